Context: an optimization exercise on an open-source flow, tuned for a short achievable clock period and few clock cycles. The choices shown serve that exercise and are no tape-out recipe. Where RTL was checked, it was by simulation tests only, not by an equivalence proof against the original. Order is by start time. A run may have started before the one above it ended, and the first run may already hold edits. The series may have gaps, and a smaller design here may also do less where the tests do not look. No functional check of the RTL was part of run 1. No activity file was given, so power comes from the tool's default toggle rates.

==> flow/design.v <==
`timescale 1ns/1ps
module alu(
    input  [31:0] a,
    input  [31:0] b,
    input  [4:0]  aluop,    
    output [31:0] result
);
    wire [31:0] sum = a + b;
    wire [32:0] diff = {1'b0, a} - {1'b0, b};
    wire is_add = ~|aluop;
    assign result = ({32{is_add}}   & sum)
                  | ({32{aluop[0]}} & diff[31:0])
                  | ({32{aluop[1]}} & (a & b))
                  | ({32{aluop[2]}} & (a | b))
                  | ({32{aluop[3]}} & (a ^ b))
                  | {31'd0, aluop[4] & diff[32]};
endmodule
`timescale 1ns/1ps
module control_unit(
    input [31:0] instr,
    output jump,         
    output condbr,       
    output regwrite,     
    output lw,
    output sw,
    output useimm,       
    output [4:0] rd,
    output [4:0] aluop   
);
    localparam RTYPE = 6'd0;
    localparam LW    = 6'd35;
    localparam SW    = 6'd43;
    localparam BEQ   = 6'd4;
    localparam ADDI  = 6'd8;
    wire [5:0] opcode = instr[31:26];
    wire [5:0] funct  = instr[5:0];
    wire is_r    = opcode == RTYPE;
    wire is_lw   = opcode == LW;
    wire is_sw   = opcode == SW;
    wire is_beq  = opcode == BEQ;
    wire is_addi = opcode == ADDI;
    wire same    = instr[25:21] == instr[20:16];
    assign jump     = is_beq & same;
    assign condbr   = is_beq & ~same;
    assign rd       = is_r ? instr[15:11] : instr[20:16];
    assign regwrite = (is_r | is_lw | is_addi) & (rd != 5'd0);
    assign lw       = is_lw;
    assign sw       = is_sw;
    assign useimm   = is_lw | is_sw | is_addi;
    assign aluop[0] = is_r & (funct == 6'h22);
    assign aluop[1] = is_r & (funct == 6'h24);
    assign aluop[2] = is_r & (funct == 6'h25);
    assign aluop[3] = is_r & (funct == 6'h26);
    assign aluop[4] = is_r & (funct == 6'h2A);
endmodule
`timescale 1ns/1ps
module forwarding_unit(
    input [4:0] rs,
    input [4:0] rt,
    input [4:0] prod_rd,
    input prod_regwrite,    
    input prod_lw,
    output fa_alu, output fa_ld,
    output fb_alu, output fb_ld
);
    wire ha = prod_regwrite & (prod_rd == rs);
    wire hb = prod_regwrite & (prod_rd == rt);
    assign fa_alu = ha & ~prod_lw;
    assign fa_ld  = ha & prod_lw;
    assign fb_alu = hb & ~prod_lw;
    assign fb_ld  = hb & prod_lw;
endmodule
`timescale 1ns/1ps
module hazard_unit(
    input e_taken,
    input [31:0] e_target,
    input f_jump,
    input [31:0] f_target,
    input [31:0] pc4,
    output [31:0] pc_next,
    output squash_f
);
    assign squash_f = e_taken;
    assign pc_next = e_taken ? e_target : (f_jump ? f_target : pc4);
endmodule
`timescale 1ns/1ps
module reg_file(
    input clk,
    input rst,
    input we,
    input [4:0] rd_addr,
    input [31:0] rd_data,
    input [4:0] rs1_addr,
    input [4:0] rs2_addr,
    output [31:0] rs1_data,
    output [31:0] rs2_data
);
    wire [32*32-1:0] regs_flat;
    assign regs_flat[31:0] = 32'd0;
    genvar g;
    generate
        for (g = 1; g < 32; g = g + 1) begin : R
            reg [31:0] q;
            reg v;
            always @(posedge clk or posedge rst) begin
                if (rst) v <= 1'b0;
                else if (we && rd_addr == g) v <= 1'b1;
            end
            always @(posedge clk) begin
                if (we && rd_addr == g) q <= rd_data;
            end
            assign regs_flat[g*32 +: 32] = q & {32{v}};
        end
    endgenerate
    wire wr1 = we && (rd_addr != 0) && (rd_addr == rs1_addr);
    wire wr2 = we && (rd_addr != 0) && (rd_addr == rs2_addr);
    assign rs1_data = wr1 ? rd_data : regs_flat[rs1_addr*32 +: 32];
    assign rs2_data = wr2 ? rd_data : regs_flat[rs2_addr*32 +: 32];
endmodule
`timescale 1ns/1ps
module cpu_top(
    input clk,
    input rst,
    output [31:0] imem_addr,
    input  [31:0] imem_rdata,
    output [31:0] dmem_addr,
    output [31:0] dmem_wdata,
    output        dmem_we,
    input  [31:0] dmem_rdata
);
    reg [31:0] pc;
    assign imem_addr = pc;
    wire [31:0] instr = imem_rdata;
    wire [4:0]  f_rs = instr[25:21];
    wire [4:0]  f_rt = instr[20:16];
    wire [31:0] f_imm = {{16{instr[15]}}, instr[15:0]};
    wire f_jump, f_condbr, f_regwrite, f_lw, f_sw, f_useimm;
    wire [4:0] f_rd;
    wire [4:0] f_aluop;    
    control_unit cu(.instr(instr), .jump(f_jump), .condbr(f_condbr), .regwrite(f_regwrite),
                    .lw(f_lw), .sw(f_sw), .useimm(f_useimm), .rd(f_rd), .aluop(f_aluop));
    wire [31:0] pc4 = pc + 32'd4;
    wire [31:0] f_target = pc4 + {f_imm[29:0], 2'b00};
    reg  [31:0] m_res, m_wdata;
    reg  [4:0]  m_rd;
    reg         m_regwrite, m_lw, m_we;
    wire [31:0] m_wval = m_lw ? dmem_rdata : m_res;
    wire [31:0] f_a, f_b;
    reg_file rf(.clk(clk), .rst(rst), .we(m_regwrite), .rd_addr(m_rd), .rd_data(m_wval),
                .rs1_addr(f_rs), .rs2_addr(f_rt), .rs1_data(f_a), .rs2_data(f_b));
    reg [31:0] e_a, e_b, e_imm, e_target;
    reg [4:0]  e_rd;
    reg [4:0]  e_aluop;
    reg        e_useimm;
    reg        e_fa_alu, e_fa_ld, e_fa_reg, e_fb_alu, e_fb_ld, e_fb_reg;
    reg        e_regwrite, e_lw, e_sw, e_condbr;
    wire fa_alu, fa_ld, fb_alu, fb_ld;
    forwarding_unit fwd(.rs(f_rs), .rt(f_rt), .prod_rd(e_rd), .prod_regwrite(e_regwrite),
                        .prod_lw(e_lw), .fa_alu(fa_alu), .fa_ld(fa_ld),
                        .fb_alu(fb_alu), .fb_ld(fb_ld));
    wire [31:0] a = ({32{e_fa_alu}} & m_res) | ({32{e_fa_ld}} & dmem_rdata) | ({32{e_fa_reg}} & e_a);
    wire [31:0] bv = ({32{e_fb_alu}} & m_res) | ({32{e_fb_ld}} & dmem_rdata) | ({32{e_fb_reg}} & e_b);
    wire [31:0] b = e_useimm ? e_imm : bv;
    wire [31:0] alu_result;
    alu ALU(.a(a), .b(b), .aluop(e_aluop), .result(alu_result));
    wire e_taken = e_condbr & (a == bv);
    wire [31:0] pc_next;
    wire squash_f;
    hazard_unit hzd(.e_taken(e_taken), .e_target(e_target), .f_jump(f_jump),
                    .f_target(f_target), .pc4(pc4), .pc_next(pc_next), .squash_f(squash_f));
    always @(posedge clk or posedge rst) begin
        if (rst) pc <= 32'd0;
        else pc <= pc_next;
    end
    always @(posedge clk or posedge rst) begin
        if (rst) begin
            e_regwrite <= 1'b0; e_lw <= 1'b0; e_sw <= 1'b0; e_condbr <= 1'b0;
        end else begin
            e_regwrite <= f_regwrite & ~squash_f;
            e_lw       <= f_lw & ~squash_f;
            e_sw       <= f_sw & ~squash_f;
            e_condbr   <= f_condbr & ~squash_f;
        end
    end
    always @(posedge clk) begin
        e_a <= f_a;
        e_b <= f_b;
        e_imm <= f_imm;
        e_target <= f_target;
        e_rd <= f_rd;
        e_aluop <= f_aluop;
        e_useimm <= f_useimm;
        e_fa_alu <= fa_alu;
        e_fa_ld <= fa_ld;
        e_fa_reg <= ~(fa_alu | fa_ld);
        e_fb_alu <= fb_alu;
        e_fb_ld <= fb_ld;
        e_fb_reg <= ~(fb_alu | fb_ld);
    end
    always @(posedge clk or posedge rst) begin
        if (rst) begin
            m_regwrite <= 1'b0; m_lw <= 1'b0; m_we <= 1'b0;
        end else begin
            m_regwrite <= e_regwrite;
            m_lw <= e_lw;
            m_we <= e_sw;
        end
    end
    always @(posedge clk) begin
        m_res <= alu_result;
        m_wdata <= bv;
        m_rd <= e_rd;
    end
    assign dmem_addr  = m_res;
    assign dmem_wdata = m_wdata;
    assign dmem_we    = m_we;
endmodule
==> flow/run.sh <==
#!/bin/bash
# synth_recipe.tcl (not shown) runs the flow's synth.tcl, then flattens the netlist and writes it again
# the make line also repeats each setting of config.mk as NAME=value (left out here)
make -C /OpenROAD-flow-scripts/flow DESIGN_CONFIG=/design/flow/config.mk WORK_HOME=/design/flow/orfs CLKGATE_MAP_FILE= SYNTH_SCRIPT=/design/flow/synth_recipe.tcl finish
==> flow/config.mk <==
export PLATFORM = sky130hd
export DESIGN_NAME = cpu_top
export DESIGN_NICKNAME = cpu_top
export VERILOG_FILES = /design/flow/design.v
export SDC_FILE = /design/flow/constraint.sdc
export NUM_CORES = 4
export LEC_CHECK = 0
export ABC_CLOCK_PERIOD_IN_PS = 2500
export CAP_MARGIN = 20
export CORE_MARGIN = 2
export CORE_UTILIZATION = 40
export SETUP_SLACK_MARGIN = 4.3
export SLEW_MARGIN = 20
export TNS_END_PERCENT = 100
==> flow/constraint.sdc <==
create_clock -name core_clock -period 7.0 [get_ports {clk}]
set_input_delay 1.4000 -clock core_clock [delete_from_list [all_inputs] [get_ports {clk}]]
set_output_delay 1.4000 -clock core_clock [all_outputs]
set_load 0.01 [all_outputs]
==> out/metrics.csv, run 1 <==
metric;value;unit
status;complete, no violations;
cts_hold_buffers;0;
vias_per_cell;6.76;
p_int;0.0142;W
critPathMaxStageDelay;550;ps
synth-edff-count;992;
worst-path-stages;20;
io_buffers;162;
cap_violations;0;
busiest_layer;met2;
die_h;414;um
ys_seq_area_share;52.9;%
die_w;414;um
vias;61400;
r2r-end;pc[25]$_DFF_PP0_;
drive_above_1_share;31.3;%
setup_tns;0;ps
power_frac_clock;36.5;%
overflow;0;
power;0.0201;W
synth_cell_type_count;80;
irDropWorstVdd;0.000271;V
syn_inst;6304;
first_global_vias;55800;
report.final.slew_viol_count;0;
met2_usage;48.7;%
ff_latch_area;35700;sq um
root_buffer;clkbuf_16;
power_frac_seq;42.8;%
fin_skew;25.0;ps
synth_top_area_cell;edfxtp_1;
critical_path.endpoint_type;flip-flop;
rsz0062_at_grt;true;
dp_hpwl;147000;um
min_path_type;reg -> reg;
cp_num_buf_inv;13;
antenna_found_initial;19;
tightest_slew;1210;ps
yosys.area.top_type_share;44.4;%
rrSetupSlack;3020;ps
initial_utilization;40.2;%
finalCritPeriodShare;57.3;%
slew_headroom;19.6;%
arrival;4700;ps
endpoint;pc[25]$_DFF_PP0_;
dp_slack;1450;ps
place.gp.congestion;0.953;
p_switching;0.00592;W
leakagePower;29.6;nW
ys_ff_latch;1260;
synth_ff_type;edfxtp_1;
crit_top_cell;buf_6;
clock-sinks;1260;
netlist_area;67100;sq um
top_register;rf.R.q;
critPathKind;in -> reg;
powerDensity;230;nW/um^2
cts_buffers;140;
grt_max_degree;72;
worstPathRequired;7690;ps
clk_pin_slew;60;ps
power_frac_comb;20.6;%
avgSynthCellArea;10.6;sq um
cp-start-kind;input port;
fmax;249;MHz
nFillCells;14000;
drc;0;
ys_warn_count;2;
yosysMostFrequentCell;edfxtp_1;
clock_latency;810;ps
dr.pass1.iters;8;
die-area;171000;sq um
design.core.area;167000;sq um
whs;369;ps
area_growth;30.8;%
setup_viol;0;
dp_cells;8207;
r2r_cells;20;
cp-startpoint;dmem_rdata[14];
routedWlPerCell;33.2;um
first_iter_violations;10800;
routed_wl;302000;um
htreeDepth;4;
use_met3;8.23;%
ant_nets;0;
netlist_top_cells_area;edfxtp_1, mux4_2, dfxtp_1;
track_usage;32.0;%
r2r_start;e_fa_alu$_DFF_P_;
worst_path_dominant_cell_family;buffers and inverters;
pin_count;163;
cp_slowest_cell;or3_4;
cts_tree;built;
hold_viol_final;0;
nNetsFinal;6952;
grt_pass1_wl;396000;um
fin_ws;2990;ps
fp-row-count;150;
min_period;4010;ps
ys_async_sr_fraction;5.56;%
synth_common_cells;edfxtp_1, nand3_1, o21ai_0;
crit_fanout;6;
multi_input_area;33200;sq um
crit_chain;buf_6, a222oi_1, buf_4, buf_6, buf_6, buf_6, buf_6, buf_6, buf_6, buf_6, buf_6, buf_6, buf_6, xnor2_4, nor4_4, nand4_1, or3_4, buf_12, and4b_1, a2111oi_2;
switching_share;29.4;%
clockBufferDepth;3;
largest_reg_flops;992;
final_cell_count_no_fill;9083;
grt_use_met1;41.2;%
cells in the final DEF (no fill, tap or decap), types with 74 or more instances in the layout:
| cell type | n |
|---|---|
| o21ai_1 | 179 |
| buf_6 | 172 |
| dfxtp_1 | 157 |
| a21oi_2 | 74 |
| edfxtp_1 | 992 |
| buf_16 | 74 |
| nand2_1 | 700 |
| mux4_2 | 253 |
| nand3_1 | 613 |
| o21ai_0 | 473 |
| a21oi_1 | 228 |
| a311oi_1 | 81 |
| nor2_1 | 268 |
| xnor2_1 | 88 |
| nand3_2 | 101 |
| ha_1 | 74 |
| o211ai_1 | 102 |
| clkbuf_16 | 195 |
| a31oi_1 | 93 |
| inv_1 | 112 |
| buf_4 | 411 |
kinds of logic after synthesis:
group / count (synthesis) / synth area share (%)
buf+inv: 739 / 4.24
xor+xnor: 143 / 1.87
mux: 339 / 9.82
compound gates: 1678 / 15.3
simple gates: 2016 / 13.5
fa+ha+maj: 129 / 2.44
flops: 1260 / 52.9
area by class of cell:
cell class / instances / share of cell area [%]
Antenna cell: 11 / 0.0314
Tap cell: 2204 / 3.14
Timing Repair Buffer: 877 / 12.3
Multi-Input combinational cell: 4307 / 37.9
Clock buffer: 194 / 4.39
Clock inverter: 59 / 0.669
Sequential cell: 1260 / 40.7
Inverter: 150 / 0.750
Timing Repair inverter: 21 / 0.180
power groups by stage:
stage,clock network [W],registers (W),logic [W]
floorplan,0,0.00868,0.00182
global placement,0,0.00878,0.00270
detailed placement,0,0.00878,0.00274
CTS,0.00737,0.00861,0.00350
global route,0.00765,0.00863,0.00428
finish,0.00736,0.00862,0.00415
worst register-to-register path: stages, from the launching register on:
cell,delay (ps)
dfxtp_4,440
buf_12,210
a222oi_1,160
buf_4,160
buf_6,110
buf_6,100
buf_6,100
buf_6,110
buf_6,100
buf_6,100
buf_6,100
buf_6,110
buf_6,100
buf_6,120
xnor2_4,130
nor4_4,320
nand4_1,190
or3_4,550
buf_12,180
and4b_1,180
a2111oi_2,310
per-stage QoR:
step | util (%) | area (sq um)
floorplan | - | 69300
global placement | 42.9 | 71600
detailed placement | 42.9 | 71600
CTS | 49.6 | 82800
global route | 52.6 | 87700
finish | 52.6 | 87700
worst min-delay path by stage:
stage	from	end	cells past startpoint	slack [ps]
floorplan	e_sw$_DFF_PP0_	m_we$_DFF_PP0_	0	330
global route	e_sw$_DFF_PP0_	m_we$_DFF_PP0_	0	380
CTS	e_sw$_DFF_PP0_	m_we$_DFF_PP0_	0	370
detailed placement	e_sw$_DFF_PP0_	m_we$_DFF_PP0_	0	350
finish	e_sw$_DFF_PP0_	m_we$_DFF_PP0_	0	370
global placement	e_sw$_DFF_PP0_	m_we$_DFF_PP0_	0	350
per-layer routing:
layer | share of wire, % | vias to the layer above
met5 | 0.039 | -
li1 | - | 24800
met4 | 7.6 | 14
met1 | 34 | 30100
met3 | 14 | 1285
met2 | 44 | 5304
what timing repair did:
item / CTS / global route
gates cloned: 80 / 74
buffers inserted: 296 / 162
endpoints found under the hold margin: 0 / 0
pin swaps: 187 / 257
setup endpoints to repair: 872 / 900
gates resized for setup: 1144 / 573
==> run 2, diff against run 1 <==
==> flow/design.v (replaced) <==
`timescale 1ns/1ps
module ks_carry #(parameter W = 32, parameter CIN = 0, parameter L = 5) (   
    input  [W-1:0] a,
    input  [W-1:0] b,
    output [W-1:0] c,
    output         cout
);
    wire [W-1:0] g = a & b;
    wire [W-1:0] t = a | b;
    wire [W-1:0] G [1:L];
    wire [W-1:0] T [1:L];
    genvar l, i;
    generate
        for (i = 0; i < W; i = i + 1) begin : L1
            if (i >= 1) begin : C
                if (CIN != 0 && i == 1) begin : C1
                    assign G[1][i] = (a[i] & b[i]) | (a[i] & t[i-1]) | (b[i] & t[i-1]);
                end else begin : C0
                    assign G[1][i] = (a[i] & b[i]) | (a[i] & a[i-1] & b[i-1]) | (b[i] & a[i-1] & b[i-1]);
                end
                assign T[1][i] = t[i] & t[i-1];
            end else begin : N
                assign G[1][i] = (CIN != 0) ? t[i] : g[i];
                assign T[1][i] = t[i];
            end
        end
        for (l = 1; l < L; l = l + 1) begin : LV
            for (i = 0; i < W; i = i + 1) begin : B
                if (i >= (1 << l)) begin : C
                    assign G[l+1][i] = G[l][i] | (T[l][i] & G[l][i - (1 << l)]);
                    assign T[l+1][i] = T[l][i] & T[l][i - (1 << l)];
                end else begin : N
                    assign G[l+1][i] = G[l][i];
                    assign T[l+1][i] = T[l][i];
                end
            end
        end
    endgenerate
    assign c = {G[L][W-2:0], CIN != 0};
    assign cout = G[L][W-1];
endmodule
module alu(
    input  [31:0] ax,       
    input  [31:0] b,
    input  [2:0]  logop,    
    input         slt,
    output [31:0] p,        
    output [31:0] c,        
    output [31:0] other,    
    output        ltu
);
    wire cout;
    ks_carry #(32) K(.a(ax), .b(b), .c(c), .cout(cout));
    assign p = ax ^ b;
    assign ltu = cout;      
    assign other = ({32{logop[0]}} & (ax & b))
                 | ({32{logop[1]}} & (ax | b))
                 | ({32{logop[2]}} & p)
                 | {31'd0, slt & cout};
endmodule
`timescale 1ns/1ps
module control_unit(
    input [31:0] instr,
    output jump,         
    output condbr,       
    output regwrite,     
    output lw,
    output sw,
    output useimm,       
    output use_rs,       
    output use_rt,       
    output [4:0] rd,
    output [4:0] aluop   
);
    localparam RTYPE = 6'd0;
    localparam LW    = 6'd35;
    localparam SW    = 6'd43;
    localparam BEQ   = 6'd4;
    localparam ADDI  = 6'd8;
    wire [5:0] opcode = instr[31:26];
    wire [5:0] funct  = instr[5:0];
    wire is_r    = opcode == RTYPE;
    wire is_lw   = opcode == LW;
    wire is_sw   = opcode == SW;
    wire is_beq  = opcode == BEQ;
    wire is_addi = opcode == ADDI;
    wire same    = instr[25:21] == instr[20:16];
    assign jump     = is_beq & same;
    assign condbr   = is_beq & ~same;
    assign rd       = is_r ? instr[15:11] : instr[20:16];
    assign regwrite = (is_r | is_lw | is_addi) & (rd != 5'd0);
    assign lw       = is_lw;
    assign sw       = is_sw;
    assign useimm   = is_lw | is_sw | is_addi;
    assign use_rs   = is_r | is_lw | is_sw | is_addi | condbr;
    assign use_rt   = is_r | condbr;
    assign aluop[0] = is_r & (funct == 6'h22);
    assign aluop[1] = is_r & (funct == 6'h24);
    assign aluop[2] = is_r & (funct == 6'h25);
    assign aluop[3] = is_r & (funct == 6'h26);
    assign aluop[4] = is_r & (funct == 6'h2A);
endmodule
`timescale 1ns/1ps
module forwarding_unit(
    input [4:0] rs,
    input [4:0] rt,
    input use_rs,
    input use_rt,
    input [4:0] prod_rd,
    input prod_regwrite,    
    input prod_lw,
    output fa_alu,
    output fb_alu,
    output fs_ld,
    output stall
);
    wire ha = prod_regwrite & (prod_rd == rs);
    wire hb = prod_regwrite & (prod_rd == rt);
    assign fa_alu = ha & ~prod_lw;
    assign fb_alu = hb & ~prod_lw;
    assign fs_ld  = hb & prod_lw;
    assign stall  = prod_lw & ((ha & use_rs) | (hb & use_rt));
endmodule
`timescale 1ns/1ps
module hazard_unit(
    input e_taken,
    input [29:0] e_targetw,
    input stall,
    input f_jump,
    input [29:0] f_targetw,
    input [29:0] pcw,
    input [29:0] pcw1,
    output [29:0] pcw_next,
    output squash_f
);
    assign squash_f = e_taken | stall;
    assign pcw_next = e_taken ? e_targetw : stall ? pcw : (f_jump ? f_targetw : pcw1);
endmodule
`timescale 1ns/1ps
module reg_file(
    input clk,
    input rst,
    input we,
    input [4:0] rd_addr,
    input [31:0] rd_data,
    input [4:0] rs1_addr,
    input [4:0] rs2_addr,
    output [31:0] rs1_data,
    output [31:0] rs2_data
);
    wire [32*32-1:0] regs_flat;
    assign regs_flat[31:0] = 32'd0;
    genvar g;
    generate
        for (g = 1; g < 32; g = g + 1) begin : R
            reg [31:0] q;
            reg v;
            always @(posedge clk or posedge rst) begin
                if (rst) v <= 1'b0;
                else if (we && rd_addr == g) v <= 1'b1;
            end
            always @(posedge clk) begin
                if (we && rd_addr == g) q <= rd_data;
            end
            assign regs_flat[g*32 +: 32] = q & {32{v}};
        end
    endgenerate
    wire wr1 = we && (rd_addr != 0) && (rd_addr == rs1_addr);
    wire wr2 = we && (rd_addr != 0) && (rd_addr == rs2_addr);
    assign rs1_data = wr1 ? rd_data : regs_flat[rs1_addr*32 +: 32];
    assign rs2_data = wr2 ? rd_data : regs_flat[rs2_addr*32 +: 32];
endmodule
`timescale 1ns/1ps
module cpu_top(
    input clk,
    input rst,
    output [31:0] imem_addr,
    input  [31:0] imem_rdata,
    output [31:0] dmem_addr,
    output [31:0] dmem_wdata,
    output        dmem_we,
    input  [31:0] dmem_rdata
);
    reg [29:0] pcw;
    assign imem_addr = {pcw, 2'b00};
    wire [31:0] instr = imem_rdata;
    wire [4:0]  f_rs = instr[25:21];
    wire [4:0]  f_rt = instr[20:16];
    wire [31:0] f_imm = {{16{instr[15]}}, instr[15:0]};
    wire f_jump, f_condbr, f_regwrite, f_lw, f_sw, f_useimm, f_use_rs, f_use_rt;
    wire [4:0] f_rd;
    wire [4:0] f_aluop;    
    control_unit cu(.instr(instr), .jump(f_jump), .condbr(f_condbr), .regwrite(f_regwrite),
                    .lw(f_lw), .sw(f_sw), .useimm(f_useimm), .use_rs(f_use_rs), .use_rt(f_use_rt),
                    .rd(f_rd), .aluop(f_aluop));
    wire [29:0] pcw1 = pcw + 30'd1;
    wire [29:0] tc;
    wire tco;
    ks_carry #(30, 1, 5) TGT(.a(pcw), .b(f_imm[29:0]), .c(tc), .cout(tco));
    wire [29:0] f_targetw = pcw ^ f_imm[29:0] ^ tc;
    reg  [31:0] m_res, m_addr, m_wdata;
    reg  [4:0]  m_rd;
    reg         m_regwrite, m_lw, m_we;
    wire [31:0] m_wval = m_lw ? dmem_rdata : m_res;
    wire [31:0] f_a, f_b;
    reg_file rf(.clk(clk), .rst(rst), .we(m_regwrite), .rd_addr(m_rd), .rd_data(m_wval),
                .rs1_addr(f_rs), .rs2_addr(f_rt), .rs1_data(f_a), .rs2_data(f_b));
    reg [31:0] e_ax, e_bop, e_st;    
    reg [29:0] e_targetw;
    reg [4:0]  e_rd;
    reg [4:0]  e_aluop;
    reg        e_arith, e_inv, e_fs_ld;    
    reg        e_regwrite, e_lw, e_sw, e_condbr;
    wire fa_alu, fb_alu, fs_ld, stall;
    forwarding_unit fwd(.rs(f_rs), .rt(f_rt), .use_rs(f_use_rs), .use_rt(f_use_rt),
                        .prod_rd(e_rd), .prod_regwrite(e_regwrite), .prod_lw(e_lw),
                        .fa_alu(fa_alu), .fb_alu(fb_alu), .fs_ld(fs_ld), .stall(stall));
    wire [31:0] p, c, other;
    wire ltu;
    alu ALU(.ax(e_ax), .b(e_bop), .logop(e_aluop[3:1]), .slt(e_aluop[4]), .p(p), .c(c),
            .other(other), .ltu(ltu));
    wire [31:0] alu_result = ({32{e_arith}} & (p ^ c ^ {32{e_inv}})) | other;
    wire f_inv = f_aluop[0] | f_aluop[4];
    wire a_arith = fa_alu & e_arith;
    wire [31:0] a_mask = {32{e_inv ^ f_inv}};
    wire [31:0] a_rest = (fa_alu ? other : f_a) ^ {32{f_inv}};
    wire [31:0] e_ax_next = ({32{a_arith}} & (p ^ a_mask ^ c)) | ({32{~a_arith}} & a_rest);
    wire bsel = fb_alu & ~f_useimm;
    wire b_arith = bsel & e_arith;
    wire [31:0] b_rest = f_useimm ? f_imm : (fb_alu ? other : f_b);
    wire [31:0] e_bop_next = ({32{b_arith}} & (p ^ {32{e_inv}} ^ c)) | ({32{~b_arith}} & b_rest);
    wire s_arith = fb_alu & e_arith;
    wire [31:0] s_rest = fb_alu ? other : f_b;
    wire [31:0] e_st_next = ({32{s_arith}} & (p ^ {32{e_inv}} ^ c)) | ({32{~s_arith}} & s_rest);
    wire e_taken = e_condbr & (e_ax == e_bop);
    wire [31:0] sv = e_fs_ld ? dmem_rdata : e_st;     
    wire [29:0] pcw_next;
    wire squash_f;
    hazard_unit hzd(.e_taken(e_taken), .e_targetw(e_targetw), .stall(stall), .f_jump(f_jump),
                    .f_targetw(f_targetw), .pcw(pcw), .pcw1(pcw1), .pcw_next(pcw_next),
                    .squash_f(squash_f));
    always @(posedge clk or posedge rst) begin
        if (rst) pcw <= 30'd0;
        else pcw <= pcw_next;
    end
    always @(posedge clk or posedge rst) begin
        if (rst) begin
            e_regwrite <= 1'b0; e_lw <= 1'b0; e_sw <= 1'b0; e_condbr <= 1'b0;
        end else begin
            e_regwrite <= f_regwrite & ~squash_f;
            e_lw       <= f_lw & ~squash_f;
            e_sw       <= f_sw & ~squash_f;
            e_condbr   <= f_condbr & ~squash_f;
        end
    end
    always @(posedge clk) begin
        e_ax  <= e_ax_next;
        e_bop <= e_bop_next;
        e_st  <= e_st_next;
        e_fs_ld <= fs_ld;
        e_targetw <= f_targetw;
        e_rd <= f_rd;
        e_aluop <= f_aluop;
        e_arith <= ~|f_aluop[4:1];
        e_inv <= f_inv;
    end
    always @(posedge clk or posedge rst) begin
        if (rst) begin
            m_regwrite <= 1'b0; m_lw <= 1'b0; m_we <= 1'b0;
            m_addr <= 32'd0;
        end else begin
            m_regwrite <= e_regwrite;
            m_lw <= e_lw;
            m_we <= e_sw;
            m_addr <= alu_result;
        end
    end
    always @(posedge clk) begin
        m_res <= alu_result;
        m_wdata <= sv;
        m_rd <= e_rd;
    end
    assign dmem_addr  = m_addr;
    assign dmem_wdata = m_wdata;
    assign dmem_we    = m_we;
endmodule
--- a/flow/config.mk
+++ b/flow/config.mk
@@ -9,6 +9,6 @@
 export CAP_MARGIN = 20
 export CORE_MARGIN = 2
 export CORE_UTILIZATION = 40
-export SETUP_SLACK_MARGIN = 4.3
+export SETUP_SLACK_MARGIN = 3.8
 export SLEW_MARGIN = 20
 export TNS_END_PERCENT = 100
==> run 2 against run 1 <==
Final area decreased by 8.3%. Largest power group unchanged. Register-to-register slack gained 740 ps. Still clean on timing, DRC and antenna. Utilization is 5.6 points lower.
==> out/metrics.csv, run 2 <==
metric;value;unit;change
ys_ff_latch;1299;;+3.1%
synth-edff-count;992;;unchanged
report.final.slew_viol_count;0;;unchanged
top_register;rf.R.q;;
mostFrequentLayoutCell;edfxtp_1;;
ys_warn_count;4;;+2
min_path_type;reg -> reg;;
critPathKind;in -> reg;;
setup_tns;0;ps;unchanged
pin_count;163;;unchanged
die_h;418;um;+1.2%
yosysMostFrequentCell;edfxtp_1;;
ys_seq_area_share;53.0;%;+0.10 points
place.gp.congestion;0.950;;-0.35%
placed_area;72900;sq um;+1.7%
cts_tree;built;;
cts_buffers;143;;+2.1%
min_period;3310;ps;-702 ps
routed_wl;272000;um;-10%
cp_num_buf_inv;2;;-11
drive_above_1_share;18.0;%;-13 points
grt_max_degree;101;;+40%
crit_chain;buf_16, buf_16, and2_4, nand2_1, o21ai_0, mux4_2, o211ai_1, o211ai_1, o21ai_2, a2bb2oi_2, xnor2_1;;
nNetsFinal;6662;;-4.2%
vias_per_cell;6.55;;-3.1%
dr.pass1.iters;8;;unchanged
clock-sinks;1299;;+3.1%
cp_slowest_cell;o211ai_1;;
avgSynthCellArea;10.7;sq um;+0.12%
synth_top_area_cell;edfxtp_1;;
netlist_area;68700;sq um;+2.4%
overflow;0;;unchanged
powerDensity;260;nW/um^2;+13%
status;complete, no violations;;
largest_reg_flops;992;;unchanged
ant_nets;0;;unchanged
yosys.area.top_type_share;43.3;%;-1.1 points
worst_path_dominant_cell_family;compound AO/OA/AOI/OAI gates;;
setup_viol;0;;unchanged
netlist_top_cells_area;edfxtp_1, mux4_2, dfxtp_1;;
cts_hold_buffers;0;;unchanged
die-area;175000;sq um;+2.4%
rsz0062_at_grt;true;;
syn_inst;6449;;+2.3%
dp_hpwl;165000;um;+12%
dp_cells;8442;;+2.9%
design.core.area;171000;sq um;+2.6%
critical_path.endpoint_type;flip-flop;;
routedWlPerCell;30.8;um;-7.4%
area_growth;17.1;%;
synth_cell_type_count;101;;+26%
cp-start-kind;input port;;
fin_skew;33.9;ps;+8.85 ps
fp-row-count;152;;+1.3%
initial_utilization;40.1;%;-0.063 points
r2r_start;rf.R[14].v$_DFFE_PP0P_;;
vias;57800;;-5.9%
busiest_layer;met2;;
clock_latency;830;ps;+20 ps
arrival;4040;ps;-660 ps
ys_async_sr_fraction;7.70;%;+2.1 points
min_from;e_sw$_DFF_PP0_;;
io_buffers;160;;-1.2%
crit_fanout;26;;+20
clk_pin_slew;60;ps;about the same
htreeDepth;4;;unchanged
die_w;418;um;+1.2%
tightest_slew;1100;ps;-107 ps
worstPathRequired;7730;ps;+40 ps
root_buffer;clkbuf_16;;
first_global_vias;53600;;-3.9%
worst-path-stages;11;;-45%
nFillCells;15400;;+10%
drc;0;;unchanged
fmax;302;MHz;+21%
synth_ff_type;edfxtp_1;;
final_cell_count_no_fill;8820;;-2.9%
antenna_found_initial;12;;-7
synth_common_cells;edfxtp_1, o21ai_0, nand2_1;;
clockBufferDepth;3;;unchanged
hold_viol_final;0;;unchanged
finalCritPeriodShare;47.3;%;-10 points
whs_path_depth;0;;unchanged
first_iter_violations;8930;;-17%
cap_violations;0;;unchanged
leakagePower;25.9;nW;-12%
multi_input_area;30700;sq um;-7.5%
critPathMaxStageDelay;550;ps;about the same
stdcell_area;80400;sq um;-8.3%
whs;353;ps;-16.2 ps
track_usage;29.8;%;-2.1 points
irDropWorstVdd;0.000214;V;-21%
ff_latch_area;36500;sq um;+2.3%
grt_use_met1;39.2;%;-2.0 points
cp-startpoint;imem_rdata[21];;
slew_headroom;26.6;%;+7.1 points
grt_pass1_wl;382000;um;-3.6%
met2_usage;46.5;%;-2.2 points
r2r_cells;8;;-60%
use_met3;7.26;%;-0.98 points
layout_common_cells;edfxtp_1, nand2_1, nand3_1;;
==> run 2: cell types whose count changed after synthesis, moves of 40 or more <==
cell	change
buf_2	+175
mux4_2	-64
a311oi_1	-42
nand2_1	+40
a21oi_1	-99
clkbuf_1	-212
nor2_1	-83
mux2_2	+53
o211ai_1	+209
mux2i_1	-50
==> run 2: where the power goes <==
group / internal, W / switching [W] / total [W]
clock: 0.00474 / 0.00328 / 0.00802
combinational: 0.00121 / 0.00251 / 0.00372
sequential: 0.00896 / 0.000210 / 0.00917
==> run 2: cell type report <==
cell class	instances	area share [%]
clock buffer	188	5.00
sequential	1299	45.4
multi-input combinational	4440	38.2
tap	2233	3.47
antenna	6	0.0187
timing repair buffer	428	5.98
inverter	150	0.764
clock inverter	76	1.16
==> run 2: routing by layer <==
metal / vias up / wire length [um]
met5: - / 26
met4: 4 / 14800
met3: 773 / 33000
met2: 4021 / 122000
met1: 28500 / 102000
li1: 24500 / -
==> run 2: path summary, 6_finish.rpt <==
path | endpoint | slack, ps
max | e_ax[28]$_DFF_P_ | 3690
min | m_we$_DFF_PP0_ | 350
max reg2reg | e_bop[12]$_DFF_P_ | 3760
min reg2reg | m_we$_DFF_PP0_ | 350
max in group asynchronous | rf.R[31].v$_DFFE_PP0P_ | 5060
min in group asynchronous | pcw[28]$_DFFE_PP0P_ | 1150
==> run 2: repair_timing <==
| action | in CTS | in global routing |
|---|---|---|
| buffers inserted | 47 | 31 |
| setup endpoints to repair | 181 | 110 |
| cloned | 16 | 14 |
| pin swaps | 23 | 31 |
| gates resized for setup | 247 | 136 |
==> run 2: through the flow <==
step	power (W)	util (%)	setup WS [ps]
floorplan	0.0113	-	3430
global placement	0.0126	42.6	2120
detailed placement	0.0126	42.6	2070
CTS	0.0208	46.4	3670
global route	0.0215	47.0	3710
finish	0.0209	47.0	3690
==> run 2: cell families (layout without fill, tap and decap cells) <==
group,Yosys count,in the layout,synth area share (%)
compound gates,1827,1827,16.9
xor+xnor,154,154,1.96
fa+ha+maj,134,134,2.45
buf+inv,713,842,4.47
flops,1299,1299,53.0
mux,276,276,7.60
other cells,1,8,0.00546
simple gates,2045,2047,13.5
Testbench counts for the RTL of run 2, summed over its fixed seeds: cycles 30,109.
==> run 3, diff against run 2 <==
==> flow/flow/run.sh (new file) <==
#!/bin/bash
# The standard layout (standard.sh, unchanged synthesis), except that the port
# buffers are sky130_fd_sc_hd__buf_4 (resizable within the buf family) instead of the
# default pick, clkdlybuf4s50_1, which repair cannot resize into a faster buffer.
set -o pipefail
bash standard.sh "BUFFER_PORTS_ARGS=-buffer_cell sky130_fd_sc_hd__buf_4" finish > standard.log 2>&1
==> flow/standard.sh (new file) <==
#!/bin/bash
# synth_recipe.tcl (not shown) runs the flow's synth.tcl, then flattens the netlist and writes it again
# the make line also repeats each setting of config.mk as NAME=value (left out here)
make -C /OpenROAD-flow-scripts/flow DESIGN_CONFIG=/design/flow/config.mk WORK_HOME=/design/flow/orfs CLKGATE_MAP_FILE= SYNTH_SCRIPT=/design/flow/synth_recipe.tcl "${@:-finish}"
removed: flow/run.sh
==> run 3 against run 2 <==
Via count is 0.66% higher. Sequential share of layout area is 0.13 points higher. Area after synthesis stayed put. Non-clock buffer count is 17 lower. Still clean on timing, DRC and antenna. Register-to-register slack better by 50 ps. Worst hold slack worse by 1.5 ps. Highest routed layer unchanged.
==> out/metrics.csv, run 3 <==
metric;value;unit;change
status;complete, no violations;;
layout_common_cells;edfxtp_1, nand2_1, nand3_1;;
design.core.area;171000;sq um;unchanged
whs;352;ps;-1.47 ps
fin_ws;3730;ps;+42.7 ps
avgSynthCellArea;10.7;sq um;unchanged
synth-edff-count;992;;unchanged
ys_ff_latch;1299;;unchanged
area_growth;16.6;%;
nNetsFinal;6647;;-0.23%
ys_seq_area_share;53.0;%;unchanged
yosysMostFrequentCell;edfxtp_1;;
min_period;3270;ps;-42.7 ps
synth_cell_type_count;101;;unchanged
cts_tree;built;;
finalCritPeriodShare;46.7;%;-0.61 points
arrival;3950;ps;-90 ps
nFillCells;15400;;+0.17%
cts_buffers;144;;+0.70%
p_int;0.0144;W;-3.3%
root_buffer;clkbuf_16;;
synth_top_area_cell;edfxtp_1;;
htreeDepth;4;;unchanged
power_frac_seq;45.2;%;+1.3 points
clk_pin_slew;60;ps;about the same
initial_utilization;40.1;%;unchanged
ant_nets;0;;unchanged
synth_common_cells;edfxtp_1, o21ai_0, nand2_1;;
report.final.slew_viol_count;0;;unchanged
critPathKind;in -> reg;;
routed_wl;275000;um;+1.3%
power_frac_clock;36.9;%;-1.4 points
mostFrequentLayoutCell;edfxtp_1;;
rsz0062_at_grt;true;;
min_path_type;reg -> reg;;
synth_ff_type;edfxtp_1;;
drc;0;;unchanged
fmax;306;MHz;+1.3%
antenna_found_initial;4;;-8
track_usage;29.8;%;about the same
dr.pass1.iters;8;;unchanged
setup_viol;0;;unchanged
powerDensity;255;nW/um^2;-2.0%
p_switching;0.00599;W;-0.18%
cap_violations;0;;unchanged
cp_slowest_cell;o211ai_1;;
yosys.area.top_type_share;43.3;%;unchanged
die_w;418;um;unchanged
first_iter_violations;9311;;+4.3%
largest_reg_flops;992;;unchanged
netlist_top_cells_area;edfxtp_1, mux4_2, dfxtp_1;;
cp-start-kind;input port;;
clock-sinks;1299;;unchanged
vias_per_cell;6.61;;+0.83%
first_global_vias;53600;;-0.056%
worst_path_dominant_cell_family;compound AO/OA/AOI/OAI gates;;
dp_slack;1930;ps;-134 ps
die_h;418;um;unchanged
io_buffers;160;;unchanged
slew_headroom;27.8;%;+1.2 points
top_register;rf.R.q;;
power;0.0204;W;-2.4%
clockBufferDepth;3;;unchanged
ys_warn_count;4;;unchanged
cp_num_buf_inv;2;;unchanged
vias;58200;;+0.66%
cts_hold_buffers;0;;unchanged
hold_viol_final;0;;unchanged
clock_latency;820;ps;about the same
grt_pass1_wl;381000;um;-0.19%
utilization;46.8;%;-0.19 points
routedWlPerCell;31.3;um;+1.5%
worstPathRequired;7680;ps;-50 ps
multi_input_area;30800;sq um;+0.15%
place.gp.congestion;0.970;;+2.2%
ys_async_sr_fraction;7.70;%;unchanged
dp_hpwl;162000;um;-1.7%
die-area;175000;sq um;unchanged
fin_skew;30.8;ps;-3.11 ps
syn_inst;6449;;unchanged
overflow;0;;unchanged
leakagePower;26.1;nW;+0.57%
switching_share;29.4;%;+0.66 points
netlist_area;68700;sq um;unchanged
irDropWorstVdd;0.000280;V;+31%
critPathMaxStageDelay;610;ps;+60 ps
drive_above_1_share;19.0;%;+1.0 points
critical_path.endpoint_type;flip-flop;;
ff_latch_area;36500;sq um;-0.12%
crit_chain;buf_16, buf_16, o21ai_0, mux4_2, o211ai_1, o211ai_1, o21ai_1, a2bb2oi_2, xnor2_1;;
setup_tns;0;ps;unchanged
power_frac_comb;17.8;%;about the same
pin_count;163;;unchanged
fp-row-count;152;;unchanged
grt_max_degree;125;;+24%
tightest_slew;1080;ps;-17.7 ps
crit_fanout;57;;+120%
run 3: final timing paths:
check,start,endpoint,slack (ps),cells past startpoint
max,imem_rdata[21],e_ax[28]$_DFF_P_,3730,9
min,e_sw$_DFF_PP0_,m_we$_DFF_PP0_,350,0
max reg2reg,rf.R[5].v$_DFFE_PP0P_,e_bop[23]$_DFF_P_,3810,9
min reg2reg,e_sw$_DFF_PP0_,m_we$_DFF_PP0_,350,0
max in group asynchronous,rst,rf.R[11].v$_DFFE_PP0P_,5480,3
min in group asynchronous,rst,pcw[24]$_DFFE_PP0P_,810,3
run 3: worst register-to-register path, stage by stage, from the launching register on:
cell	delay (ps)
dfrtp_1	610
buf_4	440
nand2_1	160
mux4_2	480
a221oi_1	370
or2_2	210
o22ai_1	90
nor2_1	410
a221o_1	260
o21a_1	110
run 3: cell families (layout without fill, tap and decap cells):
group                    count (synthesis)  count (layout)  share of synthesized area (%)
adder cells (fa/ha/maj)                134             134                           2.45
flip-flops                            1299            1299                           53.0
XOR/XNOR                               154             154                           1.96
AND/OR/NAND/NOR                       2045            2047                           13.5
multiplexers                           276             276                           7.60
other                                    1               6                        0.00546
buffers and inverters                  713             829                           4.47
AO/OA/AOI/OAI                         1827            1827                           16.9
run 3: metrics by stage:
| stage | instances | instance area, sq um |
|---|---|---|
| 3_5_place_dp | 8423 | 72400 |
| 6_report | 8805 | 80100 |
| 3_3_place_gp | 8422 | 72400 |
| 2_1_floorplan | 6450 | 70700 |
| 4_1_cts | 8735 | 78700 |
| 5_1_grt | 8801 | 80100 |
run 3: layout make-up:
type / instances / area share (%)
multi-input cells: 4440 / 38.4
well taps: 2233 / 3.49
repair inverters: 1 / 0.0141
clock buffers: 196 / 5.01
inverters: 150 / 0.784
diodes: 4 / 0.0125
repair buffers: 411 / 5.99
clock inverters: 71 / 0.761
flip-flops and latches: 1299 / 45.5
run 3: routing by layer:
metal | vias to the layer above | track usage (%) | routed length (um)
li1 | 24500 | - | -
met1 | 28600 | 38.9 | 102000
met2 | 4286 | 46.5 | 123000
met3 | 806 | 7.75 | 35800
met4 | 2 | 13.6 | 14200
met5 | - | 0 | 13
run 3: repair_timing:
action	in CTS	in global routing
setup buffers	18	43
pin swaps	19	39
gates resized for setup	165	121
setup endpoints to repair	139	123
gates cloned	27	22
run 3: power by group through the flow:
stage	Clock, W	Combinational, W	Sequential (W)
after CTS	0.00756	0.00338	0.00922
final	0.00753	0.00364	0.00923
after floorplan	0	0.00202	0.00927
after detailed placement	0	0.00319	0.00938
after global placement	0	0.00315	0.00938
after global routing	0.00787	0.00381	0.00926
==> run 4, diff against run 3 <==
--- a/flow/design.v
+++ b/flow/design.v
@@ -1,5 +1,17 @@
 `timescale 1ns/1ps
-module ks_carry #(parameter W = 32, parameter CIN = 0, parameter L = 5) (   
+module pfx_aoi(input g, input t, input g2, input t2, output gn, output tn);
+    assign gn = ~(g | (t & g2));
+    assign tn = ~(t & t2);
+endmodule
+module pfx_oai(input gn, input tn, input gn2, input tn2, output g, output t);
+    assign g = ~(gn & (tn | gn2));
+    assign t = ~(tn | tn2);
+endmodule
+module pfx_inv(input g, input t, output gn, output tn);
+    assign gn = ~g;
+    assign tn = ~t;
+endmodule
+module ks_carry #(parameter W = 32, parameter CIN = 0, parameter L = 5) (
     input  [W-1:0] a,
     input  [W-1:0] b,
     output [W-1:0] c,
@@ -7,57 +19,62 @@
 );
     wire [W-1:0] g = a & b;
     wire [W-1:0] t = a | b;
-    wire [W-1:0] G [1:L];
-    wire [W-1:0] T [1:L];
+    wire [W-1:0] G0 = {g[W-1:1], (CIN != 0) ? t[0] : g[0]};
+    wire [W-1:0] X [0:L];
+    wire [W-1:0] Y [0:L];
+    assign X[0] = G0;
+    assign Y[0] = t;
     genvar l, i;
     generate
-        for (i = 0; i < W; i = i + 1) begin : L1
-            if (i >= 1) begin : C
-                if (CIN != 0 && i == 1) begin : C1
-                    assign G[1][i] = (a[i] & b[i]) | (a[i] & t[i-1]) | (b[i] & t[i-1]);
-                end else begin : C0
-                    assign G[1][i] = (a[i] & b[i]) | (a[i] & a[i-1] & b[i-1]) | (b[i] & a[i-1] & b[i-1]);
-                end
-                assign T[1][i] = t[i] & t[i-1];
-            end else begin : N
-                assign G[1][i] = (CIN != 0) ? t[i] : g[i];
-                assign T[1][i] = t[i];
-            end
-        end
-        for (l = 1; l < L; l = l + 1) begin : LV
+        for (l = 0; l < L; l = l + 1) begin : LV
             for (i = 0; i < W; i = i + 1) begin : B
                 if (i >= (1 << l)) begin : C
-                    assign G[l+1][i] = G[l][i] | (T[l][i] & G[l][i - (1 << l)]);
-                    assign T[l+1][i] = T[l][i] & T[l][i - (1 << l)];
+                    if (l % 2 == 0) begin : A
+                        pfx_aoi u(.g(X[l][i]), .t(Y[l][i]), .g2(X[l][i - (1 << l)]), .t2(Y[l][i - (1 << l)]),
+                                  .gn(X[l+1][i]), .tn(Y[l+1][i]));
+                    end else begin : O
+                        pfx_oai u(.gn(X[l][i]), .tn(Y[l][i]), .gn2(X[l][i - (1 << l)]), .tn2(Y[l][i - (1 << l)]),
+                                  .g(X[l+1][i]), .t(Y[l+1][i]));
+                    end
                 end else begin : N
-                    assign G[l+1][i] = G[l][i];
-                    assign T[l+1][i] = T[l][i];
+                    pfx_inv u(.g(X[l][i]), .t(Y[l][i]), .gn(X[l+1][i]), .tn(Y[l+1][i]));
                 end
             end
         end
     endgenerate
-    assign c = {G[L][W-2:0], CIN != 0};
-    assign cout = G[L][W-1];
+    assign c = {~X[L][W-2:0], CIN != 0};
+    assign cout = ~X[L][W-1];
 endmodule
 module alu(
-    input  [31:0] ax,       
+    input  [31:0] a,
     input  [31:0] b,
+    input         inv,      
     input  [2:0]  logop,    
     input         slt,
-    output [31:0] p,        
-    output [31:0] c,        
-    output [31:0] other,    
-    output        ltu
+    output [31:0] pr,
+    output [31:0] c,
+    output [31:0] other     
 );
+    wire [31:0] ax = a ^ {32{inv}};
     wire cout;
     ks_carry #(32) K(.a(ax), .b(b), .c(c), .cout(cout));
-    assign p = ax ^ b;
-    assign ltu = cout;      
-    assign other = ({32{logop[0]}} & (ax & b))
-                 | ({32{logop[1]}} & (ax | b))
-                 | ({32{logop[2]}} & p)
+    assign pr = ax ^ b ^ {32{inv}};
+    assign other = ({32{logop[0]}} & (a & b))
+                 | ({32{logop[1]}} & (a | b))
+                 | ({32{logop[2]}} & (a ^ b))
                  | {31'd0, slt & cout};
 endmodule
+module fwd_bit(input pr, input c, input s, input r, output y);
+    assign y = s ? (pr ^ c) : r;
+endmodule
+module pick4(input s0, input d0, input s1, input d1, input s2, input d2, input s3, input d3,
+             output y);
+    assign y = (s0 & d0) | (s1 & d1) | (s2 & d2) | (s3 & d3);
+endmodule
+module pick5(input s0, input d0, input s1, input d1, input s2, input d2, input s3, input d3,
+             input s4, input d4, output y);
+    assign y = (s0 & d0) | (s1 & d1) | (s2 & d2) | (s3 & d3) | (s4 & d4);
+endmodule
 `timescale 1ns/1ps
 module control_unit(
     input [31:0] instr,
@@ -122,6 +139,10 @@
     assign stall  = prod_lw & ((ha & use_rs) | (hb & use_rt));
 endmodule
 `timescale 1ns/1ps
+module pc_bit(input sj, input ft, input se, input et, input sh, input pcw, input pcw1,
+              output y);
+    assign y = sj ? ft : (se ? et : (sh ? pcw : pcw1));
+endmodule
 module hazard_unit(
     input e_taken,
     input [29:0] e_targetw,
@@ -134,9 +155,59 @@
     output squash_f
 );
     assign squash_f = e_taken | stall;
-    assign pcw_next = e_taken ? e_targetw : stall ? pcw : (f_jump ? f_targetw : pcw1);
+    wire sj = f_jump & ~e_taken;
+    genvar i;
+    generate
+        for (i = 0; i < 30; i = i + 1) begin : B
+            pc_bit u(.sj(sj), .ft(f_targetw[i]), .se(e_taken), .et(e_targetw[i]), .sh(stall),
+                     .pcw(pcw[i]), .pcw1(pcw1[i]), .y(pcw_next[i]));
+        end
+    endgenerate
 endmodule
 `timescale 1ns/1ps
+module g_aoi22(input a, input b, input c, input d, output y);
+    assign y = ~((a & b) | (c & d));
+endmodule
+module g_nand2(input a, input b, output y);
+    assign y = ~(a & b);
+endmodule
+module g_nor2(input a, input b, output y);
+    assign y = ~(a | b);
+endmodule
+module or16_sel(input [15:0] sel, input [15:0] bits, output y);
+    wire [7:0] l1;
+    wire [3:0] l2;
+    wire [1:0] l3;
+    genvar i;
+    generate
+        for (i = 0; i < 8; i = i + 1) begin : A
+            g_aoi22 u(.a(sel[2*i]), .b(bits[2*i]), .c(sel[2*i+1]), .d(bits[2*i+1]), .y(l1[i]));
+        end
+        for (i = 0; i < 4; i = i + 1) begin : B
+            g_nand2 u(.a(l1[2*i]), .b(l1[2*i+1]), .y(l2[i]));
+        end
+        for (i = 0; i < 2; i = i + 1) begin : C
+            g_nor2 u(.a(l2[2*i]), .b(l2[2*i+1]), .y(l3[i]));
+        end
+    endgenerate
+    g_nand2 D(.a(l3[0]), .b(l3[1]), .y(y));
+endmodule
+module rf_read_bit(input [31:0] sel, input [31:0] bits, output y0, output y1);
+    or16_sel L(.sel(sel[15:0]), .bits(bits[15:0]), .y(y0));
+    or16_sel H(.sel(sel[31:16]), .bits(bits[31:16]), .y(y1));
+endmodule
+module rf_decode(input [4:0] addr, output [31:0] sel);
+    genvar r;
+    generate
+        for (r = 0; r < 32; r = r + 1) begin : D
+            if (r == 0) begin : Z
+                assign sel[r] = 1'b0;
+            end else begin : S
+                assign sel[r] = addr == r;
+            end
+        end
+    endgenerate
+endmodule
 module reg_file(
     input clk,
     input rst,
@@ -145,12 +216,16 @@
     input [31:0] rd_data,
     input [4:0] rs1_addr,
     input [4:0] rs2_addr,
-    output [31:0] rs1_data,
-    output [31:0] rs2_data
+    output [31:0] rs1_lo,      
+    output [31:0] rs1_hi,      
+    output [31:0] rs2_lo,
+    output [31:0] rs2_hi,
+    output wt1,                
+    output wt2
 );
-    wire [32*32-1:0] regs_flat;
-    assign regs_flat[31:0] = 32'd0;
-    genvar g;
+    wire [31:0] regs [0:31];
+    assign regs[0] = 32'd0;
+    genvar g, k;
     generate
         for (g = 1; g < 32; g = g + 1) begin : R
             reg [31:0] q;
@@ -162,13 +237,24 @@
             always @(posedge clk) begin
                 if (we && rd_addr == g) q <= rd_data;
             end
-            assign regs_flat[g*32 +: 32] = q & {32{v}};
+            assign regs[g] = q & {32{v}};
+        end
+    endgenerate
+    wire [31:0] sel1, sel2;
+    rf_decode D1(.addr(rs1_addr), .sel(sel1));
+    rf_decode D2(.addr(rs2_addr), .sel(sel2));
+    generate
+        for (k = 0; k < 32; k = k + 1) begin : B
+            wire [31:0] col;
+            for (g = 0; g < 32; g = g + 1) begin : C
+                assign col[g] = regs[g][k];
+            end
+            rf_read_bit P1(.sel(sel1), .bits(col), .y0(rs1_lo[k]), .y1(rs1_hi[k]));
+            rf_read_bit P2(.sel(sel2), .bits(col), .y0(rs2_lo[k]), .y1(rs2_hi[k]));
         end
     endgenerate
-    wire wr1 = we && (rd_addr != 0) && (rd_addr == rs1_addr);
-    wire wr2 = we && (rd_addr != 0) && (rd_addr == rs2_addr);
-    assign rs1_data = wr1 ? rd_data : regs_flat[rs1_addr*32 +: 32];
-    assign rs2_data = wr2 ? rd_data : regs_flat[rs2_addr*32 +: 32];
+    assign wt1 = we && (rd_addr != 0) && (rd_addr == rs1_addr);
+    assign wt2 = we && (rd_addr != 0) && (rd_addr == rs2_addr);
 endmodule
 `timescale 1ns/1ps
 module cpu_top(
@@ -202,10 +288,12 @@
     reg  [4:0]  m_rd;
     reg         m_regwrite, m_lw, m_we;
     wire [31:0] m_wval = m_lw ? dmem_rdata : m_res;
-    wire [31:0] f_a, f_b;
+    wire [31:0] rf_a0, rf_a1, rf_b0, rf_b1;
+    wire wt_a, wt_b;
     reg_file rf(.clk(clk), .rst(rst), .we(m_regwrite), .rd_addr(m_rd), .rd_data(m_wval),
-                .rs1_addr(f_rs), .rs2_addr(f_rt), .rs1_data(f_a), .rs2_data(f_b));
-    reg [31:0] e_ax, e_bop, e_st;    
+                .rs1_addr(f_rs), .rs2_addr(f_rt), .rs1_lo(rf_a0), .rs1_hi(rf_a1),
+                .rs2_lo(rf_b0), .rs2_hi(rf_b1), .wt1(wt_a), .wt2(wt_b));
+    reg [31:0] e_a, e_bop, e_st;
     reg [29:0] e_targetw;
     reg [4:0]  e_rd;
     reg [4:0]  e_aluop;
@@ -215,24 +303,40 @@
     forwarding_unit fwd(.rs(f_rs), .rt(f_rt), .use_rs(f_use_rs), .use_rt(f_use_rt),
                         .prod_rd(e_rd), .prod_regwrite(e_regwrite), .prod_lw(e_lw),
                         .fa_alu(fa_alu), .fb_alu(fb_alu), .fs_ld(fs_ld), .stall(stall));
-    wire [31:0] p, c, other;
-    wire ltu;
-    alu ALU(.ax(e_ax), .b(e_bop), .logop(e_aluop[3:1]), .slt(e_aluop[4]), .p(p), .c(c),
-            .other(other), .ltu(ltu));
-    wire [31:0] alu_result = ({32{e_arith}} & (p ^ c ^ {32{e_inv}})) | other;
-    wire f_inv = f_aluop[0] | f_aluop[4];
+    wire [31:0] pr, c, other;
+    alu ALU(.a(e_a), .b(e_bop), .inv(e_inv), .logop(e_aluop[3:1]), .slt(e_aluop[4]),
+            .pr(pr), .c(c), .other(other));
     wire a_arith = fa_alu & e_arith;
-    wire [31:0] a_mask = {32{e_inv ^ f_inv}};
-    wire [31:0] a_rest = (fa_alu ? other : f_a) ^ {32{f_inv}};
-    wire [31:0] e_ax_next = ({32{a_arith}} & (p ^ a_mask ^ c)) | ({32{~a_arith}} & a_rest);
-    wire bsel = fb_alu & ~f_useimm;
-    wire b_arith = bsel & e_arith;
-    wire [31:0] b_rest = f_useimm ? f_imm : (fb_alu ? other : f_b);
-    wire [31:0] e_bop_next = ({32{b_arith}} & (p ^ {32{e_inv}} ^ c)) | ({32{~b_arith}} & b_rest);
+    wire a_oth   = fa_alu;
+    wire a_wt    = ~fa_alu & wt_a;
+    wire a_rf    = ~fa_alu & ~wt_a;
+    wire b_imm   = f_useimm;
+    wire b_arith = ~f_useimm & fb_alu & e_arith;
+    wire b_oth   = ~f_useimm & fb_alu;
+    wire b_wt    = ~f_useimm & ~fb_alu & wt_b;
+    wire b_rf    = ~f_useimm & ~fb_alu & ~wt_b;
     wire s_arith = fb_alu & e_arith;
-    wire [31:0] s_rest = fb_alu ? other : f_b;
-    wire [31:0] e_st_next = ({32{s_arith}} & (p ^ {32{e_inv}} ^ c)) | ({32{~s_arith}} & s_rest);
-    wire e_taken = e_condbr & (e_ax == e_bop);
+    wire s_oth   = fb_alu;
+    wire s_wt    = ~fb_alu & wt_b;
+    wire s_rf    = ~fb_alu & ~wt_b;
+    wire [31:0] a_rest, b_rest, s_rest, e_a_next, e_bop_next, e_st_next, res, res2;
+    genvar i;
+    generate
+        for (i = 0; i < 32; i = i + 1) begin : FW
+            pick4 PA(.s0(a_oth), .d0(other[i]), .s1(a_wt), .d1(m_wval[i]), .s2(a_rf), .d2(rf_a0[i]),
+                     .s3(a_rf), .d3(rf_a1[i]), .y(a_rest[i]));
+            pick5 PB(.s0(b_imm), .d0(f_imm[i]), .s1(b_oth), .d1(other[i]), .s2(b_wt), .d2(m_wval[i]),
+                     .s3(b_rf), .d3(rf_b0[i]), .s4(b_rf), .d4(rf_b1[i]), .y(b_rest[i]));
+            pick4 PS(.s0(s_oth), .d0(other[i]), .s1(s_wt), .d1(m_wval[i]), .s2(s_rf), .d2(rf_b0[i]),
+                     .s3(s_rf), .d3(rf_b1[i]), .y(s_rest[i]));
+            fwd_bit FA(.pr(pr[i]), .c(c[i]), .s(a_arith), .r(a_rest[i]), .y(e_a_next[i]));
+            fwd_bit FB(.pr(pr[i]), .c(c[i]), .s(b_arith), .r(b_rest[i]), .y(e_bop_next[i]));
+            fwd_bit FS(.pr(pr[i]), .c(c[i]), .s(s_arith), .r(s_rest[i]), .y(e_st_next[i]));
+            fwd_bit FR(.pr(pr[i]), .c(c[i]), .s(e_arith), .r(other[i]), .y(res[i]));
+            fwd_bit FM(.pr(pr[i]), .c(c[i]), .s(e_arith), .r(other[i]), .y(res2[i]));
+        end
+    endgenerate
+    wire e_taken = e_condbr & (e_a == e_bop);
     wire [31:0] sv = e_fs_ld ? dmem_rdata : e_st;     
     wire [29:0] pcw_next;
     wire squash_f;
@@ -254,7 +358,7 @@
         end
     end
     always @(posedge clk) begin
-        e_ax  <= e_ax_next;
+        e_a   <= e_a_next;
         e_bop <= e_bop_next;
         e_st  <= e_st_next;
         e_fs_ld <= fs_ld;
@@ -262,7 +366,7 @@
         e_rd <= f_rd;
         e_aluop <= f_aluop;
         e_arith <= ~|f_aluop[4:1];
-        e_inv <= f_inv;
+        e_inv <= f_aluop[0] | f_aluop[4];
     end
     always @(posedge clk or posedge rst) begin
         if (rst) begin
@@ -272,11 +376,11 @@
             m_regwrite <= e_regwrite;
             m_lw <= e_lw;
             m_we <= e_sw;
-            m_addr <= alu_result;
+            m_addr <= res2;
         end
     end
     always @(posedge clk) begin
-        m_res <= alu_result;
+        m_res <= res;
         m_wdata <= sv;
         m_rd <= e_rd;
     end
==> flow/config.mk (replaced) <==
export PLATFORM = sky130hd
export DESIGN_NAME = cpu_top
export DESIGN_NICKNAME = cpu_top
export VERILOG_FILES = /design/flow/design.v
export SDC_FILE = /design/flow/constraint.sdc
export NUM_CORES = 4
export LEC_CHECK = 0
export CAP_MARGIN = 20
export CORE_MARGIN = 2
export CORE_UTILIZATION = 40
export SETUP_SLACK_MARGIN = 4.3
export SLEW_MARGIN = 20
export SYNTH_HIERARCHICAL = 1
export TNS_END_PERCENT = 100
==> run 4 against run 3 <==
First-iteration DRC count decreased by 15%. Sequential share of layout area shrank 8.0 points. Synthesized cell count increased by 3.2%. Register-to-register slack gained 320 ps. Critical path depth grew 6.
==> out/metrics.csv, run 4 <==
metric;value;unit;change
worstPathRequired;7710;ps;+30 ps
top_register;rf.R.q;;
powerDensity;210;nW/um^2;-18%
avgSynthCellArea;11.3;sq um;+5.7%
cap_violations;0;;unchanged
clock_latency;830;ps;about the same
dp_hpwl;185000;um;+15%
io_buffers;160;;unchanged
met2_usage;49.6;%;+3.1 points
die_h;437;um;+4.4%
rrSetupSlack;4130;ps;+320 ps
syn_inst;6654;;+3.2%
grt_use_met1;39.1;%;+0.17 points
track_usage;32.2;%;+2.3 points
grt_max_degree;69;;-45%
cts_tree;built;;
routedWlPerCell;32.4;um;+3.7%
min_period;2980;ps;-284 ps
cts_buffers;148;;+2.8%
leakagePower;35.3;nW;+35%
irDropWorstVdd;0.000201;V;-28%
r2r-end;e_bop[14]$_DFF_P_;;
min_path_type;reg -> reg;;
vias;62200;;+6.9%
use_met3;8.72;%;+0.97 points
critical_path.endpoint_type;flip-flop;;
arrival;3690;ps;-260 ps
overflow;0;;unchanged
dp_slack;2170;ps;+239 ps
r2r_cells;12;;+3
dr.pass1.iters;16;;+8
tightest_slew;1160;ps;+73.7 ps
fmax;335;MHz;+9.5%
area_growth;29.7;%;
root_buffer;clkbuf_16;;
first_iter_violations;7869;;-15%
layout_common_cells;a22oi_2, and2_1, edfxtp_1;;
crit_fanout;6;;-89%
nFillCells;15900;;+3.2%
final_cell_count_no_fill;10100;;+15%
vias_per_cell;6.14;;-7.1%
netlist_area;74900;sq um;+9.1%
dp_cells;9357;;+11%
rsz0062_at_grt;true;;
finalCritPeriodShare;42.6;%;-4.1 points
hold_end;m_we$_DFF_PP0_;;
die_w;437;um;+4.4%
clock-sinks;1299;;unchanged
grt_pass1_wl;440000;um;+15%
whs_path_depth;0;;unchanged
fin_ws;4020;ps;+284 ps
pin_count;163;;unchanged
drc;0;;unchanged
design.core.area;186000;sq um;+8.6%
die-area;191000;sq um;+9.0%
report.final.slew_viol_count;0;;unchanged
ys_warn_count;10;;+6
utilization;52.3;%;+5.5 points
drive_above_1_share;43.3;%;+24 points
place.gp.congestion;0.992;;+2.2%
r2r_start;m_rd[4]$_DFF_P_;;
status;complete, no violations;;
largest_reg_flops;992;;unchanged
mostFrequentLayoutCell;a22oi_2;;
first_global_vias;59800;;+12%
fp-row-count;158;;+3.9%
min_from;e_sw$_DFF_PP0_;;
clockBufferDepth;3;;unchanged
busiest_layer;met2;;
slew_headroom;22.2;%;-5.6 points
power;0.0204;W;-0.21%
critPathKind;in -> reg;;
clk_pin_slew;70;ps;about the same
initial_utilization;40.3;%;+0.18 points
hold_viol_final;0;;unchanged
routed_wl;329000;um;+19%
ant_nets;0;;unchanged
fin_skew;45.6;ps;+14.8 ps
cp-start-kind;input port;;
setup_tns;0;ps;unchanged
antenna_found_initial;24;;+20
htreeDepth;4;;unchanged
nNetsFinal;7658;;+15%
setup_viol;0;;unchanged
## run 4: worst max path at each step
stage | startpoint | to
after CTS | pcw[14]$_DFF_PP0_ | imem_addr[16]
after global placement | imem_rdata[25] | e_a[27]$_DFF_P_
after detailed placement | imem_rdata[25] | e_a[27]$_DFF_P_
after global routing | imem_rdata[19] | e_bop[14]$_DFF_P_
after floorplan | imem_rdata[18] | e_bop[0]$_DFF_P_
final | imem_rdata[19] | e_bop[14]$_DFF_P_
## run 4: area by class of cell
cell class	instances	area, sq um	area share [%]
multi-input combinational	5106	42000	43.3
sequential	1299	36500	37.6
antenna	11	27.5	0.0283
inverter	196	757	0.779
timing repair buffer	776	9900	10.2
clock inverter	73	778	0.801
tap	2480	3100	3.19
clock buffer	196	4070	4.19
## run 4: metal layers
layer | up-vias | share of wire [%]
met5 | - | 0.14
met4 | 15 | 8.9
met3 | 1186 | 10
met2 | 3854 | 44
met1 | 31100 | 37
li1 | 26100 | -
## run 4: power breakdown
group          switching (W)  internal, W
logic                0.00227      0.00115
clock network        0.00339      0.00458
registers           0.000189      0.00877
## run 4: repair_timing
item,in CTS,in global routing
gates cloned,79,32
buffers inserted,276,108
gates resized for setup,903,558
hold buffers,0,0
pin swaps,303,432
setup endpoints to repair,313,249
## run 4: stage by stage
stage	hold slack, ps	instance area, sq um
2_1_floorplan	331	75500
3_3_place_gp	338	80600
3_5_place_dp	348	80800
4_1_cts	360	93100
5_1_grt	372	97200
6_report	360	97200
## run 4: critical path, stage by stage
cell	delay (ps)
buf_16	130
xor2_2	150
nor4_2	320
nand3_2	170
nor2_4	130
buf_12	140
buf_12	130
nor3_4	70
buf_12	170
buf_8	130
buf_16	140
a222oi_1	280
nand2_1	120
nor2_2	150
a21oi_2	50
Testbench counts for the RTL of run 4, summed over its fixed seeds: cycles 30,109.
==> run 5, diff against run 4 <==
--- a/flow/design.v
+++ b/flow/design.v
@@ -75,6 +75,35 @@
              input s4, input d4, output y);
     assign y = (s0 & d0) | (s1 & d1) | (s2 & d2) | (s3 & d3) | (s4 & d4);
 endmodule
+module neq_bit(input a, input b, input la, input lb, input d, output y);
+    assign y = (la ? d : a) ^ (lb ? d : b);
+endmodule
+module eq_cmp(input [31:0] a, input [31:0] b, input la, input lb, input [31:0] d, output eq);
+    wire [31:0] ne;
+    wire [15:0] l1;
+    wire [7:0]  l2;
+    wire [3:0]  l3;
+    wire [1:0]  l4;
+    genvar i;
+    generate
+        for (i = 0; i < 32; i = i + 1) begin : B
+            neq_bit u(.a(a[i]), .b(b[i]), .la(la), .lb(lb), .d(d[i]), .y(ne[i]));
+        end
+        for (i = 0; i < 16; i = i + 1) begin : L1
+            g_nor2 u(.a(ne[2*i]), .b(ne[2*i+1]), .y(l1[i]));
+        end
+        for (i = 0; i < 8; i = i + 1) begin : L2
+            g_nand2 u(.a(l1[2*i]), .b(l1[2*i+1]), .y(l2[i]));
+        end
+        for (i = 0; i < 4; i = i + 1) begin : L3
+            g_nor2 u(.a(l2[2*i]), .b(l2[2*i+1]), .y(l3[i]));
+        end
+        for (i = 0; i < 2; i = i + 1) begin : L4
+            g_nand2 u(.a(l3[2*i]), .b(l3[2*i+1]), .y(l4[i]));
+        end
+    endgenerate
+    g_nor2 L5(.a(l4[0]), .b(l4[1]), .y(eq));
+endmodule
 `timescale 1ns/1ps
 module control_unit(
     input [31:0] instr,
@@ -109,8 +138,8 @@
     assign lw       = is_lw;
     assign sw       = is_sw;
     assign useimm   = is_lw | is_sw | is_addi;
-    assign use_rs   = is_r | is_lw | is_sw | is_addi | condbr;
-    assign use_rt   = is_r | condbr;
+    assign use_rs   = is_r | is_lw | is_sw | is_addi;
+    assign use_rt   = is_r;
     assign aluop[0] = is_r & (funct == 6'h22);
     assign aluop[1] = is_r & (funct == 6'h24);
     assign aluop[2] = is_r & (funct == 6'h25);
@@ -128,6 +157,7 @@
     input prod_lw,
     output fa_alu,
     output fb_alu,
+    output fa_ld,
     output fs_ld,
     output stall
 );
@@ -135,31 +165,42 @@
     wire hb = prod_regwrite & (prod_rd == rt);
     assign fa_alu = ha & ~prod_lw;
     assign fb_alu = hb & ~prod_lw;
+    assign fa_ld  = ha & prod_lw;
     assign fs_ld  = hb & prod_lw;
     assign stall  = prod_lw & ((ha & use_rs) | (hb & use_rt));
 endmodule
 `timescale 1ns/1ps
-module pc_bit(input sj, input ft, input se, input et, input sh, input pcw, input pcw1,
-              output y);
-    assign y = sj ? ft : (se ? et : (sh ? pcw : pcw1));
+module g_ao22(input a, input b, input c, input d, output y);
+    assign y = (a & b) | (c & d);
+endmodule
+module pc_rest(input se, input et, input sh, input pcw, input pcw1, output y);
+    assign y = se ? et : (sh ? pcw : pcw1);
+endmodule
+module pc_bit(input sj, input nsj, input ft, input se, input et, input sh, input pcw,
+              input pcw1, output y);
+    wire r;
+    pc_rest R(.se(se), .et(et), .sh(sh), .pcw(pcw), .pcw1(pcw1), .y(r));
+    g_ao22 O(.a(sj), .b(ft), .c(nsj), .d(r), .y(y));
 endmodule
 module hazard_unit(
-    input e_taken,
-    input [29:0] e_targetw,
+    input e_misp,
+    input [29:0] e_redir,
     input stall,
     input f_jump,
+    input f_pred,
     input [29:0] f_targetw,
     input [29:0] pcw,
     input [29:0] pcw1,
     output [29:0] pcw_next,
     output squash_f
 );
-    assign squash_f = e_taken | stall;
-    wire sj = f_jump & ~e_taken;
+    assign squash_f = e_misp | stall;
+    wire sj = (f_jump | f_pred) & ~e_misp;
+    wire nsj = ~sj;
     genvar i;
     generate
         for (i = 0; i < 30; i = i + 1) begin : B
-            pc_bit u(.sj(sj), .ft(f_targetw[i]), .se(e_taken), .et(e_targetw[i]), .sh(stall),
+            pc_bit u(.sj(sj), .nsj(nsj), .ft(f_targetw[i]), .se(e_misp), .et(e_redir[i]), .sh(stall),
                      .pcw(pcw[i]), .pcw1(pcw1[i]), .y(pcw_next[i]));
         end
     endgenerate
@@ -256,6 +297,24 @@
     assign wt1 = we && (rd_addr != 0) && (rd_addr == rs1_addr);
     assign wt2 = we && (rd_addr != 0) && (rd_addr == rs2_addr);
 endmodule
+module bht_read(input [5:0] idx, input [63:0] bits, output y);
+    wire [63:0] sel;
+    genvar r;
+    generate
+        for (r = 0; r < 64; r = r + 1) begin : D
+            assign sel[r] = idx == r;
+        end
+    endgenerate
+    wire [3:0] q;
+    wire [1:0] n;
+    or16_sel T0(.sel(sel[15:0]),  .bits(bits[15:0]),  .y(q[0]));
+    or16_sel T1(.sel(sel[31:16]), .bits(bits[31:16]), .y(q[1]));
+    or16_sel T2(.sel(sel[47:32]), .bits(bits[47:32]), .y(q[2]));
+    or16_sel T3(.sel(sel[63:48]), .bits(bits[63:48]), .y(q[3]));
+    g_nor2 N0(.a(q[0]), .b(q[1]), .y(n[0]));
+    g_nor2 N1(.a(q[2]), .b(q[3]), .y(n[1]));
+    g_nand2 O(.a(n[0]), .b(n[1]), .y(y));
+endmodule
 `timescale 1ns/1ps
 module cpu_top(
     input clk,
@@ -284,6 +343,11 @@
     wire tco;
     ks_carry #(30, 1, 5) TGT(.a(pcw), .b(f_imm[29:0]), .c(tc), .cout(tco));
     wire [29:0] f_targetw = pcw ^ f_imm[29:0] ^ tc;
+    reg  [63:0] bht;
+    reg  [5:0]  bidx;
+    wire        bht_bit;
+    bht_read BR(.idx(bidx), .bits(bht), .y(bht_bit));
+    wire        f_pred = f_condbr & bht_bit;
     reg  [31:0] m_res, m_addr, m_wdata;
     reg  [4:0]  m_rd;
     reg         m_regwrite, m_lw, m_we;
@@ -297,12 +361,16 @@
     reg [29:0] e_targetw;
     reg [4:0]  e_rd;
     reg [4:0]  e_aluop;
-    reg        e_arith, e_inv, e_fs_ld;    
+    reg        e_arith, e_inv, e_fs_ld, e_fa_ld;    
     reg        e_regwrite, e_lw, e_sw, e_condbr;
-    wire fa_alu, fb_alu, fs_ld, stall;
+    reg        e_pred;           
+    reg [5:0]  e_bidx;           
+    reg [29:0] e_fallw;          
+    wire fa_alu, fb_alu, fa_ld, fs_ld, stall;
     forwarding_unit fwd(.rs(f_rs), .rt(f_rt), .use_rs(f_use_rs), .use_rt(f_use_rt),
                         .prod_rd(e_rd), .prod_regwrite(e_regwrite), .prod_lw(e_lw),
-                        .fa_alu(fa_alu), .fb_alu(fb_alu), .fs_ld(fs_ld), .stall(stall));
+                        .fa_alu(fa_alu), .fb_alu(fb_alu), .fa_ld(fa_ld), .fs_ld(fs_ld),
+                        .stall(stall));
     wire [31:0] pr, c, other;
     alu ALU(.a(e_a), .b(e_bop), .inv(e_inv), .logop(e_aluop[3:1]), .slt(e_aluop[4]),
             .pr(pr), .c(c), .other(other));
@@ -336,11 +404,14 @@
             fwd_bit FM(.pr(pr[i]), .c(c[i]), .s(e_arith), .r(other[i]), .y(res2[i]));
         end
     endgenerate
-    wire e_taken = e_condbr & (e_a == e_bop);
+    wire e_eq;
+    eq_cmp EQ(.a(e_a), .b(e_st), .la(e_fa_ld), .lb(e_fs_ld), .d(dmem_rdata), .eq(e_eq));
+    wire e_misp = e_condbr & (e_eq ^ e_pred);
+    wire [29:0] e_redir = e_pred ? e_fallw : e_targetw;
     wire [31:0] sv = e_fs_ld ? dmem_rdata : e_st;     
     wire [29:0] pcw_next;
     wire squash_f;
-    hazard_unit hzd(.e_taken(e_taken), .e_targetw(e_targetw), .stall(stall), .f_jump(f_jump),
+    hazard_unit hzd(.e_misp(e_misp), .e_redir(e_redir), .stall(stall), .f_jump(f_jump), .f_pred(f_pred),
                     .f_targetw(f_targetw), .pcw(pcw), .pcw1(pcw1), .pcw_next(pcw_next),
                     .squash_f(squash_f));
     always @(posedge clk or posedge rst) begin
@@ -349,8 +420,9 @@
     end
     always @(posedge clk or posedge rst) begin
         if (rst) begin
-            e_regwrite <= 1'b0; e_lw <= 1'b0; e_sw <= 1'b0; e_condbr <= 1'b0;
+            e_regwrite <= 1'b0; e_lw <= 1'b0; e_sw <= 1'b0; e_condbr <= 1'b0; e_pred <= 1'b0;
         end else begin
+            e_pred     <= f_pred;
             e_regwrite <= f_regwrite & ~squash_f;
             e_lw       <= f_lw & ~squash_f;
             e_sw       <= f_sw & ~squash_f;
@@ -362,25 +434,33 @@
         e_bop <= e_bop_next;
         e_st  <= e_st_next;
         e_fs_ld <= fs_ld;
+        e_fa_ld <= fa_ld;
         e_targetw <= f_targetw;
+        e_fallw <= pcw1;
+        e_bidx <= bidx;
+        bidx <= pcw_next[5:0];
         e_rd <= f_rd;
         e_aluop <= f_aluop;
         e_arith <= ~|f_aluop[4:1];
         e_inv <= f_aluop[0] | f_aluop[4];
     end
     always @(posedge clk or posedge rst) begin
+        if (rst) bht <= 64'd0;
+        else if (e_condbr) bht[e_bidx] <= e_eq;
+    end
+    always @(posedge clk or posedge rst) begin
         if (rst) begin
             m_regwrite <= 1'b0; m_lw <= 1'b0; m_we <= 1'b0;
-            m_addr <= 32'd0;
+            m_res <= 32'd0;
         end else begin
             m_regwrite <= e_regwrite;
             m_lw <= e_lw;
             m_we <= e_sw;
-            m_addr <= res2;
+            m_res <= res;
         end
     end
     always @(posedge clk) begin
-        m_res <= res;
+        m_addr <= res2;
         m_wdata <= sv;
         m_rd <= e_rd;
     end
--- a/flow/config.mk
+++ b/flow/config.mk
@@ -8,7 +8,7 @@
 export CAP_MARGIN = 20
 export CORE_MARGIN = 2
 export CORE_UTILIZATION = 40
-export SETUP_SLACK_MARGIN = 4.3
+export SETUP_SLACK_MARGIN = 5.0
 export SLEW_MARGIN = 20
 export SYNTH_HIERARCHICAL = 1
 export TNS_END_PERCENT = 100
==> run 5 against run 4 <==
Critical path type unchanged. Still clean. Global-route usage up 0.28 points. Sequential share of layout area down 1.9 points. Largest cell class unchanged. Cell count up 13%. Final area up 13%.
==> out/metrics.csv, run 5 <==
metric;value;unit;change
grt_max_degree;123;;+78%
root_buffer;clkbuf_16;;
nNetsFinal;8716;;+14%
layout_common_cells;a22oi_2, and2_1, edfxtp_1;;
nFillCells;16700;;+5.0%
fin_skew;40.3;ps;-5.22 ps
top_register;rf.R.q;;
dr.pass1.iters;9;;-7
worstPathRequired;7700;ps;about the same
grt_pass1_wl;484000;um;+9.9%
largestRegisters;rf.R.q (992), bht (64);;
power;0.0255;W;+25%
status;complete, no violations;;
fmax;332;MHz;-0.93%
leakagePower;39.6;nW;+12%
critical_path.endpoint_type;flip-flop;;
pin_count;163;;unchanged
clockBufferDepth;3;;unchanged
die_h;455;um;+4.2%
largest_reg_flops;992;;unchanged
setup_viol;0;;unchanged
finalCritPeriodShare;43.0;%;+0.40 points
tightest_slew;1020;ps;-133 ps
htreeDepth;4;;unchanged
cp_slowest_cell;and2_4;;
r2r_start;e_fs_ld$_DFF_P_;;
hold_viol_final;0;;unchanged
dp_hpwl;202000;um;+8.8%
critPathKind;in -> reg;;
crit_chain;buf_4, xnor2_2, o21ai_1, and4_1, nor2_1, nand2_2, nor2_4, nand2_8, nor2_4, xor2_4, and2_4, buf_12, buf_6, o21ai_2, a22o_1;;
rsz0062_at_grt;true;;
clock-sinks;1407;;+8.3%
whs;363;ps;+2.94 ps
design.core.area;202000;sq um;+8.9%
cap_violations;0;;unchanged
antenna_found_initial;18;;-25%
powerDensity;233;nW/um^2;+11%
slew_headroom;31.8;%;+9.7 points
vias;69300;;+11%
ys_warn_count;10;;unchanged
ant_nets;0;;unchanged
rrSetupSlack;3990;ps;-140 ps
min_from;e_sw$_DFF_PP0_;;
first_global_vias;67500;;+13%
utilization;54.2;%;+1.9 points
crit_top_cell;nor2_4;;
place.gp.congestion;0.987;;-0.50%
min_period;3010;ps;+28.0 ps
multi_input_area;49000;sq um;+17%
ff_latch_area;39100;sq um;+7.1%
netlist_area;81400;sq um;+8.6%
vias_per_cell;6.07;;-1.0%
die_w;455;um;+4.2%
track_usage;32.4;%;+0.28 points
io_buffers;160;;unchanged
cts_tree;built;;
clock_latency;850;ps;+20 ps
avgSynthCellArea;10.9;sq um;-3.3%
r2r_cells;16;;+4
critPathMaxStageDelay;270;ps;-50 ps
routedWlPerCell;30.6;um;-5.5%
worst_path_dominant_cell_family;simple AND/OR/NAND/NOR gates;;
first_iter_violations;7639;;-2.9%
arrival;3720;ps;+30 ps
report.final.slew_viol_count;0;;unchanged
r2r-end;pcw[4]$_DFF_PP0_;;
hold_end;m_we$_DFF_PP0_;;
cp_num_buf_inv;3;;-3
irDropWorstVdd;0.000295;V;+47%
syn_inst;7477;;+12%
drive_above_1_share;47.2;%;+4.0 points
drc;0;;unchanged
clk_pin_slew;60;ps;about the same
area_growth;34.7;%;
initial_utilization;40.2;%;-0.085 points
cp-start-kind;input port;;
mostFrequentLayoutCell;a22oi_2;;
setup_tns;0;ps;unchanged
routed_wl;350000;um;+6.4%
overflow;0;;unchanged
die-area;207000;sq um;+8.6%
fp-row-count;165;;+4.4%
min_path_type;reg -> reg;;
crit_fanout;8;;+2
whs_path_depth;0;;unchanged
cts_buffers;166;;+12%
run 5: routing by layer:
layer  routed length, um  vias to the layer above  track usage [%]
li1                    -                    29500                -
met1              126000                    34500             38.1
met2              156000                     4004             50.1
met3               33400                     1220             8.43
met4               34300                        4             26.4
met5                  24                        -                0
run 5: worst max path at each step:
stage | from | end | slack, ps | cells past startpoint
2_1_floorplan | imem_rdata[17] | e_bop[0]$_DFF_P_ | 2200 | 7
3_3_place_gp | dmem_rdata[13] | pcw[5]$_DFF_PP0_ | 2050 | 13
3_5_place_dp | dmem_rdata[25] | pcw[4]$_DFF_PP0_ | 2040 | 13
4_1_cts | pcw[11]$_DFF_PP0_ | imem_addr[13] | 4090 | 1
5_1_grt | imem_rdata[20] | e_bop[25]$_DFF_P_ | 3930 | 13
6_report | dmem_rdata[30] | pcw[4]$_DFF_PP0_ | 3990 | 15
run 5: stage by stage:
step | setup WS [ps] | instance area, sq um | instances
2_1_floorplan | 2200 | 82700 | 7541
3_3_place_gp | 2050 | 87900 | 10400
3_5_place_dp | 2040 | 88000 | 10400
4_1_cts | 4090 | 106000 | 11200
5_1_grt | 3930 | 110000 | 11400
6_report | 3990 | 110000 | 11400
run 5: repair_timing:
item	in CTS	in global routing
resized for setup	1693	626
buffers inserted	466	150
endpoints found under the hold margin	0	0
hold buffers	0	0
pin swaps	814	543
setup endpoints to repair	2274	643
gates cloned	88	8
run 5: final cells by class:
cell class / count / area share [%]
Antenna cell: 18 / 0.0411
Clock buffer: 235 / 4.29
Clock inverter: 73 / 0.599
Inverter: 199 / 0.853
Multi-Input combinational cell: 5822 / 44.7
Sequential cell: 1407 / 35.7
Tap cell: 2672 / 3.05
Timing Repair Buffer: 984 / 10.8
run 5: worst register-to-register path: stages, from the launching register on:
cell     delay (ps)
dfxtp_4         410
buf_12          150
buf_12          110
buf_16          130
nand3_1          90
and4_1          240
nor2_1          140
nand2_2          80
nor2_4          200
nand2_8         130
nor2_4          200
xor2_4          210
and2_4          270
buf_12          150
buf_6           110
o21ai_2          60
a22o_1          210
run 5: report_power, final:
group / leakage (nW) / switching (W) / internal (W) / total, W
Combinational: 24.0 / 0.00408 / 0.00256 / 0.00664
Clock: 2.61 / 0.00372 / 0.00501 / 0.00873
Sequential: 13.0 / 0.000451 / 0.00968 / 0.0101
Testbench counts for the RTL of run 5, summed over its fixed seeds: cycles 29,431.
==> run 6, diff against run 5 <==
--- a/flow/design.v
+++ b/flow/design.v
@@ -104,6 +104,14 @@
     endgenerate
     g_nor2 L5(.a(l4[0]), .b(l4[1]), .y(eq));
 endmodule
+module pick_rf(input s0, input d0, input s1, input d1, input s2, input d2, input srf,
+               input lo, input hi, output y);
+    wire e = (s0 & d0) | (s1 & d1) | (s2 & d2);
+    wire n1, n2;
+    g_nor2 A(.a(lo), .b(hi), .y(n1));           
+    g_nand2 B(.a(srf), .b(~n1), .y(n2));        
+    assign y = ~n2 | e;
+endmodule
 `timescale 1ns/1ps
 module control_unit(
     input [31:0] instr,
@@ -173,14 +181,12 @@
 module g_ao22(input a, input b, input c, input d, output y);
     assign y = (a & b) | (c & d);
 endmodule
-module pc_rest(input se, input et, input sh, input pcw, input pcw1, output y);
-    assign y = se ? et : (sh ? pcw : pcw1);
-endmodule
-module pc_bit(input sj, input nsj, input ft, input se, input et, input sh, input pcw,
-              input pcw1, output y);
-    wire r;
-    pc_rest R(.se(se), .et(et), .sh(sh), .pcw(pcw), .pcw1(pcw1), .y(r));
-    g_ao22 O(.a(sj), .b(ft), .c(nsj), .d(r), .y(y));
+module pc_bit(input se, input nse, input et, input sj, input nsj, input ft, input sh,
+              input pcw, input pcw1, output y);
+    wire r = sh ? pcw : pcw1;
+    wire f;
+    g_ao22 F(.a(sj), .b(ft), .c(nsj), .d(r), .y(f));
+    g_ao22 E(.a(se), .b(et), .c(nse), .d(f), .y(y));
 endmodule
 module hazard_unit(
     input e_misp,
@@ -195,13 +201,14 @@
     output squash_f
 );
     assign squash_f = e_misp | stall;
-    wire sj = (f_jump | f_pred) & ~e_misp;
+    wire sj = f_jump | f_pred;
     wire nsj = ~sj;
+    wire nse = ~e_misp;
     genvar i;
     generate
         for (i = 0; i < 30; i = i + 1) begin : B
-            pc_bit u(.sj(sj), .nsj(nsj), .ft(f_targetw[i]), .se(e_misp), .et(e_redir[i]), .sh(stall),
-                     .pcw(pcw[i]), .pcw1(pcw1[i]), .y(pcw_next[i]));
+            pc_bit u(.se(e_misp), .nse(nse), .et(e_redir[i]), .sj(sj), .nsj(nsj), .ft(f_targetw[i]),
+                     .sh(stall), .pcw(pcw[i]), .pcw1(pcw1[i]), .y(pcw_next[i]));
         end
     endgenerate
 endmodule
@@ -391,12 +398,12 @@
     genvar i;
     generate
         for (i = 0; i < 32; i = i + 1) begin : FW
-            pick4 PA(.s0(a_oth), .d0(other[i]), .s1(a_wt), .d1(m_wval[i]), .s2(a_rf), .d2(rf_a0[i]),
-                     .s3(a_rf), .d3(rf_a1[i]), .y(a_rest[i]));
-            pick5 PB(.s0(b_imm), .d0(f_imm[i]), .s1(b_oth), .d1(other[i]), .s2(b_wt), .d2(m_wval[i]),
-                     .s3(b_rf), .d3(rf_b0[i]), .s4(b_rf), .d4(rf_b1[i]), .y(b_rest[i]));
-            pick4 PS(.s0(s_oth), .d0(other[i]), .s1(s_wt), .d1(m_wval[i]), .s2(s_rf), .d2(rf_b0[i]),
-                     .s3(s_rf), .d3(rf_b1[i]), .y(s_rest[i]));
+            pick_rf PA(.s0(a_oth), .d0(other[i]), .s1(a_wt), .d1(m_wval[i]), .s2(1'b0), .d2(1'b0),
+                       .srf(a_rf), .lo(rf_a0[i]), .hi(rf_a1[i]), .y(a_rest[i]));
+            pick_rf PB(.s0(b_imm), .d0(f_imm[i]), .s1(b_oth), .d1(other[i]), .s2(b_wt), .d2(m_wval[i]),
+                       .srf(b_rf), .lo(rf_b0[i]), .hi(rf_b1[i]), .y(b_rest[i]));
+            pick_rf PS(.s0(s_oth), .d0(other[i]), .s1(s_wt), .d1(m_wval[i]), .s2(1'b0), .d2(1'b0),
+                       .srf(s_rf), .lo(rf_b0[i]), .hi(rf_b1[i]), .y(s_rest[i]));
             fwd_bit FA(.pr(pr[i]), .c(c[i]), .s(a_arith), .r(a_rest[i]), .y(e_a_next[i]));
             fwd_bit FB(.pr(pr[i]), .c(c[i]), .s(b_arith), .r(b_rest[i]), .y(e_bop_next[i]));
             fwd_bit FS(.pr(pr[i]), .c(c[i]), .s(s_arith), .r(s_rest[i]), .y(e_st_next[i]));
@@ -444,9 +451,20 @@
         e_arith <= ~|f_aluop[4:1];
         e_inv <= f_aluop[0] | f_aluop[4];
     end
+    reg       u_valid, u_taken;
+    reg [5:0] u_idx;
     always @(posedge clk or posedge rst) begin
-        if (rst) bht <= 64'd0;
-        else if (e_condbr) bht[e_bidx] <= e_eq;
+        if (rst) begin
+            u_valid <= 1'b0;
+            bht <= 64'd0;
+        end else begin
+            u_valid <= e_condbr;
+            if (u_valid) bht[u_idx] <= u_taken;
+        end
+    end
+    always @(posedge clk) begin
+        u_taken <= e_eq;
+        u_idx <= e_bidx;
     end
     always @(posedge clk or posedge rst) begin
         if (rst) begin
==> run 6 against run 5 <==
Still clean on timing, DRC and antenna. Die area up 1.6%. Area after synthesis up 1.6%. Global-route usage up 0.33 points. Sequential power is essentially flat. Critical path depth increased by 1. Clock skew increased by 30 ps. Clock-buffer cell count decreased by 2. Synthesized cell count grew 3.8%. Sequential share of layout area decreased by 0.58 points. Fmax shrank 1.6%. First-iteration DRC count up 15%.
==> out/metrics.csv, run 6 <==
metric;value;unit;change
status;complete, no violations;;
design.core.area;205000;sq um;+1.4%
setup_viol;0;;unchanged
dp_hpwl;204000;um;+1.2%
place.gp.congestion;0.952;;-3.5%
dr.pass1.iters;6;;-3
ff_latch_area;39300;sq um;+0.45%
track_usage;32.8;%;+0.33 points
slew_headroom;42.7;%;+11 points
r2r_cells;16;;unchanged
cap_violations;0;;unchanged
arrival;3780;ps;+60 ps
mostFrequentLayoutCell;a22oi_2;;
cts_hold_buffers;0;;unchanged
nNetsFinal;9034;;+3.6%
first_iter_violations;8795;;+15%
setup_tns;0;ps;unchanged
routedWlPerCell;30.9;um;+0.90%
area_growth;35.3;%;
fmax;327;MHz;-1.6%
drc;0;;unchanged
root_buffer;clkbuf_16;;
finalCritPeriodShare;43.7;%;+0.69 points
crit_fanout;7;;-1
routed-wl-met3;41500;um;+24%
cts_buffers;166;;unchanged
multi_input_area;50300;sq um;+2.6%
io_buffers;160;;unchanged
cp-start-kind;flip-flop;;
initial_utilization;40.3;%;+0.074 points
hold_viol_final;0;;unchanged
met1Wirelength;139000;um;+10%
top_layer_used;met5;;
whs_path_depth;0;;unchanged
grt_max_degree;74;;-40%
htreeDepth;4;;unchanged
grt_pass1_wl;500000;um;+3.2%
power;0.0254;W;-0.22%
die-area;210000;sq um;+1.6%
min_period;3060;ps;+48.2 ps
largest_reg_flops;992;;unchanged
powerDensity;227;nW/um^2;-2.3%
ys_warn_count;10;;unchanged
ant_nets;0;;unchanged
top_register;rf.R.q;;
routed_wl;363000;um;+3.9%
critPathKind;reg -> reg;;
irDropWorstVdd;0.000307;V;+4.1%
rsz0062_at_grt;true;;
clock_latency;870;ps;+20 ps
largestRegisters;rf.R.q (992), bht (64);;
netlist_area;82700;sq um;+1.6%
clk_pin_slew;60;ps;about the same
report.final.slew_viol_count;0;;unchanged
die_h;459;um;+0.80%
die_w;459;um;+0.80%
antenna_found_initial;23;;+5
drive_above_1_share;46.8;%;-0.40 points
syn_inst;7762;;+3.8%
vias;71900;;+3.7%
pin_count;163;;unchanged
nFillCells;17000;;+1.8%
first_global_vias;69100;;+2.4%
overflow;0;;unchanged
critical_path.endpoint_type;flip-flop;;
tightest_slew;857;ps;-166 ps
clockBufferDepth;3;;unchanged
layout_common_cells;a22oi_2, and2_1, edfxtp_1;;
fin_skew;70.7;ps;+30.3 ps
cts_tree;built;;
vias_per_cell;6.12;;+0.72%
dr_wl_met2;156000;um;+0.30%
min_path_type;reg -> reg;;
clock-sinks;1415;;+0.57%
avgSynthCellArea;10.7;sq um;-2.1%
worstPathRequired;7720;ps;+20 ps
leakagePower;41.7;nW;+5.2%
fp-row-count;166;;+0.61%
[run 6: layer usage]
| layer | track usage, % | vias up |
|---|---|---|
| met4 | 19.8 | 10 |
| li1 | - | 30100 |
| met2 | 49.2 | 4502 |
| met3 | 9.08 | 1148 |
| met1 | 42.0 | 36100 |
| met5 | 0 | - |
[run 6: per-stage QoR]
stage	cells	utilization, %	area [sq um]	worst slack [ps]	hold WS (ps)
finish	11800	54.6	112000	3940	322
global route	11700	54.5	112000	3900	331
global placement	10800	43.6	89500	2050	311
CTS	11600	52.2	107000	4080	324
floorplan	7954	-	84600	2220	310
detailed placement	10800	43.6	89500	2100	312
[run 6: where the power goes]
group | internal [W] | switching, W
Combinational | 0.00236 | 0.00406
Sequential | 0.00976 | 0.000352
Clock | 0.00507 | 0.00383
[run 6: worst paths after layout]
check	slack, ps	end	start
setup / recovery	3940	pcw[22]$_DFF_PP0_	bidx[4]$_DFF_P_
hold / removal	320	u_idx[1]$_DFF_P_	e_bidx[1]$_DFF_P_
max in group asynchronous	5250	pcw[22]$_DFF_PP0_	rst
hold reg to reg	320	u_idx[1]$_DFF_P_	e_bidx[1]$_DFF_P_
setup reg to reg	3940	pcw[22]$_DFF_PP0_	bidx[4]$_DFF_P_
min in group asynchronous	600	rf.R[25].v$_DFFE_PP0P_	rst
[run 6: worst max-delay path, stage by stage (launching register included)]
cell and delay (ps):
dfxtp_4 360, buf_12 140, or4_4 620, nor2_4 180, a22oi_2 100, nand2_1 120, nor2_2 70, nand2_1 70
nor2_2 40, nand2_2 150, and2_4 180, buf_6 100, nor2_4 70, buf_12 170, buf_16 140, a22o_1 190
a22o_1 180
[run 6: area by class of cell]
type                    count  share of cell area (%)
multi-input cells        6089                    44.9
flip-flops and latches   1415                    35.1
repair buffers            930                    10.8
clock buffers             233                    4.11
well taps                2688                    3.00
inverters                 294                    1.19
clock inverters            77                   0.810
diodes                     25                  0.0559
repair inverters            2                  0.0156
[run 6: timing repair]
| item | CTS | global route |
|---|---|---|
| setup buffers | 422 | 109 |
| resized for setup | 1777 | 836 |
| endpoints found under the setup margin | 2167 | 866 |
| gates cloned | 81 | 21 |
| pin swaps | 736 | 585 |
Testbench counts for the RTL of run 6, summed over its fixed seeds: cycles 29,431.

## afterwards: timing with drivers on the ports
How much do the figures lean on ideal ports? The routed layouts below were timed once more, with nothing changed but the port constraints. Step 1 sets driving cells, clkbuf_16 on the clock port and buf_2 on the other inputs (assumed; they add their load-dependent delay and slew). Step 2, shift: input delay + t, output delay - t, t = (earliest + latest rising clock arrival at the registers) / 2. This alone moves slack from input paths to output paths. Three values: no drivers, after step 1, after step 2; two values: the first two.
| run | t, ns | setup slack, ns | worst register clock-pin slew, ns |
|---|---|---|---|
| run 1 | 0.879 | 2.987 / 3.016 / 2.151 | 0.07 / 0.07 |
| run 2 | 0.905 | 3.689 / 3.383 / 2.477 | 0.07 / 0.07 |
| run 3 | 0.901 | 3.732 / 3.504 / 2.603 | 0.06 / 0.06 |
| run 4 | 0.896 | 4.016 / 3.972 / 3.076 | 0.07 / 0.07 |
| run 5 | 0.919 | 3.988 / 3.857 / 2.937 | 0.07 / 0.07 |
| run 6 | 0.922 | 3.939 / 3.864 / 2.942 | 0.07 / 0.07 |
After both steps setup and hold are still met in every run listed. The setup slack of run 2, which loses most, moves by -0.306 ns with the drivers and by -1.212 ns with both steps.
